What follows belongs to an exercise in optimizing a design on an open flow for small area; a production flow would make more cautious choices. Where RTL was checked, it was by simulation tests only, not by an equivalence proof against the original. The runs stand in the order in which they began. Some may have run side by side, so a run need not build on the results above it, and the first need not be the original design. Not every run is shown, and edits may drop behaviour that the tests do not exercise. Function not checked in runs 1, 2 and 7: the RTL went through the layout flow alone. No driver is modelled on the clock port, so clocking that relies on it looks cheaper here than on a real chip.

==> design.v <==
`timescale 1ns / 1ps
module AHB_MASTER(
                     input             Hclk,
                     input             Hresetn,
                     input [1:0]       Htrans,
                     input [31:0]      Haddr,
                     input [31:0]      Hwdata,
                     input [1:0]       Hburst,
                     input             Hwrite, Hsel, Hready,
                     output reg [31:0]  Haddr_temp,
                     output reg [31:0]  Hwdata_temp,
                     output reg        valid,
                     output reg        Hwrite_temp
                 );
parameter [1:0] IDLE     = 2'b00;
parameter [1:0] BUSY     = 2'b01;
parameter [1:0] ADDRESS  = 2'b10;
parameter [1:0] TRANSFER = 2'b11;
(*MARK_DEBUG = "TRUE"*)(*KEEP = "TRUE"*)reg [1:0] present_state;
(*MARK_DEBUG = "TRUE"*)(*KEEP = "TRUE"*)reg [1:0] next_state;
reg [31:0] addr;
reg [31:0] data;
reg [3:0] count;
reg [3:0] count_next;
always @(posedge Hclk) begin
    if (Hresetn == 1'b0) begin
        addr <= 'b0;
        data <= 'b0;
    end else begin
        if(present_state == ADDRESS || present_state == TRANSFER)
        begin
            addr <= Haddr;
            data <= Hwdata;
        end
    end
end
always @(posedge Hclk) begin
    if (Hresetn == 1'b0) begin
        present_state <= IDLE;
        count <= 4'd0;
    end else begin
        present_state <= next_state;
        count <= count_next;
    end
end
always @* begin
    count_next = count;
    case(present_state)
        IDLE: begin
            if (Hsel && Htrans == 2'b01) begin
                next_state = BUSY;
            end else if (Hsel && (Htrans == 2'b10 || Htrans == 2'b11) && Hready) begin
                next_state = ADDRESS;
            end else begin
                next_state = IDLE;
            end
        end
        BUSY: begin
            if (Hsel && Htrans == 2'b10 && Hready) begin
                next_state = ADDRESS;
            end else if ((Hsel && (Htrans == 2'b01)) || (!Hready)) begin
                next_state = BUSY;
            end else begin
                next_state = IDLE;
            end
        end
        ADDRESS: begin
            if (Hsel && (Htrans == 2'b10 || Htrans == 2'b11) && Hready) begin
                next_state = TRANSFER;
            end else if ((Hsel && (Htrans == 2'b01)) || (!Hready)) begin
                next_state = BUSY;
            end else begin
                next_state = IDLE;   
            end
        end
        TRANSFER: begin
            if (!Hsel || Htrans == 2'b00) begin
                next_state = IDLE;
            end else if ((Htrans == 2'b01) || (!Hready)) begin
                next_state = BUSY;
            end else begin
                case (Hburst)
                    2'b00: next_state = ADDRESS;
                    2'b01: next_state = TRANSFER;
                    2'b10: 
                    begin
                        if(count<=3)
                        begin
                            next_state = TRANSFER;
                            count_next = count+1'b1;
                        end
                        else begin
                            next_state = ADDRESS;
                            count_next = 4'd0;
                        end
                    end
                    2'b11: 
                    begin
                        if(count<=7)
                        begin
                            next_state = TRANSFER;
                            count_next = count+1'b1;
                        end
                        else begin
                            next_state = ADDRESS;
                            count_next = 4'd0;
                        end
                    end
                    default: next_state = IDLE;  
                endcase
            end
        end
        default: begin
            next_state = IDLE;  
        end
    endcase
end
always @(posedge Hclk) begin
    case(present_state)
        IDLE: begin
            valid <= 1'b0;
            Haddr_temp  <= 'b0;
            Hwdata_temp <= 'b0;
            Hwrite_temp <= 1'b0; 
        end
        BUSY: begin
            valid <= valid;
            Haddr_temp  <= Haddr_temp;
            Hwdata_temp <= Hwdata_temp;
            Hwrite_temp <= Hwrite_temp; 
        end
        ADDRESS: begin
            valid <= valid;
            Haddr_temp  <= addr;
            if(Hburst == 2'b00)
            begin
                Hwdata_temp <= data;
                Hwrite_temp <= Hwrite;
            end
            else
            begin
                Hwdata_temp <= Hwdata_temp;
                Hwrite_temp <= Hwrite_temp; 
           end
        end
        TRANSFER: begin
            case (Hburst)
                2'b00: begin
                    valid <= 1'b1;
                    Haddr_temp <= Haddr_temp;
                    Hwdata_temp <= data;
                    Hwrite_temp <= Hwrite; 
                end
                2'b01: begin
                    valid <= 1'b1;
                    Haddr_temp <= Haddr_temp + 1'b1;  
                    Hwdata_temp <= data;  
                    Hwrite_temp <= Hwrite;
                end
                2'b10: begin
                    if (Haddr_temp < (Haddr + 4)) begin
                        valid <= 1'b1;
                        Hwdata_temp <= data;
                        Haddr_temp <=  Haddr_temp + 1'b1;
                        Hwrite_temp <= Hwrite;
                    end else begin
                        valid <= 1'b1;
                        Hwdata_temp <= data;
                        Haddr_temp <=  addr;
                        Hwrite_temp <= Hwrite;
                    end
                end
                2'b11: begin
                    if (Haddr_temp < (Haddr + 8)) begin
                        valid <= 1'b1;
                        Hwdata_temp <= data;
                        Haddr_temp <= Haddr_temp + 1'b1;  
                        Hwrite_temp <= Hwrite;
                    end else begin
                        valid <= 1'b1;
                        Hwdata_temp <= data;
                        Haddr_temp <= addr;                
                        Hwrite_temp <= Hwrite;
                    end
                end
                default: begin
                    valid <= 1'b0;
                    Haddr_temp  <= 'b0;
                    Hwdata_temp <= 'b0;
                    Hwrite_temp <= 'b0; 
                end
            endcase
        end
    endcase
end
endmodule
`timescale 1ns / 1ps
module APB_SLAVE(
input Presetn,
input Pclk,
input [32:0] addr_temp,
input [31:0] data_temp,
input [31:0] Prdata,
input transfer,
input Pready,
output reg    Psel,
output reg [31:0] Paddr,
output reg [31:0] Pdata,
output reg [31:0] rdata_temp,
output reg Pwrite,
output reg Penable
);
reg [2:0] present_state, next_state;
parameter idle  = 2'b01;
parameter setup  = 2'b10;
parameter enable = 2'b11;
always@(posedge Pclk)
begin
  if(!Presetn)
     present_state <= idle;
  else
     present_state <= next_state;
end
always@(*)
begin
next_state = idle;
case(present_state)
idle:
   begin
     if(!transfer)
        next_state = idle;
     else
        next_state = setup;
   end
setup:
    begin      
     if(Psel)
     next_state = enable;
     else
     next_state = idle;
    end
enable:
    begin
     if(Psel)
       if(transfer)
         begin
           if(Pready)
             begin
             next_state = setup;
             end
           else 
             next_state = enable;
         end
     else
       next_state = idle;
   end    
endcase
end
always @(posedge Pclk)
begin
if(!Presetn)
begin
 Psel       <= 1'b0;
 Penable    <= 1'b0;
 Paddr      <= 32'b0;
 Pdata      <= 32'b0;
 rdata_temp <= 32'b0;
 Pwrite     <= 1'b0;
end
else
case(present_state)
idle:
begin
 Psel    <= 1'b1;
 Penable <= 1'b0;
end 
setup:
 Penable <= 1'b0;
enable:
     begin
     if(Psel)
       Penable <= 1'b1;
       if(transfer)
         begin
           if(Pready)
             begin
             Paddr <= addr_temp[31:0];
             Pwrite <= addr_temp[32];
              if(addr_temp[32])
               begin
                 Pdata  <= data_temp;
                 rdata_temp  <= 'b0;
               end
               else
               begin
                 Pdata  <= Pdata;
                 rdata_temp  <= Prdata;
               end  
             end 
             end
end
endcase
end
endmodule
module FIFO_SYNC #(
    parameter WIDTH = 32,
    parameter DEPTH = 16,
    parameter AW    = 4
)(
    input                  clk,
    input                  rst,
    input      [WIDTH-1:0] din,
    input                  wr_en,
    input                  rd_en,
    output reg [WIDTH-1:0] dout,
    output                 full,
    output                 empty
);
reg [WIDTH-1:0] mem [0:DEPTH-1];
reg [AW-1:0]    wptr;
reg [AW-1:0]    rptr;
reg [AW:0]      count;
wire do_wr = wr_en && !full;
wire do_rd = rd_en && !empty;
assign full  = (count == DEPTH);
assign empty = (count == 0);
always @(posedge clk) begin
    if (do_wr)
        mem[wptr] <= din;
end
always @(posedge clk) begin
    if (rst) begin
        wptr  <= {AW{1'b0}};
        rptr  <= {AW{1'b0}};
        count <= {(AW+1){1'b0}};
        dout  <= {WIDTH{1'b0}};
    end else begin
        if (do_wr)
            wptr <= wptr + 1'b1;
        if (do_rd) begin
            rptr <= rptr + 1'b1;
            dout <= mem[rptr];
        end
        case ({do_wr, do_rd})
            2'b10:   count <= count + 1'b1;
            2'b01:   count <= count - 1'b1;
            default: count <= count;
        endcase
    end
end
endmodule
`timescale 1ns / 1ps
module FIFO_CONTROL(
                     input Hclk,
                     input Hresetn,
                     input[31:0]  Haddr_temp,
                     input[31:0]  Hwdata_temp,
                     input       valid,
                     input       Hwrite_temp,
                     input       Pready,
                     output [31:0] data_temp,
                     output [32:0] addr_temp,
                     output transfer,
                     output full
    );
    wire resetn,empty_data, wr_en,rd_en,full_data,full_addr,empty_addr;
    wire [32:0] addr_in;
    FIFO_SYNC #(.WIDTH(32)) F1(
  .rst(resetn),                   
  .clk(Hclk),                
  .din(Hwdata_temp),                   
  .wr_en(wr_en),               
  .rd_en(rd_en),               
  .dout(data_temp),                 
  .full(full_data),                 
  .empty(empty_data)               
);
FIFO_SYNC #(.WIDTH(33)) F2 (
  .rst(resetn),                   
  .clk(Hclk),                
  .din(addr_in),                   
  .wr_en(wr_en),               
  .rd_en(rd_en),               
  .dout(addr_temp),                 
  .full(full_addr),                 
  .empty(empty_addr)               
);
assign full     =  full_data || full_addr;
assign transfer = (!empty_data && !empty_addr);
assign wr_en    =  valid && Hwrite_temp;
assign rd_en    =  transfer && Pready ;
assign addr_in  =  {Hwrite_temp, Haddr_temp};
assign resetn   = !Hresetn;
endmodule
`timescale 1ns / 1ps
module TOP_BRIDGE(
   input Hclk, Hresetn,
                     input [1:0]       Htrans,
                     input [31:0]       Haddr,
                     input [31:0]       Hwdata,
                     input [1:0]       Hburst,
                     input             Hwrite,
                     input             Hsel,
                     input             Pready,
                     input [31:0]      Prdata,
                     output Psel,
                     output [31:0] Paddr,
                     output [31:0] Pdata,
                     output [31:0] rdata_temp,
                     output Pwrite,
                     output Penable
    );
                    wire [31:0]  Haddr_temp;
                    wire [31:0]  Hwdata_temp;
                    wire         valid;
                    wire         Hwrite_temp;
                    wire [31:0]  data_temp;
                    wire [32:0]  addr_temp;
                    wire         transfer;
                    wire         full;
                    wire         Hready;
                    assign Hready = !full;
                    AHB_MASTER AS (
                      .Hclk(Hclk),
                      .Hresetn(Hresetn),
                      .Htrans(Htrans),
                      .Haddr(Haddr),
                      .Hwdata(Hwdata),
                      .Hburst(Hburst),
                      .Hwrite(Hwrite), 
                      .Hsel(Hsel), 
                      .Hready(Hready),
                      .Haddr_temp(Haddr_temp),
                      .Hwdata_temp(Hwdata_temp),
                      .valid(valid),
                      .Hwrite_temp(Hwrite_temp)
                    );  
                    FIFO_CONTROL FC (
                      .Hclk(Hclk), 
                      .Hresetn(Hresetn),
                      .Haddr_temp(Haddr_temp),
                      .Hwdata_temp(Hwdata_temp),
                      .valid(valid),
                      .Hwrite_temp(Hwrite_temp),
                      .Pready(Pready),
                     .data_temp(data_temp),
                     .addr_temp(addr_temp),
                     .transfer(transfer),
                     .full(full)
                    );
                    APB_SLAVE AM (
                    .Presetn(Hresetn),
                    .Pclk(Hclk),
                    .addr_temp(addr_temp),
                    .data_temp(data_temp),
                    .Prdata(Prdata),
                    .transfer(transfer),
                    .Pready(Pready),
                    .Psel(Psel),
                    .Paddr(Paddr),
                    .Pdata(Pdata),
                    .rdata_temp(rdata_temp),
                    .Pwrite(Pwrite),
                    .Penable(Penable)
                    );
endmodule
==> run.sh <==
#!/bin/bash
# synth_recipe.tcl (not shown) runs the flow's synth.tcl, then flattens the netlist and writes it again
# the make line also repeats each setting of config.mk as NAME=value (left out here)
make -C /OpenROAD-flow-scripts/flow DESIGN_CONFIG=/design/flow/config.mk WORK_HOME=/design/flow/orfs CLKGATE_MAP_FILE= SYNTH_SCRIPT=/design/flow/synth_recipe.tcl finish
==> config.mk <==
export PLATFORM = sky130hd
export DESIGN_NAME = TOP_BRIDGE
export DESIGN_NICKNAME = TOP_BRIDGE
export VERILOG_FILES = /design/flow/design.v
export SDC_FILE = /design/flow/constraint.sdc
export NUM_CORES = 4
export LEC_CHECK = 0
export CAP_MARGIN = 20
export CORE_MARGIN = 2
export CORE_UTILIZATION = 40
export PLACE_DENSITY = 0.6
export SLEW_MARGIN = 20
==> constraint.sdc <==
create_clock -name core_clock -period 5.0 [get_ports {Hclk}]
set_input_delay 1.0000 -clock core_clock [delete_from_list [all_inputs] [get_ports {Hclk}]]
set_output_delay 1.0000 -clock core_clock [all_outputs]
set_load 0.01 [all_outputs]
==> metrics.md, run 1 <==
| Metric | Value |
|---|---|
| Post-DP HPWL | `80.1 mm` |
| Worst EP arrival | `4860 ps` |
| Critical Path Slowest Stage Cell | `clkdlybuf4s50_1` |
| Clk buf depth | `3` |
| Final worst-path cycle share | `87.1%` |
| Num CTS Buffers | `144` |
| CTS H-tree lvls | `4` |
| Worst-path clk slew | `60 ps` |
| # DRC | `0` |
| DR top layer | `met4` |
| Crit path time final | `4360 ps` |
| Initial core utilization | `40.4%` |
| Mapped Cells | `3279` |
| Largest Register | `FC.F2.mem` |
| Cell Chain, Critical Path | `clkdlybuf4s50_1 > ha_1 > and3_1 > and2_1 > nor3b_4 > nand2_1 > nor2_1 > nand3_1 > xor2_1 > ha_1 > nand2_1 > or3_4 > nand2b_1 > nand4_1 > a21oi_2 > o31ai_4 > buf_12 > o2bb2ai_1` |
| Die Ht | `376 um` |
| Area leader, netlist | `edfxtp_1` |
| Post-Synthesis Net Count | `3478` |
| Share of cells above drive strength 1 | `20.0%` |
| Yosys top cell area share | `59.9%` |
| Metal3 WL | `5.69 mm` |
| Worst Setup Start Kind | `input port` |
| Global-route congestion overflow total | `0` |
| Critical Path Fanout Max | `31` |
| Die width | `376 um` |
| Cts repair resizes | `0` |
| Max-Cap Viols | `0` |
| Initial antenna violation count | `2` |
| Standard-cell rows | `136` |
| Main synth FF type | `edfxtp_1` |
| Vias | `29400` |
| RePlAce Congestion | `0.816` |
| Clk sink count | `1368` |
| Syn avg cell area | `16.9 um2` |
| Vias per inst | `5.37` |
| Sequential Area | `38500 um2` |
| Port bufs | `203` |
| Skew-Pair Late Insertion Delay | `760 ps` |
| Fillers | `11700` |
| Layout area overhead | `16.8%` |
| Final Max Tran Viols | `0` |
| Biggest regs | `FC.F2.mem: 528 flops, FC.F1.mem: 512 flops, FC.F2.dout: 33 flops` |
| Global-route wire length before repair | `201 mm` |
| Seq/Total Area, Yosys | `69.3%` |
| Met2 WL | `71.1 mm` |
| Die Footprint | `142000 um2` |
| Worst clock skew | `24.0 ps` |
| Max reg flops | `528` |
| Routed WL per cell | `24.7 um` |
| Synth Warn # | `4` |
| Final #Nets | `3756` |
| Metal1 wirelength | `56.0 mm` |
| Critical Path End Type | `flip-flop` |
| Final Setup Violations | `0` |
| Path type of the worst setup path | `input port to flip-flop` |
| Top cells by area, synth | `edfxtp_1 60%, mux4_2 13%, dfxtp_1 9.5%` |
| Largest net degree at the start of global routing | `111` |
| Mapped cell area | `55500 um2` |
| Antenna cells | `0` |
| Drt pass-1 iters | `7` |
| Number of global-route vias before repair | `30300` |
| EDFF count, synth | `1106` |
| Relative slew slack | `32.5%` |
| Final hold vios | `0` |
| Final core occ | `47.1%` |
| Critical path required time | `5500 ps` |
| I/O pin count | `204` |
| Worst-Margin Slew | `1010 ps` |
| Unrepaired setup endpoints after global routing | `false` |
| Cell variety after synth | `67` |
| Clk root buf | `clkbuf_16` |
| Overall routing resource usage | `19.3%` |
| WL final | `135 mm` |
| #FFs+latches synth | `1368` |
| Area of the multi-input gates | `16200 um2` |
| Fmax | `0.230 GHz` |
| Post-CTS Hold Fix Bufs | `0` |
| Initial DRC count | `2631` |
| Post-DRT Antenna Nets | `0` |
| Status | `complete, no violations` |
| Hold Crit Class | `flip-flop to flip-flop` |
| Post-CTS setup buffer count | `0` |
| Max stage delay on crit path | `480 ps` |
| Async SR Flop Fraction | `0%` |
| CTS tree | `built` |
| Core box area | `137000 um2` |
-- kinds of logic after synthesis --
kind of cell,share of synthesized area [%]
and+or+nand+nor,6.45
adders and majority gates,2.15
buffers and inverters,2.00
xor gates and xnor gates,1.66
DFF,69.3
AOI/OAI and AO/OA,5.18
muxes,13.2
-- synthesized netlist by cell type (16+ instances only) --
master        n
buf_6        21
nor3_1       16
xnor2_1      54
clkbuf_1     93
mux4_2      325
xor2_1       51
edfxtp_1   1106
o21ai_0      20
nand3b_1     33
a21boi_0     73
and2_1       58
a21oi_1      35
nor2_1       64
buf_1        20
nand4_1      24
inv_1        39
buf_2        45
a21boi_1    162
ha_1         92
nand2_1     499
nand3_1      35
o2bb2ai_2    30
dfxtp_1     262
-- placed cells by master, fill, tap and decap left out, types with 20 or more instances in the layout --
| master | count |
|---|---|
| edfxtp_1 | 1106 |
| nand2_1 | 497 |
| mux4_2 | 325 |
| dfxtp_1 | 254 |
| clkdlybuf4s50_1 | 202 |
| a21boi_1 | 162 |
| clkbuf_16 | 147 |
| buf_4 | 100 |
| ha_1 | 92 |
| a21boi_0 | 73 |
| and2_1 | 57 |
| xnor2_1 | 54 |
| xor2_1 | 51 |
| inv_1 | 39 |
| nor2_1 | 39 |
| clkbuf_1 | 38 |
| nand3_1 | 35 |
| a21oi_1 | 34 |
| nand3b_1 | 33 |
| clkinv_1 | 32 |
| o2bb2ai_2 | 30 |
| nor2_4 | 25 |
| nand4_1 | 24 |
| clkinv_2 | 22 |
| o21ai_0 | 20 |
-- per-layer routing --
metal | vias to the layer above | track usage (%)
met4 | 0 | 4.66
met5 | - | 0
met3 | 181 | 2.83
li1 | 13200 | -
met1 | 15300 | 24.9
met2 | 687 | 34.3
-- metrics by stage --
step | hold WS (ps) | area (um2) | std cells | setup WS, ps | TNS, ps
after CTS | 450 | 64800 | 5470 | 676 | 0
after detailed placement | 442 | 60200 | 5204 | -159 | -3760
after global routing | 464 | 64800 | 5471 | 397 | 0
after floorplan | 431 | 55500 | 3279 | 658 | 0
after global placement | 436 | 60200 | 5204 | -86.6 | -1730
final | 447 | 64800 | 5471 | 644 | 0
-- final cells by class --
type,instances,share of cell area (%)
Timing Repair Buffer,321,4.87
Tap cell,1794,3.46
Inverter,40,0.234
Sequential cell,1368,59.4
Multi-Input combinational cell,1682,25.0
Clock inverter,77,1.10
Clock buffer,189,5.98
-- path summary, 6_finish.rpt --
path                                    end  cells after the start                           start  slack [ps]
max             AS.Haddr_temp[31]$_DFFE_PP_                     18                        Haddr[3]         640
min reg2reg  AM.rdata_temp[17]$_SDFFE_PN0P_                      2  AM.rdata_temp[17]$_SDFFE_PN0P_         450
max reg2reg     FC.F2.count[4]$_SDFFE_PN0P_                     12    AS.Hwrite_temp$_SDFFCE_PN0P_        1420
min          AM.rdata_temp[17]$_SDFFE_PN0P_                      2  AM.rdata_temp[17]$_SDFFE_PN0P_         450
-- critical path: cells and delay by family --
kind	cells	cell delay, ps
XOR/XNOR	1	170
buffers and inverters	2	760
adder cells (fa/ha/maj)	2	480
AND/OR/NAND/NOR	10	1980
AO/OA/AOI/OAI	3	450
Power of run 1 is not shown: the default activity estimate is doubtful for this run.
==> run 2: changes to the inputs <==
==> design.v (replaced) <==
module AHB_MASTER(
    input             Hclk,
    input             Hresetn,
    input      [1:0]  Htrans,
    input      [31:0] Haddr,
    input      [31:0] Hwdata,
    input      [1:0]  Hburst,
    input             Hwrite, Hsel, Hready,
    output reg [31:0] Haddr_temp,
    output reg [31:0] Hwdata_temp,
    output reg        valid,
    output reg        Hwrite_temp
);
localparam [1:0] IDLE     = 2'b00;
localparam [1:0] BUSY     = 2'b01;
localparam [1:0] ADDRESS  = 2'b10;
localparam [1:0] TRANSFER = 2'b11;
reg [1:0]  present_state, next_state;
reg [31:0] addr;
reg [31:0] data;
reg [3:0]  count, count_next;
always @(posedge Hclk) begin
    if (!Hresetn)
        addr <= 32'b0;
    else if (present_state[1])
        addr <= Haddr;
    if (present_state[1])
        data <= Hwdata;
end
always @(posedge Hclk) begin
    if (!Hresetn) begin
        present_state <= IDLE;
        count         <= 4'd0;
    end else begin
        present_state <= next_state;
        count         <= count_next;
    end
end
wire active = Hsel && Htrans[1];
wire busy   = Hsel && (Htrans == 2'b01);
always @* begin
    count_next = count;
    case (present_state)
        IDLE:
            if (busy)                 next_state = BUSY;
            else if (active && Hready) next_state = ADDRESS;
            else                      next_state = IDLE;
        BUSY:
            if (Hsel && Htrans == 2'b10 && Hready) next_state = ADDRESS;
            else if (busy || !Hready)              next_state = BUSY;
            else                                   next_state = IDLE;
        ADDRESS:
            if (active && Hready)     next_state = TRANSFER;
            else if (busy || !Hready) next_state = BUSY;
            else                      next_state = IDLE;
        default:  
            if (!Hsel || Htrans == 2'b00)        next_state = IDLE;
            else if (Htrans == 2'b01 || !Hready) next_state = BUSY;
            else if (Hburst == 2'b00)            next_state = ADDRESS;
            else if (Hburst == 2'b01)            next_state = TRANSFER;
            else if (count <= {1'b0, Hburst[0], 2'b11}) begin
                next_state = TRANSFER;
                count_next = count + 1'b1;
            end else begin
                next_state = ADDRESS;
                count_next = 4'd0;
            end
    endcase
end
wire [31:0] limit = Haddr + {28'b0, Hburst[0], ~Hburst[0], 2'b00};
wire        below = Haddr_temp < limit;
always @(posedge Hclk) begin
    case (present_state)
        IDLE:
            valid <= 1'b0;
        BUSY: ;
        ADDRESS: begin
            Haddr_temp <= addr;
            if (Hburst == 2'b00) begin
                Hwdata_temp <= data;
                Hwrite_temp <= Hwrite;
            end
        end
        default: begin  
            valid       <= 1'b1;
            Hwdata_temp <= data;
            Hwrite_temp <= Hwrite;
            if (Hburst != 2'b00)
                Haddr_temp <= (Hburst == 2'b01 || below) ? Haddr_temp + 1'b1 : addr;
        end
    endcase
end
endmodule
module APB_SLAVE(
    input             Presetn,
    input             Pclk,
    input      [31:0] addr_temp,
    input      [31:0] data_temp,
    input             popped,
    input      [31:0] Prdata,
    input             transfer,
    input             Pready,
    output reg        Psel,
    output     [31:0] Paddr,
    output     [31:0] Pdata,
    output     [31:0] rdata_temp,
    output reg        Pwrite,
    output reg        Penable
);
localparam [1:0] idle   = 2'b00;
localparam [1:0] setup  = 2'b01;
localparam [1:0] enable = 2'b10;
reg [1:0]  present_state;
reg        rmode;
reg [31:0] a_reg, d_reg;
wire load = (present_state == enable) && transfer && Pready;
always @(posedge Pclk) begin
    if (!Presetn)
        present_state <= idle;
    else case (present_state)
        idle:    present_state <= transfer ? setup : idle;
        setup:   present_state <= enable;
        default: present_state <= !transfer ? idle : Pready ? setup : enable;
    endcase
end
always @(posedge Pclk) begin
    Psel    <= Presetn;
    Penable <= Presetn && (present_state == enable);
    if (!Presetn) begin
        Pwrite <= 1'b0;
        rmode  <= 1'b0;
    end else if (load) begin
        Pwrite <= popped;
        rmode  <= !popped;
    end
    if (load) begin
        a_reg <= addr_temp;
        d_reg <= popped ? data_temp : Prdata;
    end
end
assign Paddr      = a_reg & {32{Pwrite}};
assign Pdata      = d_reg & {32{Pwrite}};
assign rdata_temp = d_reg & {32{rmode}};
endmodule
module FIFO_SYNC #(
    parameter WIDTH = 64,
    parameter DEPTH = 16,
    parameter AW    = 4
)(
    input                  clk,
    input                  rst,
    input      [WIDTH-1:0] din,
    input                  wr_en,
    input                  rd_en,
    output reg [WIDTH-1:0] dout,
    output                 full,
    output                 empty
);
reg [AW:0]   wptr;
reg [AW:0]   rptr;
reg [AW-1:0] wptr_n;
assign empty = (wptr == rptr);
assign full  = (wptr == {~rptr[AW], rptr[AW-1:0]});
wire do_wr = wr_en && !full;
wire do_rd = rd_en && !empty;
reg  [WIDTH-1:0] mem [0:DEPTH-1];
reg  [WIDTH-1:0] rd_data;
integer k;
genvar i;
generate
for (i = 0; i < DEPTH; i = i + 1) begin : row
    wire we   = do_wr && (wptr[AW-1:0] == i);
    wire hold = !do_wr || (wptr_n != ~i[AW-1:0]);
    always @(posedge clk)
        mem[i] <= ({WIDTH{we}} & din) | ({WIDTH{hold}} & mem[i]);
end
endgenerate
always @* begin
    rd_data = {WIDTH{1'b0}};
    for (k = 0; k < DEPTH; k = k + 1)
        rd_data = rd_data | ({WIDTH{rptr[AW-1:0] == k}} & mem[k]);
end
always @(posedge clk)
    if (do_rd)
        dout <= rd_data;
always @(posedge clk) begin
    if (rst) begin
        wptr   <= {(AW+1){1'b0}};
        wptr_n <= {AW{1'b1}};
        rptr   <= {(AW+1){1'b0}};
    end else begin
        if (do_wr) begin
            wptr   <= wptr + 1'b1;
            wptr_n <= wptr_n - 1'b1;
        end
        if (do_rd)
            rptr <= rptr + 1'b1;
    end
end
endmodule
module FIFO_CONTROL(
    input         Hclk,
    input         Hresetn,
    input  [31:0] Haddr_temp,
    input  [31:0] Hwdata_temp,
    input         valid,
    input         Hwrite_temp,
    input         Pready,
    output [31:0] data_temp,
    output [31:0] addr_temp,
    output reg    popped,
    output        transfer,
    output        full
);
wire empty;
wire rd = transfer && Pready;
FIFO_SYNC #(.WIDTH(64)) F (
    .clk(Hclk),
    .rst(!Hresetn),
    .din({Haddr_temp, Hwdata_temp}),
    .wr_en(valid && Hwrite_temp),
    .rd_en(rd),
    .dout({addr_temp, data_temp}),
    .full(full),
    .empty(empty)
);
assign transfer = !empty;
always @(posedge Hclk)
    popped <= Hresetn && (popped || rd);
endmodule
module TOP_BRIDGE(
    input         Hclk, Hresetn,
    input  [1:0]  Htrans,
    input  [31:0] Haddr,
    input  [31:0] Hwdata,
    input  [1:0]  Hburst,
    input         Hwrite,
    input         Hsel,
    input         Pready,
    input  [31:0] Prdata,
    output        Psel,
    output [31:0] Paddr,
    output [31:0] Pdata,
    output [31:0] rdata_temp,
    output        Pwrite,
    output        Penable
);
wire [31:0] Haddr_temp, Hwdata_temp, data_temp, addr_temp;
wire        valid, Hwrite_temp, popped, transfer, full;
AHB_MASTER AS (
    .Hclk(Hclk), .Hresetn(Hresetn), .Htrans(Htrans), .Haddr(Haddr),
    .Hwdata(Hwdata), .Hburst(Hburst), .Hwrite(Hwrite), .Hsel(Hsel),
    .Hready(!full),
    .Haddr_temp(Haddr_temp), .Hwdata_temp(Hwdata_temp), .valid(valid),
    .Hwrite_temp(Hwrite_temp)
);
FIFO_CONTROL FC (
    .Hclk(Hclk), .Hresetn(Hresetn), .Haddr_temp(Haddr_temp),
    .Hwdata_temp(Hwdata_temp), .valid(valid), .Hwrite_temp(Hwrite_temp),
    .Pready(Pready),
    .data_temp(data_temp), .addr_temp(addr_temp), .popped(popped),
    .transfer(transfer), .full(full)
);
APB_SLAVE AM (
    .Presetn(Hresetn), .Pclk(Hclk), .addr_temp(addr_temp),
    .data_temp(data_temp), .popped(popped), .Prdata(Prdata),
    .transfer(transfer), .Pready(Pready),
    .Psel(Psel), .Paddr(Paddr), .Pdata(Pdata), .rdata_temp(rdata_temp),
    .Pwrite(Pwrite), .Penable(Penable)
);
endmodule
--- a/config.mk
+++ b/config.mk
@@ -5,8 +5,10 @@
 export SDC_FILE = /design/flow/constraint.sdc
 export NUM_CORES = 4
 export LEC_CHECK = 0
-export CAP_MARGIN = 20
+export CAP_MARGIN = 0
 export CORE_MARGIN = 2
 export CORE_UTILIZATION = 40
+export CTS_BUF_LIST = sky130_fd_sc_hd__clkbuf_8
+export CTS_CLUSTER_SIZE = 40
 export PLACE_DENSITY = 0.6
-export SLEW_MARGIN = 20
+export SLEW_MARGIN = 0
==> run 2 against run 1 <==
  * Worst hold slack lost 55 ps
  * Critical path depth shrank 2
  * Fmax grew 1.0%
  * Clock skew grew 30 ps
  * Synthesized cell count grew 31%
  * Sequential cell count shrank 59
  * Cell area shrank 9.7%
  * Count of clock-buffer cells in the layout grew 78
  * Wire length grew 40%
  * Global-route usage grew 9.4 points
  * Critical endpoint is now AS.Haddr_temp[8]$_DFFE_PP_
==> metrics.md, run 2 <==
| Metric | Value |
|---|---|
| CTS H-tree lvls | `4` |
| Worst-Margin Slew | `1250 ps` |
| # DRC | `0` |
| Worst Reg2Reg Path Length in Cells | `7` |
| Worst clock skew | `53.8 ps` |
| Critical Path End Type | `flip-flop` |
| Sequential Area | `28500 um2` |
| Yosys top cell area share | `43.1%` |
| Crit path buf inv count | `2` |
| Post-DP HPWL | `105 mm` |
| Die Footprint | `129000 um2` |
| Post-Synthesis Net Count | `4442` |
| Worst Setup Start Kind | `input port` |
| Mux contribution to synthesized area | `3.54%` |
| Cell variety after synth | `66` |
| Top cells by area, synth | `dfxtp_1 43%, a22o_1 19%, edfxtp_1 13%` |
| Port bufs | `203` |
| Overall routing resource usage | `28.7%` |
| Mapped Cells | `4282` |
| Main synth FF type | `dfxtp_1` |
| Drt pass-1 iters | `8` |
| Die width | `359 um` |
| Critical path required time | `5640 ps` |
| Crit path time final | `4310 ps` |
| EDFF count, synth | `226` |
| Commonest non-fill, non-tap cell in the layout | `a22o_1` |
| Most instantiated library cell after synthesis | `a22o_1` |
| Core box area | `125000 um2` |
| Initial DRC count | `5178` |
| Worst-path clk slew | `60 ps` |
| Worst EP arrival | `4950 ps` |
| Final Setup Violations | `0` |
| Relative slew slack | `16.9%` |
| Clk buf depth | `3` |
| Largest net degree at the start of global routing | `65` |
| Seq/Total Area, Yosys | `56.6%` |
| Critical Path Fanout Max | `32` |
| Standard-cell rows | `130` |
| Synth Warn # | `5` |
| Mapped cell area | `50300 um2` |
| Synth Area in Simple Gates | `6.07%` |
| CTS tree | `built` |
| Async SR Flop Fraction | `0%` |
| Worst hold slack | `392 ps` |
| Number of global-route vias before repair | `38700` |
| Max stage delay on crit path | `490 ps` |
| Num CTS Buffers | `213` |
| Vias | `39700` |
| Synth Area in Compound Gates | `26.7%` |
| Largest family of logic cells by synthesized area | `compound AO/OA/AOI/OAI gates` |
| #FFs+latches synth | `1309` |
| Crit path max-delay family | `compound AO/OA/AOI/OAI gates` |
| Unrepaired setup endpoints after global routing | `false` |
| Fillers | `11400` |
| Final hold vios | `0` |
| Share of cells above drive strength 1 | `13.2%` |
| Clk root buf | `clkbuf_8` |
| Area leader, netlist | `dfxtp_1` |
| WL final | `189 mm` |
| Syn avg cell area | `11.7 um2` |
| Area of the multi-input gates | `19900 um2` |
| Layout area overhead | `16.3%` |
| Path type of the worst setup path | `input port to flip-flop` |
| Die Ht | `359 um` |
| Cts repair resizes | `0` |
| Hold depth | `0` |
| Hold Crit Class | `flip-flop to flip-flop` |
| Post-CTS setup buffer count | `0` |
| RePlAce Congestion | `0.820` |
| Vias per inst | `6.42` |
| WP depth | `16` |
| Biggest regs | `FC.F.mem: 1024 flops, FC.F.dout: 64 flops` |
| Final #Nets | `4500` |
| Synth Area in XOR/XNOR | `1.29%` |
| Max reg flops | `1024` |
| Cell Chain, Critical Path | `clkdlybuf4s50_1 > ha_1 > fa_1 > nand3_1 > nor2_1 > nand4_1 > nor2_1 > xnor2_1 > ha_1 > a21oi_1 > nand2_1 > a2111oi_0 > a21oi_1 > a41oi_4 > buf_12 > mux2_1` |
| Final worst-path cycle share | `86.3%` |
| Fmax | `0.232 GHz` |
| Routed WL per cell | `30.7 um` |
| Post-Synth Adder-Cell Area | `1.38%` |
| List of most frequent post-synthesis cells | `1109 x a22o_1, 1083 x dfxtp_1, 282 x clkbuf_1` |
| Largest Register | `FC.F.mem` |
| Commonest non-fill, non-tap cells in the layout | `1109 x a22o_1, 1078 x dfxtp_1, 267 x clkbuf_8, 226 x edfxtp_1, 202 x clkdlybuf4s50_1` |
| Max-Cap Viols | `0` |
| Clk sink count | `1309` |
| Global-route congestion overflow total | `0` |
| Post-CTS Hold Fix Bufs | `0` |
| Critical Path Slowest Stage Cell | `clkdlybuf4s50_1` |
| Initial core utilization | `40.2%` |
| Initial antenna violation count | `6` |
| Global-route wire length before repair | `272 mm` |
| I/O pin count | `204` |
| Status | `complete, no violations` |
| Final Max Tran Viols | `0` |
| Post-DRT Antenna Nets | `0` |
| Skew-Pair Late Insertion Delay | `920 ps` |
-- run 2: cell types whose count changed after synthesis, sizes merged, moves of 229 or more --
cell    before   now
nand2      499   115
a22o         0  1109
mux4       325     0
edfxtp    1106   226
dfxtp      262  1083
a21boi     235     6
-- run 2: final cells by class --
class	instances	area share, %
multi-input combinational	2443	34.0
sequential	1309	48.7
clock inverter	135	1.36
tap	1650	3.53
inverter	23	0.150
antenna	1	0.00428
timing repair buffer	350	5.99
clock buffer	267	6.28
-- run 2: routing by layer --
layer	routed length, um	global-route usage, %	up-vias
met3	19700	5.79	491
met2	83400	44.4	2455
met5	26	0	-
met4	7580	11.3	4
met1	78600	39.3	20000
li1	-	-	16800
-- run 2: worst reg2reg max path, delay by kind of cell (launching register included) --
kind	cells	cell delay, ps
compound gates	2	890
xor+xnor	1	320
buf+inv	2	1050
flops	1	760
simple gates	2	940
-- run 2: logic make-up (layout without fill, tap and decap cells) --
family	after synthesis	count (layout)
compound gates	1594	1594
xor+xnor	74	74
fa+ha+maj	55	55
buf+inv	530	775
flops	1309	1309
mux	166	166
other cells	0	1
simple gates	554	554
-- run 2: final timing paths --
kind / start / end / slack (ps)
min: AS.data[29]$_DFFE_PP_ / AS.Hwdata_temp[29]$_DFFE_PP_ / 390
max: Haddr[2] / AS.Haddr_temp[8]$_DFFE_PP_ / 690
max reg2reg: FC.F.rptr[3]$_SDFFE_PN0P_ / FC.F.mem[9][41]$_DFF_P_ / 910
min reg2reg: AS.data[29]$_DFFE_PP_ / AS.Hwdata_temp[29]$_DFFE_PP_ / 390
-- run 2: through the flow --
stage,worst slack [ps],utilization [%],area (um2),std cells,setup TNS (ps)
final,687,46.7,58500,6178,0
after global routing,408,46.7,58500,6178,0
after CTS,703,46.7,58500,6177,0
after detailed placement,-243,43.1,54000,5775,-6920
after global placement,-247,43.1,54000,5775,-7320
after floorplan,26.6,-,50300,4282,0
Power of run 2 is not shown: the default activity estimate is doubtful for this run.
==> run 3: changes to the inputs <==
--- a/design.v
+++ b/design.v
@@ -6,9 +6,11 @@
     input      [31:0] Hwdata,
     input      [1:0]  Hburst,
     input             Hwrite, Hsel, Hready,
+    input             ph,
     output reg [31:0] Haddr_temp,
     output reg [31:0] Hwdata_temp,
     output reg        valid,
+    output reg        valid_n,
     output reg        Hwrite_temp
 );
 localparam [1:0] IDLE     = 2'b00;
@@ -16,6 +18,7 @@
 localparam [1:0] ADDRESS  = 2'b10;
 localparam [1:0] TRANSFER = 2'b11;
 reg [1:0]  present_state, next_state;
+reg [1:0]  state_n;
 reg [31:0] addr;
 reg [31:0] data;
 reg [3:0]  count, count_next;
@@ -24,17 +27,25 @@
         addr <= 32'b0;
     else if (present_state[1])
         addr <= Haddr;
-    if (present_state[1])
-        data <= Hwdata;
 end
 always @(posedge Hclk) begin
     if (!Hresetn) begin
         present_state <= IDLE;
+        state_n       <= ~IDLE;
         count         <= 4'd0;
     end else begin
         present_state <= next_state;
+        state_n       <= ~next_state;
         count         <= count_next;
     end
+end
+wire data_ld   = present_state[1];
+wire data_hold = state_n[1];
+wire wd_ld     = present_state[1] && (present_state[0] || Hburst == 2'b00);
+wire wd_hold   = state_n[1] || (state_n[0] && Hburst != 2'b00);
+always @(posedge Hclk) begin
+    data        <= ~(({32{data_hold}} | (Hwdata ^ {32{ph}})) & ({32{data_ld}} | data));
+    Hwdata_temp <= ~(({32{wd_hold}} | data) & ({32{wd_ld}} | Hwdata_temp));
 end
 wire active = Hsel && Htrans[1];
 wire busy   = Hsel && (Htrans == 2'b01);
@@ -71,19 +82,19 @@
 wire        below = Haddr_temp < limit;
 always @(posedge Hclk) begin
     case (present_state)
-        IDLE:
-            valid <= 1'b0;
+        IDLE: begin
+            valid   <= 1'b0;
+            valid_n <= 1'b1;
+        end
         BUSY: ;
         ADDRESS: begin
             Haddr_temp <= addr;
-            if (Hburst == 2'b00) begin
-                Hwdata_temp <= data;
+            if (Hburst == 2'b00)
                 Hwrite_temp <= Hwrite;
-            end
         end
         default: begin  
             valid       <= 1'b1;
-            Hwdata_temp <= data;
+            valid_n     <= 1'b0;
             Hwrite_temp <= Hwrite;
             if (Hburst != 2'b00)
                 Haddr_temp <= (Hburst == 2'b01 || below) ? Haddr_temp + 1'b1 : addr;
@@ -133,12 +144,14 @@
         Pwrite <= popped;
         rmode  <= !popped;
     end
-    if (load) begin
-        a_reg <= addr_temp;
+    if (!Presetn)
+        a_reg <= 32'b0;
+    else if (load)
+        a_reg <= addr_temp & {32{popped}};
+    if (load)
         d_reg <= popped ? data_temp : Prdata;
-    end
-end
-assign Paddr      = a_reg & {32{Pwrite}};
+end
+assign Paddr      = a_reg;
 assign Pdata      = d_reg & {32{Pwrite}};
 assign rdata_temp = d_reg & {32{rmode}};
 endmodule
@@ -151,51 +164,43 @@
     input                  rst,
     input      [WIDTH-1:0] din,
     input                  wr_en,
+    input                  wr_hold,
     input                  rd_en,
     output reg [WIDTH-1:0] dout,
     output                 full,
     output                 empty
 );
-reg [AW:0]   wptr;
-reg [AW:0]   rptr;
-reg [AW-1:0] wptr_n;
-assign empty = (wptr == rptr);
-assign full  = (wptr == {~rptr[AW], rptr[AW-1:0]});
-wire do_wr = wr_en && !full;
-wire do_rd = rd_en && !empty;
+reg [AW:0] count;
+assign empty = (count == 0);
+assign full  = count[AW];
+wire do_wr   = wr_en && !full;
+wire wr_keep = wr_hold || full;
+wire do_rd   = rd_en && !empty;
 reg  [WIDTH-1:0] mem [0:DEPTH-1];
 reg  [WIDTH-1:0] rd_data;
 integer k;
+always @(posedge clk)
+    mem[0] <= ~(({WIDTH{wr_keep}} | din) & ({WIDTH{do_wr}} | mem[0]));
 genvar i;
 generate
-for (i = 0; i < DEPTH; i = i + 1) begin : row
-    wire we   = do_wr && (wptr[AW-1:0] == i);
-    wire hold = !do_wr || (wptr_n != ~i[AW-1:0]);
+for (i = 1; i < DEPTH; i = i + 1) begin : row
     always @(posedge clk)
-        mem[i] <= ({WIDTH{we}} & din) | ({WIDTH{hold}} & mem[i]);
+        mem[i] <= ~(({WIDTH{wr_keep}} | mem[i-1]) & ({WIDTH{do_wr}} | mem[i]));
 end
 endgenerate
+wire keep = !do_rd;
 always @* begin
-    rd_data = {WIDTH{1'b0}};
+    rd_data = {WIDTH{keep}} & dout;
     for (k = 0; k < DEPTH; k = k + 1)
-        rd_data = rd_data | ({WIDTH{rptr[AW-1:0] == k}} & mem[k]);
+        rd_data = rd_data | ({WIDTH{do_rd && count == k + 1}} & mem[k]);
 end
 always @(posedge clk)
-    if (do_rd)
-        dout <= rd_data;
+    dout <= ~rd_data;
 always @(posedge clk) begin
-    if (rst) begin
-        wptr   <= {(AW+1){1'b0}};
-        wptr_n <= {AW{1'b1}};
-        rptr   <= {(AW+1){1'b0}};
-    end else begin
-        if (do_wr) begin
-            wptr   <= wptr + 1'b1;
-            wptr_n <= wptr_n - 1'b1;
-        end
-        if (do_rd)
-            rptr <= rptr + 1'b1;
-    end
+    if (rst)
+        count <= {(AW+1){1'b0}};
+    else if (do_wr != do_rd)
+        count <= do_wr ? count + 1'b1 : count - 1'b1;
 end
 endmodule
 module FIFO_CONTROL(
@@ -204,26 +209,31 @@
     input  [31:0] Haddr_temp,
     input  [31:0] Hwdata_temp,
     input         valid,
+    input         valid_n,
     input         Hwrite_temp,
     input         Pready,
+    input         ph,
     output [31:0] data_temp,
     output [31:0] addr_temp,
     output reg    popped,
     output        transfer,
     output        full
 );
-wire empty;
-wire rd = transfer && Pready;
+wire        empty;
+wire        rd = transfer && Pready;
+wire [63:0] dout;
 FIFO_SYNC #(.WIDTH(64)) F (
     .clk(Hclk),
     .rst(!Hresetn),
-    .din({Haddr_temp, Hwdata_temp}),
+    .din({Haddr_temp ^ {32{ph}}, Hwdata_temp}),
     .wr_en(valid && Hwrite_temp),
+    .wr_hold(valid_n || !Hwrite_temp),
     .rd_en(rd),
-    .dout({addr_temp, data_temp}),
+    .dout(dout),
     .full(full),
     .empty(empty)
 );
+assign {addr_temp, data_temp} = dout ^ {64{ph}};
 assign transfer = !empty;
 always @(posedge Hclk)
     popped <= Hresetn && (popped || rd);
@@ -246,18 +256,21 @@
     output        Penable
 );
 wire [31:0] Haddr_temp, Hwdata_temp, data_temp, addr_temp;
-wire        valid, Hwrite_temp, popped, transfer, full;
+wire        valid, valid_n, Hwrite_temp, popped, transfer, full;
+reg ph;
+always @(posedge Hclk)
+    ph <= Hresetn && !ph;
 AHB_MASTER AS (
     .Hclk(Hclk), .Hresetn(Hresetn), .Htrans(Htrans), .Haddr(Haddr),
     .Hwdata(Hwdata), .Hburst(Hburst), .Hwrite(Hwrite), .Hsel(Hsel),
-    .Hready(!full),
-    .Haddr_temp(Haddr_temp), .Hwdata_temp(Hwdata_temp), .valid(valid),
+    .Hready(!full), .ph(ph),
+    .Haddr_temp(Haddr_temp), .Hwdata_temp(Hwdata_temp), .valid(valid), .valid_n(valid_n),
     .Hwrite_temp(Hwrite_temp)
 );
 FIFO_CONTROL FC (
     .Hclk(Hclk), .Hresetn(Hresetn), .Haddr_temp(Haddr_temp),
-    .Hwdata_temp(Hwdata_temp), .valid(valid), .Hwrite_temp(Hwrite_temp),
-    .Pready(Pready),
+    .Hwdata_temp(Hwdata_temp), .valid(valid), .valid_n(valid_n), .Hwrite_temp(Hwrite_temp),
+    .Pready(Pready), .ph(ph),
     .data_temp(data_temp), .addr_temp(addr_temp), .popped(popped),
     .transfer(transfer), .full(full)
 );
==> flow/run.sh (new file) <==
#!/bin/bash
# Standard layout with two changes: the port buffers are the smallest
# buffer, and the clock tree uses larger sink clusters and no dummy loads.
set -euo pipefail
export BUFFER_PORTS_ARGS="-buffer_cell sky130_fd_sc_hd__buf_1"
export CTS_ARGS="-sink_clustering_enable -repair_clock_nets -dont_use_dummy_load -buf_list sky130_fd_sc_hd__clkbuf_16 -sink_clustering_size 30 -sink_clustering_max_diameter 80"
bash standard.sh > standard.log 2>&1
==> standard.sh (new file) <==
#!/bin/bash
# synth_recipe.tcl (not shown) runs the flow's synth.tcl, then flattens the netlist and writes it again
# the make line also repeats each setting of config.mk as NAME=value (left out here)
make -C /OpenROAD-flow-scripts/flow DESIGN_CONFIG=/design/flow/config.mk WORK_HOME=/design/flow/orfs CLKGATE_MAP_FILE= SYNTH_SCRIPT=/design/flow/synth_recipe.tcl "${@:-finish}"
==> config.mk (replaced) <==
export PLATFORM = sky130hd
export DESIGN_NAME = TOP_BRIDGE
export DESIGN_NICKNAME = TOP_BRIDGE
export VERILOG_FILES = /design/flow/design.v
export SDC_FILE = /design/flow/constraint.sdc
export NUM_CORES = 4
export LEC_CHECK = 0
export CAP_MARGIN = 0
export CORE_AREA = 2.3 2.72 373.98 372.64
export DIE_AREA = 0 0 376.425 376.425
export PLACE_DENSITY = 0.6
export SLEW_MARGIN = 0
removed: run.sh
==> run 3 against run 2 <==
  * Still clean on timing, DRC and antenna
  * Final cell count hardly changed
  * Global-route usage is 11 points lower
  * Utilization is 10 points lower
  * Synthesized area is 7.3% lower
  * Die area is 10% higher
  * First-iteration DRC count is 36% lower
  * Sequential share of layout area is 4.5 points higher
  * Critical path depth is 2 higher
  * Cell area is 14% lower
  * Sequential cell count is 5 lower
  * Highest routed layer unchanged
==> metrics.md, run 3 <==
| Metric | Value |
|---|---|
| Status | `complete, no violations` |
| Final Max Tran Viols | `0` |
| Commonest non-fill, non-tap cells in the layout | `1234 x dfxtp_1, 1089 x o22ai_1, 452 x a22oi_1, 225 x nand2_1, 202 x buf_1` |
| Final worst-path cycle share | `86.3%` |
| Clk buf depth | `3` |
| Number of global-route vias before repair | `33900` |
| Mapped Cells | `4460` |
| Largest Register | `FC.F.mem` |
| Hold Crit Class | `flip-flop to flip-flop` |
| Cts repair resizes | `0` |
| Num CTS Buffers | `53` |
| #FFs+latches synth | `1304` |
| Async SR Flop Fraction | `0%` |
| Biggest regs | `FC.F.mem: 1024 flops, FC.F.dout: 64 flops` |
| Critical Path End Type | `flip-flop` |
| CTS tree | `built` |
| Crit path time final | `4320 ps` |
| Worst Setup Start Kind | `input port` |
| Die Footprint | `142000 um2` |
| Largest net degree at the start of global routing | `224` |
| Commonest non-fill, non-tap cell in the layout | `dfxtp_1` |
| Yosys top cell area share | `53.1%` |
| Relative slew slack | `13.7%` |
| Die Ht | `376 um` |
| Post-DRT Antenna Nets | `0` |
| Vias per inst | `5.80` |
| Global-route congestion overflow total | `0` |
| Path type of the worst setup path | `input port to flip-flop` |
| Routed WL per cell | `21.0 um` |
| Reg-to-reg critical path endpoint | `FC.F.mem[8][61]$_DFF_P_` |
| Area leader, netlist | `dfxtp_1` |
| List of most frequent post-synthesis cells | `1237 x dfxtp_1, 1089 x o22ai_1, 452 x a22oi_1` |
| Final hold vios | `0` |
| Worst EP arrival | `4720 ps` |
| I/O pin count | `204` |
| Reg2Reg Launch Point | `FC.F.count[4]$_SDFFE_PN0P_` |
| Post-CTS Hold Fix Bufs | `0` |
| Post-Synthesis Net Count | `4612` |
| Main synth FF type | `dfxtp_1` |
| Hold endpoint | `FC.F.mem[11][62]$_DFF_P_` |
| Layout area overhead | `8.02%` |
| Max-Cap Viols | `0` |
| Port bufs | `203` |
| Synth Warn # | `6` |
| Final #Nets | `4536` |
| Overall routing resource usage | `17.5%` |
| Final core occ | `36.6%` |
| Worst-Margin Slew | `1290 ps` |
| Core box area | `137000 um2` |
| Mapped cell area | `46600 um2` |
| Seq/Total Area, Yosys | `57.4%` |
| Drt pass-1 iters | `5` |
| Standard-cell rows | `136` |
| Worst Reg2Reg Path Length in Cells | `5` |
| Clk root buf | `clkbuf_16` |
| Fmax | `0.232 GHz` |
| Die width | `376 um` |
| Critical Path Fanout Max | `32` |
| Clk sink count | `1304` |
| Worst-path clk slew | `110 ps` |
| Worst clock skew | `73.0 ps` |
| Unrepaired setup endpoints after global routing | `false` |
| RePlAce Congestion | `0.809` |
| CTS H-tree lvls | `2` |
| EDFF count, synth | `67` |
| Critical path required time | `5400 ps` |
| Max reg flops | `1024` |
| # DRC | `0` |
| Skew-Pair Late Insertion Delay | `710 ps` |
| Final Setup Violations | `0` |
| Hold depth | `1` |
| FF-to-FF setup slack | `1850 ps` |
| Share of cells above drive strength 1 | `4.52%` |
| Cell variety after synth | `57` |
| WL final | `130 mm` |
| Global-route wire length before repair | `201 mm` |
| Initial antenna violation count | `2` |
| Top cells by area, synth | `dfxtp_1 53%, o22ai_1 15%, a22oi_1 7.3%` |
| Vias | `35800` |
| Initial DRC count | `3328` |
| Post-DP HPWL | `77.3 mm` |
| Post-CTS setup buffer count | `0` |
| Hold Crit Start | `FC.F.mem[10][62]$_DFF_P_` |
| Syn avg cell area | `10.5 um2` |
| Initial core utilization | `33.9%` |
| Fillers | `13700` |
| Most instantiated library cell after synthesis | `dfxtp_1` |
run 3: metrics by stage:
stage	cells	worst slack [ps]	hold WS [ps]	setup TNS [ps]	instance area, um2
finish	6177	685	412	0	50400
global route	6176	406	435	0	50400
CTS	6176	712	405	0	50400
detailed placement	6123	-6.42	426	-6.42	49000
global placement	6123	47.0	418	0	49000
floorplan	4460	330	412	0	46600
run 3: kinds of logic (layout without fill, tap and decap cells):
| group | count (synthesis) | after routing | share of synthesized area [%] |
|---|---|---|---|
| other cells | 0 | 1 | 0 |
| mux | 64 | 64 | 1.66 |
| fa+ha+maj | 47 | 47 | 1.28 |
| compound gates | 1747 | 1747 | 25.2 |
| simple gates | 665 | 665 | 7.13 |
| xor+xnor | 191 | 191 | 3.59 |
| flops | 1304 | 1304 | 57.4 |
| buf+inv | 442 | 364 | 3.70 |
run 3: worst max-delay path, cell delays in order:
cell	delay, ps
buf_1	90
inv_1	80
ha_1	160
inv_1	50
fa_1	390
nor3_1	320
nand2_1	120
nor2_1	120
buf_4	150
nand2_1	60
xor2_1	150
ha_1	290
and3_1	180
a221oi_1	290
o21ai_0	250
a2111oi_4	310
buf_12	300
mux2_2	370
run 3: how the worst max path moves through the flow:
stage               cells after the start                           to  startpoint  slack (ps)
finish                                 18  AS.Haddr_temp[31]$_DFFE_PP_   Hburst[0]         680
global route                           18  AS.Haddr_temp[31]$_DFFE_PP_   Hburst[0]         410
CTS                                    18  AS.Haddr_temp[31]$_DFFE_PP_   Hburst[0]         710
detailed placement                     18  AS.Haddr_temp[31]$_DFFE_PP_   Hburst[0]          -6
global placement                       18  AS.Haddr_temp[31]$_DFFE_PP_   Hburst[0]          50
floorplan                              16  AS.Haddr_temp[10]$_DFFE_PP_   Hburst[0]         330
run 3: layout make-up:
cell class	instances	area, um2	area share [%]
inverter	25	93.8	0.186
antenna	1	2.50	0.00497
timing repair buffer	286	1710	3.40
multi-input combinational	2714	18200	36.1
sequential	1304	26800	53.2
tap	1794	2240	4.46
clock buffer	53	1330	2.63
run 3: layer usage:
metal / wire (um) / global-route usage (%) / vias to the layer above
li1: - / - / 17000
met1: 61400 / 25.4 / 17700
met2: 59100 / 28.0 / 954
met3: 7410 / 2.14 / 131
met4: 2020 / 3.25 / 4
met5: 26 / 0 / -
Power of run 3 is not shown: the default activity estimate is doubtful for this run.
==> run 4: changes to the inputs <==
--- a/config.mk
+++ b/config.mk
@@ -6,7 +6,7 @@
 export NUM_CORES = 4
 export LEC_CHECK = 0
 export CAP_MARGIN = 0
-export CORE_AREA = 2.3 2.72 373.98 372.64
-export DIE_AREA = 0 0 376.425 376.425
-export PLACE_DENSITY = 0.6
+export CORE_MARGIN = 2
+export CORE_UTILIZATION = 35
+export PLACE_DENSITY = 0.55
 export SLEW_MARGIN = 0
==> run 4 against run 3 <==
  * Utilization rose by 1.7 points
  * Wire length increased by 4.9%
  * Sequential share of layout area shrank 0.11 points
  * Sequential cell count unchanged
  * Global-route usage increased by 1.7 points
  * Cell area is 0.20% higher
  * Critical endpoint is now AS.Haddr_temp[1]$_DFFE_PP_
  * Critical path depth shrank 1
==> metrics.md, run 4 <==
| Metric | Value |
|---|---|
| Status | `complete, no violations` |
| Critical path required time | `5400 ps` |
| Post-CTS Hold Fix Bufs | `0` |
| I/O pin count | `204` |
| CTS H-tree lvls | `2` |
| Synth Warn # | `6` |
| Global-route congestion overflow total | `0` |
| Largest Register | `FC.F.mem` |
| Reg-to-reg critical path endpoint | `FC.F.dout[6]$_DFF_P_` |
| Setup TNS Final | `0 ps` |
| Final worst-path cycle share | `85.6%` |
| Skew-Pair Late Insertion Delay | `710 ps` |
| Area leader, netlist | `dfxtp_1` |
| Die width | `369 um` |
| Core box area | `132000 um2` |
| Path type of the worst setup path | `input port to flip-flop` |
| Num CTS Buffers | `53` |
| Global-route wire length before repair | `208 mm` |
| Clk root buf | `clkbuf_16` |
| Cell variety after synth | `57` |
| Critical Path End Type | `flip-flop` |
| Hold Crit Start | `FC.F.mem[12][46]$_DFF_P_` |
| Vias per inst | `5.84` |
| Hold depth | `1` |
| Drt pass-1 iters | `6` |
| Worst-Margin Slew | `1160 ps` |
| Unrepaired setup endpoints after global routing | `false` |
| FF-to-FF setup slack | `1890 ps` |
| Max-Cap Viols | `0` |
| Die Footprint | `136000 um2` |
| Post-DRT Antenna Nets | `0` |
| # DRC | `0` |
| Clk buf depth | `3` |
| Mapped Cells | `4460` |
| Yosys top cell area share | `53.1%` |
| Worst Reg2Reg Path Length in Cells | `9` |
| Share of cells above drive strength 1 | `4.69%` |
| Overall routing resource usage | `19.2%` |
| Most instantiated library cell after synthesis | `dfxtp_1` |
| Worst-path clk slew | `110 ps` |
| Initial antenna violation count | `2` |
| EDFF count, synth | `67` |
| Die Ht | `369 um` |
| Number of global-route vias before repair | `34100` |
| Worst clock skew | `145 ps` |
| Initial DRC count | `3259` |
| Largest net degree at the start of global routing | `134` |
| List of most frequent post-synthesis cells | `1237 x dfxtp_1, 1089 x o22ai_1, 452 x a22oi_1` |
| Crit. Startpoint | `Hburst[0]` |
| Layout area overhead | `8.24%` |
| Commonest non-fill, non-tap cells in the layout | `1234 x dfxtp_1, 1089 x o22ai_1, 452 x a22oi_1, 225 x nand2_1, 202 x buf_1` |
| Cts repair resizes | `0` |
| Fmax | `0.234 GHz` |
| Commonest non-fill, non-tap cell in the layout | `dfxtp_1` |
| #FFs+latches synth | `1304` |
| RePlAce Congestion | `0.801` |
| Relative slew slack | `22.5%` |
| CTS tree | `built` |
| Post-Synthesis Net Count | `4612` |
| Crit path time final | `4280 ps` |
| Biggest regs | `FC.F.mem: 1024 flops, FC.F.dout: 64 flops` |
| Initial core utilization | `35.4%` |
| Port bufs | `203` |
| Standard-cell rows | `133` |
| Post-CTS setup buffer count | `0` |
| Fillers | `13200` |
| Max reg flops | `1024` |
| Reg2Reg Launch Point | `FC.F.count[0]$_SDFFE_PN0P_` |
| Final hold vios | `0` |
| Worst EP arrival | `4680 ps` |
| Final #Nets | `4544` |
| Vias | `35900` |
| WL final | `136 mm` |
| Routed WL per cell | `22.2 um` |
| Seq/Total Area, Yosys | `57.4%` |
| Clk sink count | `1304` |
| Main synth FF type | `dfxtp_1` |
| Hold endpoint | `FC.F.mem[13][46]$_DFF_P_` |
| Hold Crit Class | `flip-flop to flip-flop` |
| Critical Path Fanout Max | `32` |
| Mapped cell area | `46600 um2` |
| Post-DP HPWL | `81.0 mm` |
| Syn avg cell area | `10.5 um2` |
| Async SR Flop Fraction | `0%` |
| Final Max Tran Viols | `0` |
| Top cells by area, synth | `dfxtp_1 53%, o22ai_1 15%, a22oi_1 7.3%` |
| Final Setup Violations | `0` |
| Worst Setup Start Kind | `input port` |
==> run 4: worst max path at each step <==
stage	slack, ps	cells after the start	endpoint
after global routing	420	18	AS.Haddr_temp[21]$_DFFE_PP_
after floorplan	330	16	AS.Haddr_temp[10]$_DFFE_PP_
after detailed placement	80	18	AS.Haddr_temp[31]$_DFFE_PP_
after CTS	800	18	AS.Haddr_temp[1]$_DFFE_PP_
final	720	17	AS.Haddr_temp[1]$_DFFE_PP_
after global placement	90	18	AS.Haddr_temp[1]$_DFFE_PP_
==> run 4: logic make-up after synthesis <==
family          after synthesis  share of synthesized area, %
compound gates             1747                          25.2
simple gates                665                          7.13
flops                      1304                          57.4
fa+ha+maj                    47                          1.28
buf+inv                     442                          3.70
xor+xnor                    191                          3.59
mux                          64                          1.66
==> run 4: critical path, cell delays in order <==
cell and delay (ps):
buf_1 90, buf_4 140, ha_1 270, a21oi_1 120, nor3_1 350, nand2_1 210
nor2_1 140, buf_4 170, nand3_1 100, xor2_1 170, ha_1 300, and3_1 170
a221oi_1 280, o21ai_0 210, a2111oi_4 290, buf_12 300, mux2_2 360
==> run 4: per-layer routing <==
| layer | GRT usage, % | vias to the layer above | wire (um) |
|---|---|---|---|
| met5 | 0 | - | 0 |
| met1 | 27.4 | 17900 | 63900 |
| li1 | - | 17000 | - |
| met3 | 1.96 | 134 | 6840 |
| met2 | 31.4 | 868 | 63400 |
| met4 | 3.88 | 0 | 2250 |
==> run 4: cell type report <==
class / count / area (um2) / share of cell area (%)
Clock buffer: 53 / 1330 / 2.63
Timing Repair Buffer: 294 / 1860 / 3.68
Inverter: 25 / 93.8 / 0.186
Sequential cell: 1304 / 26800 / 53.1
Multi-Input combinational cell: 2714 / 18200 / 36.1
Tap cell: 1755 / 2200 / 4.35
Antenna cell: 3 / 7.51 / 0.0149
==> run 4: stage by stage <==
step	setup slack [ps]	area [um2]	cells	hold slack, ps	util [%]
after global routing	417	50500	6147	368	38.3
after floorplan	330	46600	4460	412	-
final	718	50500	6148	334	38.3
after global placement	91.0	49100	6092	416	37.3
after CTS	795	50500	6145	305	38.3
after detailed placement	83.8	49100	6092	423	37.3
Power of run 4 is not shown: the default activity estimate is doubtful for this run.
==> run 5: changes to the inputs <==
==> flow/run.sh (replaced) <==
#!/bin/bash
# Standard layout with two changes: the port buffers are the smallest
# buffer, and the clock tree uses larger sink clusters (up to 25 flip-flops
# per leaf buffer) and no dummy loads.
set -euo pipefail
export BUFFER_PORTS_ARGS="-buffer_cell sky130_fd_sc_hd__buf_1"
export CTS_ARGS="-sink_clustering_enable -repair_clock_nets -dont_use_dummy_load -buf_list sky130_fd_sc_hd__clkbuf_16 -sink_clustering_size 25 -sink_clustering_max_diameter 100"
bash standard.sh > standard.log 2>&1
--- a/config.mk
+++ b/config.mk
@@ -6,7 +6,7 @@
 export NUM_CORES = 4
 export LEC_CHECK = 0
 export CAP_MARGIN = 0
-export CORE_MARGIN = 2
-export CORE_UTILIZATION = 35
-export PLACE_DENSITY = 0.55
+export CORE_AREA = 2.3 2.72 373.98 372.64
+export DIE_AREA = 0 0 376.425 376.425
+export PLACE_DENSITY = 0.6
 export SLEW_MARGIN = 0
==> run 5 against run 4 <==
  * Critical path type unchanged
  * Critical path depth up 1
  * Die area up 4.1%
  * Still clean on timing, DRC and antenna
  * Sequential cell count unchanged
  * Wire length down 4.7%
  * Synthesized cell count unchanged
==> metrics.md, run 5 <==
| Metric | Value |
|---|---|
| Final #Nets | `4541` |
| Worst-path clk slew | `100 ps` |
| Port bufs | `203` |
| Global-route wire length before repair | `201 mm` |
| DP Area | `49000 um2` |
| Max-Cap Viols | `0` |
| Crit path time final | `4270 ps` |
| Synth Area in Simple Gates | `7.13%` |
| Critical Path Fanout Max | `32` |
| Post-Synth Adder-Cell Area | `1.28%` |
| Final Setup Violations | `0` |
| Post-CTS setup buffer count | `0` |
| Post-Synthesis Net Count | `4612` |
| Mux contribution to synthesized area | `1.66%` |
| RePlAce Congestion | `0.809` |
| EDFF count, synth | `67` |
| Largest Register | `FC.F.mem` |
| Worst EP arrival | `4710 ps` |
| Clk root buf | `clkbuf_16` |
| Vias | `35800` |
| Worst hold slack | `401 ps` |
| Number of global-route vias before repair | `34100` |
| Post-CTS Hold Fix Bufs | `0` |
| Cts repair resizes | `0` |
| Path type of the worst setup path | `input port to flip-flop` |
| Main synth FF type | `dfxtp_1` |
| Share of cells above drive strength 1 | `4.63%` |
| Worst Setup Start Kind | `input port` |
| Vias per inst | `5.80` |
| Relative slew slack | `14.9%` |
| Async SR Flop Fraction | `0%` |
| Crit path max-delay family | `adder cells` |
| Clk buf depth | `3` |
| Num CTS Buffers | `58` |
| Initial antenna violation count | `1` |
| Mapped cell area | `46600 um2` |
| Final Max Tran Viols | `0` |
| Skew-Pair Late Insertion Delay | `740 ps` |
| Largest family of logic cells by synthesized area | `compound AO/OA/AOI/OAI gates` |
| Critical Path End Type | `flip-flop` |
| Status | `complete, no violations` |
| Cell variety after synth | `57` |
| Top cells by area, synth | `dfxtp_1 53%, o22ai_1 15%, a22oi_1 7.3%` |
| Worst clock skew | `102 ps` |
| Die width | `376 um` |
| Routed WL per cell | `21.0 um` |
| Area leader, netlist | `dfxtp_1` |
| CTS tree | `built` |
| Crit path buf inv count | `5` |
| Drt pass-1 iters | `6` |
| WL final | `130 mm` |
| Clk sink count | `1304` |
| Critical Path Slowest Stage Cell | `fa_1` |
| Final worst-path cycle share | `85.4%` |
| # DRC | `0` |
| Overall routing resource usage | `17.6%` |
| Synth Warn # | `6` |
| Yosys top cell area share | `53.1%` |
| Syn avg cell area | `10.5 um2` |
| Non-filler instance count after layout | `6182` |
| CTS H-tree lvls | `2` |
| Final hold vios | `0` |
| Synth Area in XOR/XNOR | `3.59%` |
| Die Ht | `376 um` |
| I/O pin count | `204` |
| Max stage delay on crit path | `390 ps` |
| Final instance area | `50500 um2` |
| Max reg flops | `1024` |
| Commonest non-fill, non-tap cell in the layout | `dfxtp_1` |
| Fmax | `0.234 GHz` |
| Worst-Margin Slew | `1280 ps` |
| Standard-cell rows | `136` |
| Post-DRT Antenna Nets | `0` |
| Hold Crit Class | `flip-flop to flip-flop` |
| Most instantiated library cell after synthesis | `dfxtp_1` |
| Initial core utilization | `33.9%` |
| Unrepaired setup endpoints after global routing | `false` |
| List of most frequent post-synthesis cells | `1237 x dfxtp_1, 1089 x o22ai_1, 452 x a22oi_1` |
| Layout area overhead | `8.29%` |
| Initial DRC count | `3147` |
| Cell Chain, Critical Path | `buf_1 > inv_1 > ha_1 > inv_1 > fa_1 > nor3_1 > nand2_1 > nor2_1 > buf_4 > nand2_1 > xor2_1 > ha_1 > and3_1 > a221oi_1 > o21ai_0 > a2111oi_4 > buf_12 > mux2_2` |
| Die Footprint | `142000 um2` |
| Seq/Total Area, Yosys | `57.4%` |
| Biggest regs | `FC.F.mem: 1024 flops, FC.F.dout: 64 flops` |
| Post-DP HPWL | `77.3 mm` |
| Global-route congestion overflow total | `0` |
| Critical path required time | `5430 ps` |
| Inst Count DP | `6123` |
| Core box area | `137000 um2` |
| Largest net degree at the start of global routing | `224` |
| Mapped Cells | `4460` |
| #FFs+latches synth | `1304` |
| Commonest non-fill, non-tap cells in the layout | `1234 x dfxtp_1, 1089 x o22ai_1, 452 x a22oi_1, 225 x nand2_1, 202 x buf_1` |
| Synth Area in Compound Gates | `25.2%` |
-- run 5: cell counts after synthesis --
Identical to the previous run, type by type.
-- run 5: layout make-up --
type                       count  area, um2
fill                       13700      87000
sequential                  1304      26800
multi-input combinational   2714      18200
tap                         1794       2240
timing repair buffer         286       1710
clock buffer                  58       1450
inverter                      25       93.8
antenna                        1       2.50
-- run 5: logic make-up after synthesis --
logic type                 count (synthesis)
xor gates and xnor gates                 191
muxes                                     64
and+or+nand+nor                          665
buffers and inverters                    442
DFF                                     1304
adders and majority gates                 47
AOI/OAI and AO/OA                       1747
-- run 5: through the flow --
step           setup TNS, ps  setup WS, ps  utilization (%)
4_1_cts                    0           754             36.7
3_5_place_dp           -6.42         -6.42             35.7
2_1_floorplan              0           330                -
5_1_grt                    0           447             36.7
3_3_place_gp               0          47.0             35.7
6_report                   0           728             36.7
-- run 5: final timing paths --
check / start / to / slack [ps] / cells past startpoint
setup / recovery: Hburst[0] / AS.Haddr_temp[31]$_DFFE_PP_ / 730 / 18
hold / removal: FC.F.mem[14][34]$_DFF_P_ / FC.F.mem[15][34]$_DFF_P_ / 400 / 1
setup reg to reg: FC.F.count[4]$_SDFFE_PN0P_ / FC.F.mem[2][3]$_DFF_P_ / 1910 / 5
hold reg to reg: FC.F.mem[14][34]$_DFF_P_ / FC.F.mem[15][34]$_DFF_P_ / 400 / 1
-- run 5: metal layers --
layer / global-route usage [%] / part of all wire, % / vias to the layer above
met5: 0 / 0.0092 / -
met4: 3.85 / 1.8 / 2
met3: 2.10 / 5.5 / 151
met2: 28.0 / 46 / 960
met1: 25.4 / 47 / 17700
li1: - / - / 17000
Power of run 5 is not shown: the default activity estimate is doubtful for this run.
==> run 6: changes to the inputs <==
==> flow/run.sh (replaced) <==
#!/bin/bash
# The standard layout (standard.sh) with three changes:
# - synthesis is the standard flow's own script, except that Yosys's abc maps the
#   combinational logic with flow/area.abc, an area-oriented ABC script
#   (delay-relaxed &nf mapping); flip-flop mapping is unchanged, so the
#   registers are the standard synthesis's;
# - the port buffers are the smallest buffer;
# - the clock tree uses larger sink clusters (up to 25 flip-flops per leaf
#   buffer) and no dummy loads.
# Each tool's output goes to its log under orfs/logs; make's output goes to
# standard.log.
set -euo pipefail
W=$PWD
{
  echo "proc abc {args} {"
  echo "  set i [lsearch -exact \$args -script]"
  echo "  if {\$i >= 0} { lset args [expr {\$i + 1}] $W/flow/area.abc }"
  echo "  yosys abc {*}\$args"
  echo "}"
  cat synth_recipe.tcl
} > flow_synth.tcl
sed "s#SYNTH_SCRIPT=[^ ]*#SYNTH_SCRIPT=$W/flow_synth.tcl#" standard.sh > flow_standard.sh
grep -q "SYNTH_SCRIPT=$W/flow_synth.tcl" flow_standard.sh
export BUFFER_PORTS_ARGS="-buffer_cell sky130_fd_sc_hd__buf_1"
export CTS_ARGS="-sink_clustering_enable -repair_clock_nets -dont_use_dummy_load -buf_list sky130_fd_sc_hd__clkbuf_16 -sink_clustering_size 25 -sink_clustering_max_diameter 100"
bash flow_standard.sh > standard.log 2>&1
==> flow/area.abc (new file) <==
&get -n
&st
&dch
&nf -R 1000 -p
&st
&dch
&nf -R 1000 -p
&put
topo
stime -c
==> run 6 against run 5 <==
  * The layout now fails its checks (negative setup slack)
  * Global-route usage rose by 0.59 points
  * Synthesized cell count fell by 13%
  * Clock skew fell by 6.8 ps
  * Die area did not move
  * Utilization fell by 0.21 points
  * Critical path type unchanged
==> metrics.md, run 6 <==
| Metric | Value |
|---|---|
| Routed WL per cell | `22.3 um` |
| Final instance area | `50200 um2` |
| Syn avg cell area | `11.3 um2` |
| Async SR Flop Fraction | `0%` |
| Port bufs | `203` |
| Seq/Total Area, Yosys | `61.1%` |
| CTS H-tree lvls | `2` |
| GRT busiest layer | `met2` |
| Hold depth | `1` |
| Hold Crit Start | `AS.Hwdata_temp[29]$_DFF_P_` |
| Drt pass-1 iters | `9` |
| Clk buf depth | `3` |
| Critical Path Fanout Max | `15` |
| Overall routing resource usage | `18.2%` |
| Critical Path Slowest Stage Cell | `or3_4` |
| Crit path buf inv count | `10` |
| Initial antenna violation count | `3` |
| Post-Synthesis Net Count | `4040` |
| Vias per inst | `5.89` |
| Mapped cell area | `43800 um2` |
| Biggest regs | `FC.F.mem: 1024 flops, FC.F.dout: 64 flops` |
| Commonest non-fill, non-tap cell in the layout | `dfxtp_1` |
| I/O pin count | `204` |
| Worst Reg2Reg Path Length in Cells | `12` |
| Mapped Cells | `3888` |
| Area leader, netlist | `dfxtp_1` |
| List of most frequent post-synthesis cells | `1237 x dfxtp_1, 1089 x o22ai_1, 207 x a222oi_1` |
| Largest Register | `FC.F.mem` |
| Max stage delay on crit path | `360 ps` |
| Clk root buf | `clkbuf_16` |
| FF-to-FF setup slack | `1270 ps` |
| Core box area | `137000 um2` |
| Clk sink count | `1304` |
| # DRC | `0` |
| Crit path max-delay family | `simple AND/OR/NAND/NOR gates` |
| Inst Count DP | `6002` |
| Global routing usage on met2 | `29.3%` |
| Worst-path clk slew | `90 ps` |
| Initial DRC count | `4181` |
| Fmax | `0.195 GHz` |
| Status | `complete, but fails checks` |
| Hold Crit Class | `flip-flop to flip-flop` |
| WL final | `135 mm` |
| Global-route congestion overflow total | `0` |
| Unrepaired setup endpoints after global routing | `true` |
| Reg-to-reg critical path endpoint | `AS.Haddr_temp[30]$_DFFE_PP_` |
| RePlAce Congestion | `0.803` |
| Number of global-route vias before repair | `33100` |
| Hold endpoint | `FC.F.mem[0][29]$_DFF_P_` |
| Post-DP HPWL | `78.4 mm` |
| Initial core utilization | `31.9%` |
| Final worst-path cycle share | `102%` |
| Grt met3 use | `2.35%` |
| Worst Setup Start Kind | `input port` |
| Relative slew slack | `24.9%` |
| Final core occ | `36.5%` |
| Setup TNS Final | `-2170 ps` |
| Critical path required time | `5430 ps` |
| Global-route wire length before repair | `204 mm` |
| Die width | `376 um` |
| Vias | `35800` |
| Share of cells above drive strength 1 | `6.44%` |
| Post-CTS Hold Fix Bufs | `0` |
| Final Max Tran Viols | `0` |
| Top cells by area, synth | `dfxtp_1 57%, o22ai_1 16%, a222oi_1 4.7%` |
| Main synth FF type | `dfxtp_1` |
| Yosys top cell area share | `56.5%` |
| Most frequent CP cell | `buf_4` |
| Path type of the worst setup path | `input port to flip-flop` |
| Final hold vios | `0` |
| Final Setup Violations | `28` |
| Synth Warn # | `6` |
| Fail Reasons | `negative setup slack` |
| Non-filler instance count after layout | `6080` |
| Die Footprint | `142000 um2` |
| Die Ht | `376 um` |
| Setup WS post-layout | `-123 ps` |
| Worst EP arrival | `5550 ps` |
| Skew-Pair Late Insertion Delay | `740 ps` |
| Max-Cap Viols | `0` |
| Largest net degree at the start of global routing | `199` |
| Crit path time final | `5120 ps` |
| Reg2Reg Launch Point | `AS.Haddr_temp[0]$_DFFE_PP_` |
| Max reg flops | `1024` |
| #FFs+latches synth | `1304` |
| Met1 Use GR | `25.9%` |
| EDFF count, synth | `67` |
| Cell variety after synth | `42` |
| Critical Path End Type | `flip-flop` |
| DP Area | `48300 um2` |
| Worst clock skew | `94.8 ps` |
| Post-DRT Antenna Nets | `0` |
| Num CTS Buffers | `61` |
| WP depth | `30` |
| Layout area overhead | `14.6%` |
| Worst-Margin Slew | `1120 ps` |
| Standard-cell rows | `136` |
| Commonest non-fill, non-tap cells in the layout | `1230 x dfxtp_1, 1089 x o22ai_1, 207 x a222oi_1, 200 x buf_1, 145 x nand2_1` |
| Most instantiated library cell after synthesis | `dfxtp_1` |
| CTS tree | `built` |
| Final #Nets | `4439` |
-- run 6: changes by cell type after synthesis, moves of 46 or more --
| cell | before | now |
|---|---|---|
| a22oi_1 | 452 | 103 |
| a21oi_1 | 51 | 117 |
| buf_1 | 80 | 0 |
| a211oi_1 | 11 | 64 |
| and2_0 | 0 | 70 |
| clkbuf_1 | 298 | 0 |
| a222oi_1 | 0 | 207 |
| and2_1 | 85 | 0 |
| clkinv_1 | 1 | 48 |
| nand2_1 | 225 | 150 |
| o21ai_0 | 10 | 56 |
-- run 6: logic make-up after synthesis --
| group | share of synthesized area, % |
|---|---|
| simple gates | 6.38 |
| flops | 61.1 |
| buf+inv | 0.411 |
| compound gates | 27.2 |
| xor+xnor | 3.52 |
| mux | 0.0257 |
| fa+ha+maj | 1.36 |
-- run 6: layout make-up --
cell class                      count  area (um2)
Timing Repair Buffer              335        2200
Clock buffer                       61        1530
Sequential cell                  1304       26800
Multi-Input combinational cell   2537       17200
Inverter                           48         195
Antenna cell                        1        2.50
Tap cell                         1794        2240
Fill cell                       13800       87300
-- run 6: worst max-delay path by stage --
stage,from,slack (ps),to
after floorplan,AS.valid_n$_DFFE_PN_,-15900,FC.F.mem[0][0]$_DFF_P_
after global placement,Haddr[2],-1170,AS.Haddr_temp[4]$_DFFE_PP_
after detailed placement,Hburst[0],-1290,AS.Haddr_temp[4]$_DFFE_PP_
after CTS,Hburst[0],-110,AS.Haddr_temp[20]$_DFFE_PP_
after global routing,Hburst[0],-330,AS.Haddr_temp[23]$_DFFE_PP_
final,Hburst[0],-120,AS.Haddr_temp[30]$_DFFE_PP_
-- run 6: stage by stage --
| step | setup WS (ps) | hold WS [ps] |
|---|---|---|
| 2_1_floorplan | -15900 | 404 |
| 3_3_place_gp | -1170 | 418 |
| 3_5_place_dp | -1290 | 423 |
| 4_1_cts | -110 | 372 |
| 5_1_grt | -328 | 399 |
| 6_report | -123 | 365 |
-- run 6: per-layer routing --
metal  routed length [um]  vias to the layer above  part of all wire [%]
li1                     -                    16800                     -
met1                61700                    17700                    46
met2                62200                     1165                    46
met3                 9110                      128                   6.7
met4                 2420                        0                   1.8
met5                    0                        -                     0
-- run 6: what timing repair did --
item | CTS | global route
buffers inserted | 13 | 0
pin swaps | 15 | 5
gates cloned | 3 | 0
resized for setup | 68 | 14
setup endpoints to repair | 32 | 32
Power of run 6 is not shown: the default activity estimate is doubtful for this run.
==> run 7: changes to the inputs <==
--- a/design.v
+++ b/design.v
@@ -78,8 +78,62 @@
             end
     endcase
 end
-wire [31:0] limit = Haddr + {28'b0, Hburst[0], ~Hburst[0], 2'b00};
-wire        below = Haddr_temp < limit;
+wire [31:0] x = Haddr_temp ^ Haddr;
+wire [31:4] run;
+genvar b;
+generate
+for (b = 4; b < 32; b = b + 1) begin : runbit
+    assign run[b] = ~(x[b] ^ (x[b-1] & Haddr[b-1]));
+end
+endgenerate
+wire run_hi = &run;
+wire next8  = x[3] && run_hi;
+wire next4  = x[2] && !(x[3] ^ (x[2] & Haddr[2])) && run_hi;
+wire [31:0] g0, e0;
+generate
+for (b = 0; b < 32; b = b + 1) begin : leaf
+    if (b < 3) begin : pad
+        assign g0[b] = 1'b0;
+        assign e0[b] = 1'b1;
+    end else begin : cmp
+        assign g0[b] = Haddr_temp[b] & ~Haddr[b];
+        assign e0[b] = ~x[b];
+    end
+end
+endgenerate
+wire [15:0] g1, e1;
+wire [7:0]  g2, e2;
+wire [3:0]  g3, e3;
+wire [1:0]  g4, e4;
+generate
+for (b = 0; b < 16; b = b + 1) begin : l1
+    assign g1[b] = g0[2*b+1] | (e0[2*b+1] & g0[2*b]);
+    assign e1[b] = e0[2*b+1] & e0[2*b];
+end
+for (b = 0; b < 8; b = b + 1) begin : l2
+    assign g2[b] = g1[2*b+1] | (e1[2*b+1] & g1[2*b]);
+    assign e2[b] = e1[2*b+1] & e1[2*b];
+end
+for (b = 0; b < 4; b = b + 1) begin : l3
+    assign g3[b] = g2[2*b+1] | (e2[2*b+1] & g2[2*b]);
+    assign e3[b] = e2[2*b+1] & e2[2*b];
+end
+for (b = 0; b < 2; b = b + 1) begin : l4
+    assign g4[b] = g3[2*b+1] | (e3[2*b+1] & g3[2*b]);
+    assign e4[b] = e3[2*b+1] & e3[2*b];
+end
+endgenerate
+wire gt_hi = g4[1] | (e4[1] & g4[0]);
+wire eq_hi = e4[1] & e4[0];
+wire all1_8 = &Haddr[31:3];
+wire all1_4 = all1_8 && Haddr[2];
+wire le_8   = !gt_hi;
+wire le_4   = !gt_hi && (!eq_hi || !Haddr_temp[2] || Haddr[2]);
+wire lo_8   = Haddr_temp[2:0] < Haddr[2:0];
+wire lo_4   = Haddr_temp[1:0] < Haddr[1:0];
+wire below8 = (le_8 && !all1_8) || (next8 && lo_8);
+wire below4 = (le_4 && !all1_4) || (next4 && lo_4);
+wire below  = Hburst[0] ? below8 : below4;
 always @(posedge Hclk) begin
     case (present_state)
         IDLE: begin
==> flow/area.abc (replaced) <==
strash
dch
amap
&get -n
&st
&dch
&nf -R 1000 -p
&put
topo
stime -c
==> run 7 against run 6 <==
  * Now clean on timing, DRC and antenna
  * Via count is 1.0% lower
  * Synthesized cell count grew 2.2%
  * First-iteration DRC count down 7.0%
  * Largest cell class unchanged
  * Highest routed layer unchanged
==> metrics.md, run 7 <==
| Metric | Value |
|---|---|
| Post-Synthesis Net Count | `4152` |
| Overall routing resource usage | `17.5%` |
| Critical Path Fanout Max | `20` |
| Drt pass-1 iters | `7` |
| Initial core utilization | `32.1%` |
| Hold endpoint | `FC.F.mem[10][63]$_DFF_P_` |
| Largest net degree at the start of global routing | `245` |
| Mapped cell area | `44100 um2` |
| Fillers | `13800` |
| Cts repair resizes | `0` |
| Crit path max-delay family | `compound AO/OA/AOI/OAI gates` |
| Setup WS post-layout | `989 ps` |
| Clk root buf | `clkbuf_16` |
| Top cells by area, synth | `dfxtp_1 56%, o22ai_1 15%, edfxtp_1 4.6%` |
| Yosys top cell area share | `56.2%` |
| Global-route congestion overflow total | `0` |
| Share of cells above drive strength 1 | `3.87%` |
| Unrepaired setup endpoints after global routing | `false` |
| Worst Setup Start Kind | `input port` |
| Synth Warn # | `6` |
| Post-DP HPWL | `76.4 mm` |
| Worst-path clk slew | `90 ps` |
| Die Footprint | `142000 um2` |
| CTS tree | `built` |
| Initial DRC count | `3890` |
| Place WS | `294 ps` |
| Vias per inst | `5.80` |
| Die Ht | `376 um` |
| Biggest regs | `FC.F.mem: 1024 flops, FC.F.dout: 64 flops` |
| Post-DRT Antenna Nets | `0` |
| Standard-cell rows | `136` |
| Max reg flops | `1024` |
| Worst clock skew | `126 ps` |
| Worst EP arrival | `4490 ps` |
| Most frequent CP cell | `buf_4` |
| Final worst-path cycle share | `80.2%` |
| Port bufs | `203` |
| Synth Area in XOR/XNOR | `2.90%` |
| Commonest non-fill, non-tap cells in the layout | `1231 x dfxtp_1, 1088 x o22ai_1, 234 x nand2_1, 202 x buf_1, 190 x a222oi_1` |
| Path type of the worst setup path | `input port to flip-flop` |
| Crit path buf inv count | `4` |
| Number of global-route vias before repair | `33000` |
| Fmax | `0.249 GHz` |
| Largest family of logic cells by synthesized area | `compound AO/OA/AOI/OAI gates` |
| Async SR Flop Fraction | `0%` |
| Critical path required time | `5480 ps` |
| Global-route wire length before repair | `197 mm` |
| Worst Reg2Reg Path Length in Cells | `12` |
| Cell Chain, Critical Path | `buf_1 > clkinv_1 > ha_1 > xor2_1 > o21ai_0 > a2111oi_0 > buf_4 > nand4_1 > nor4_1 > nand2_1 > a41oi_1 > o21ai_4 > buf_4 > o31ai_1` |
| CTS H-tree lvls | `2` |
| Final hold vios | `0` |
| Post-CTS Hold Fix Bufs | `0` |
| Area of the multi-input gates | `17200 um2` |
| Mapped Cells | `3974` |
| Max-Cap Viols | `0` |
| Crit path time final | `4010 ps` |
| List of most frequent post-synthesis cells | `1237 x dfxtp_1, 1088 x o22ai_1, 235 x nand2_1` |
| Hold Crit Class | `flip-flop to flip-flop` |
| Skew-Pair Late Insertion Delay | `760 ps` |
| Synth Area in Simple Gates | `6.67%` |
| FF-to-FF setup slack | `1090 ps` |
| Num CTS Buffers | `60` |
| Largest Register | `FC.F.mem` |
| Setup TNS Final | `0 ps` |
| Initial antenna violation count | `2` |
| Final #Nets | `4494` |
| RePlAce Congestion | `0.835` |
| Core box area | `137000 um2` |
| I/O pin count | `204` |
| Clk sink count | `1304` |
| Critical Path End Type | `flip-flop` |
| Max stage delay on crit path | `590 ps` |
| Critical Path Slowest Stage Cell | `a2111oi_0` |
| #FFs+latches synth | `1304` |
| Hold depth | `1` |
| Hold Crit Start | `FC.F.mem[9][63]$_DFF_P_` |
| Reg2Reg Launch Point | `AS.Haddr_temp[20]$_DFFE_PP_` |
| Most instantiated library cell after synthesis | `dfxtp_1` |
| Cell variety after synth | `48` |
| Final Max Tran Viols | `0` |
| Post-Synth Adder-Cell Area | `2.07%` |
| Status | `complete, no violations` |
| Area leader, netlist | `dfxtp_1` |
| Sequential Area | `26800 um2` |
| Layout area overhead | `12.7%` |
| # DRC | `0` |
| Relative slew slack | `21.6%` |
| Clk buf depth | `3` |
| Synth Area in Compound Gates | `26.9%` |
| Die width | `376 um` |
| Syn avg cell area | `11.1 um2` |
| EDFF count, synth | `67` |
| Mux contribution to synthesized area | `0.0738%` |
| Worst-Margin Slew | `1170 ps` |
| Post-CTS setup buffer count | `0` |
| WL final | `129 mm` |
| Routed WL per cell | `21.2 um` |
| Seq/Total Area, Yosys | `60.7%` |
| Reg-to-reg critical path endpoint | `AS.Haddr_temp[24]$_DFFE_PP_` |
| Vias | `35500` |
| Final Setup Violations | `0` |
| Commonest non-fill, non-tap cell in the layout | `dfxtp_1` |
| Main synth FF type | `dfxtp_1` |
[run 7: area by class of cell]
class                      instances  share of cell area [%]
timing repair buffer             280                    3.43
sequential                      1304                    53.9
clock buffer                      60                    3.02
tap                             1794                    4.52
inverter                          74                   0.559
antenna                            2                  0.0101
multi-input combinational       2596                    34.6
[run 7: per-stage QoR]
stage               cells  utilization, %  instance area, um2  hold WS (ps)
floorplan            3974               -               44100           412
global placement     6048            35.1               48200           417
detailed placement   6048            35.1               48200           422
CTS                  6108            36.2               49700           365
global route         6109            36.2               49700           386
finish               6110            36.2               49700           369
[run 7: cells by family after synthesis]
group	after synthesis
compound gates	1767
flops	1304
simple gates	607
xor+xnor	146
buf+inv	74
fa+ha+maj	73
mux	3
[run 7: worst register-to-register path: stages (launching register included)]
cell,delay (ps)
edfxtp_1,550
clkinv_1,180
ha_1,220
xnor2_1,120
a2111oi_0,670
buf_4,220
nand4_1,80
nor4_1,490
nand2_1,110
a41oi_1,320
o21ai_4,250
buf_4,250
o31ai_1,260
[run 7: per-layer routing]
| metal | up-vias | routed length, um | GRT usage (%) |
|---|---|---|---|
| li1 | 17000 | - | - |
| met1 | 17400 | 59300 | 24.6 |
| met2 | 956 | 59400 | 28.2 |
| met3 | 147 | 7380 | 2.11 |
| met4 | 0 | 3090 | 4.68 |
| met5 | - | 0 | 0 |
[run 7: worst max-delay path by stage]
stage,start,endpoint,slack [ps],cells after the start
finish,Haddr[25],AS.Haddr_temp[24]$_DFFE_PP_,990,14
global placement,Haddr[25],AS.Haddr_temp[28]$_DFFE_PP_,330,15
CTS,Haddr[25],AS.Haddr_temp[24]$_DFFE_PP_,970,14
detailed placement,Haddr[25],AS.Haddr_temp[24]$_DFFE_PP_,290,14
global route,Haddr[25],AS.Haddr_temp[29]$_DFFE_PP_,760,15
floorplan,FC.F.count[4]$_SDFFE_PN0P_,FC.F.mem[0][0]$_DFF_P_,-15940,3
Power of run 7 is not shown: the default activity estimate is doubtful for this run.
==> run 8: changes to the inputs <==
--- a/design.v
+++ b/design.v
@@ -6,7 +6,6 @@
     input      [31:0] Hwdata,
     input      [1:0]  Hburst,
     input             Hwrite, Hsel, Hready,
-    input             ph,
     output reg [31:0] Haddr_temp,
     output reg [31:0] Hwdata_temp,
     output reg        valid,
@@ -18,7 +17,6 @@
 localparam [1:0] ADDRESS  = 2'b10;
 localparam [1:0] TRANSFER = 2'b11;
 reg [1:0]  present_state, next_state;
-reg [1:0]  state_n;
 reg [31:0] addr;
 reg [31:0] data;
 reg [3:0]  count, count_next;
@@ -31,22 +29,15 @@
 always @(posedge Hclk) begin
     if (!Hresetn) begin
         present_state <= IDLE;
-        state_n       <= ~IDLE;
         count         <= 4'd0;
     end else begin
         present_state <= next_state;
-        state_n       <= ~next_state;
         count         <= count_next;
     end
 end
-wire data_ld   = present_state[1];
-wire data_hold = state_n[1];
-wire wd_ld     = present_state[1] && (present_state[0] || Hburst == 2'b00);
-wire wd_hold   = state_n[1] || (state_n[0] && Hburst != 2'b00);
-always @(posedge Hclk) begin
-    data        <= ~(({32{data_hold}} | (Hwdata ^ {32{ph}})) & ({32{data_ld}} | data));
-    Hwdata_temp <= ~(({32{wd_hold}} | data) & ({32{wd_ld}} | Hwdata_temp));
-end
+always @(posedge Hclk)
+    if (present_state[1])
+        data <= Hwdata;
 wire active = Hsel && Htrans[1];
 wire busy   = Hsel && (Htrans == 2'b01);
 always @* begin
@@ -143,12 +134,15 @@
         BUSY: ;
         ADDRESS: begin
             Haddr_temp <= addr;
-            if (Hburst == 2'b00)
+            if (Hburst == 2'b00) begin
+                Hwdata_temp <= data;
                 Hwrite_temp <= Hwrite;
+            end
         end
         default: begin  
             valid       <= 1'b1;
             valid_n     <= 1'b0;
+            Hwdata_temp <= data;
             Hwrite_temp <= Hwrite;
             if (Hburst != 2'b00)
                 Haddr_temp <= (Hburst == 2'b01 || below) ? Haddr_temp + 1'b1 : addr;
@@ -279,7 +273,7 @@
 FIFO_SYNC #(.WIDTH(64)) F (
     .clk(Hclk),
     .rst(!Hresetn),
-    .din({Haddr_temp ^ {32{ph}}, Hwdata_temp}),
+    .din({Haddr_temp, Hwdata_temp} ^ {64{ph}}),
     .wr_en(valid && Hwrite_temp),
     .wr_hold(valid_n || !Hwrite_temp),
     .rd_en(rd),
@@ -317,7 +311,7 @@
 AHB_MASTER AS (
     .Hclk(Hclk), .Hresetn(Hresetn), .Htrans(Htrans), .Haddr(Haddr),
     .Hwdata(Hwdata), .Hburst(Hburst), .Hwrite(Hwrite), .Hsel(Hsel),
-    .Hready(!full), .ph(ph),
+    .Hready(!full),
     .Haddr_temp(Haddr_temp), .Hwdata_temp(Hwdata_temp), .valid(valid), .valid_n(valid_n),
     .Hwrite_temp(Hwrite_temp)
 );
==> run 8 against run 7 <==
  * Fmax shrank 3.5%
  * Synthesized area grew 0.38%
  * Count of clock-buffer cells in the layout increased by 1
  * Via count is 0.25% lower
  * Sequential share of layout area up 0.76 points
  * Cell area increased by 0.82%
  * Still clean
  * Register-to-register slack worse by 240 ps
  * First-iteration DRC count grew 7.7%
  * Utilization increased by 0.30 points
  * Die area is the same
  * Worst hold slack worse by 8.7 ps
  * Non-clock buffer count is 18 higher
==> metrics.md, run 8 <==
| Metric | Value |
|---|---|
| Die width | `376 um` |
| Place WS | `224 ps` |
| Most instantiated library cell after synthesis | `dfxtp_1` |
| Worst clock skew | `124 ps` |
| Die Ht | `376 um` |
| Setup WS post-layout | `845 ps` |
| Final worst-path cycle share | `83.1%` |
| Hold Crit Class | `flip-flop to flip-flop` |
| Clk buf depth | `3` |
| FF-to-FF setup slack | `850 ps` |
| Final Max Tran Viols | `0` |
| Post-CTS setup buffer count | `0` |
| Post-DP HPWL | `77.9 mm` |
| Biggest regs | `FC.F.mem: 1024 flops, FC.F.dout: 64 flops` |
| Final #Nets | `4429` |
| CTS tree | `built` |
| Post-CTS Hold Fix Bufs | `0` |
| Area of the multi-input gates | `16800 um2` |
| Antenna cells | `0` |
| Crit path time final | `4160 ps` |
| I/O pin count | `204` |
| Unrepaired setup endpoints after global routing | `false` |
| Cts repair resizes | `0` |
| Max reg flops | `1024` |
| Clk sink count | `1302` |
| Yosys top cell area share | `53.0%` |
| Drt pass-1 iters | `7` |
| Synth Warn # | `6` |
| Die Footprint | `142000 um2` |
| Async SR Flop Fraction | `0%` |
| Vias per inst | `5.85` |
| CTS H-tree lvls | `2` |
| Clk root buf | `clkbuf_16` |
| Area leader, netlist | `dfxtp_1` |
| WL final | `131 mm` |
| Main synth FF type | `dfxtp_1` |
| Cell variety after synth | `44` |
| Commonest non-fill, non-tap cell in the layout | `dfxtp_1` |
| List of most frequent post-synthesis cells | `1171 x dfxtp_1, 1024 x o22ai_1, 253 x a222oi_1` |
| Final hold vios | `0` |
| #FFs+latches synth | `1302` |
| Largest net degree at the start of global routing | `214` |
| Port bufs | `203` |
| Worst EP arrival | `4560 ps` |
| Critical path required time | `5400 ps` |
| Skew-Pair Late Insertion Delay | `720 ps` |
| Core box area | `137000 um2` |
| # DRC | `0` |
| Hold depth | `0` |
| Critical Path Fanout Max | `45` |
| Mapped cell area | `44300 um2` |
| Global-route wire length before repair | `198 mm` |
| Vias | `35400` |
| Reg-to-reg critical path endpoint | `AS.Haddr_temp[1]$_DFFE_PP_` |
| Largest Register | `FC.F.mem` |
| Layout area overhead | `13.2%` |
| Max-Cap Viols | `0` |
| Fmax | `0.241 GHz` |
| Hold endpoint | `AS.Hwdata_temp[11]$_DFFE_PP_` |
| Seq/Total Area, Yosys | `61.8%` |
| Sequential Area | `27400 um2` |
| Global-route congestion overflow total | `0` |
| Post-DRT Antenna Nets | `0` |
| Number of global-route vias before repair | `32600` |
| Setup TNS Final | `0 ps` |
| RePlAce Congestion | `0.849` |
| Top cells by area, synth | `dfxtp_1 53%, o22ai_1 14%, edfxtp_1 8.9%` |
| Routed WL per cell | `21.6 um` |
| Initial core utilization | `32.2%` |
| Mapped Cells | `3890` |
| Commonest non-fill, non-tap cells in the layout | `1165 x dfxtp_1, 1024 x o22ai_1, 253 x a222oi_1, 202 x buf_1, 201 x nand2_1` |
| Critical Path End Type | `flip-flop` |
| EDFF count, synth | `131` |
| Fillers | `13700` |
| Initial DRC count | `4189` |
| Worst-Margin Slew | `1150 ps` |
| Syn avg cell area | `11.4 um2` |
| Num CTS Buffers | `61` |
| Worst Setup Start Kind | `input port` |
| Share of cells above drive strength 1 | `4.40%` |
| Relative slew slack | `22.9%` |
| Worst-path clk slew | `100 ps` |
| Overall routing resource usage | `17.6%` |
| Hold Crit Start | `AS.data[11]$_DFFE_PP_` |
| Status | `complete, no violations` |
| Path type of the worst setup path | `input port to flip-flop` |
| Initial antenna violation count | `12` |
| Final Setup Violations | `0` |
| Crit. Startpoint | `Haddr[11]` |
| Reg2Reg Launch Point | `AS.Haddr_temp[10]$_DFFE_PP_` |
| Standard-cell rows | `136` |
| Worst Reg2Reg Path Length in Cells | `14` |
| Post-Synthesis Net Count | `4068` |
## run 8: metrics by stage
| stage | hold slack, ps | cell area [um2] | std cells | util, % |
|---|---|---|---|---|
| detailed placement | 405 | 48600 | 5982 | 35.3 |
| CTS | 366 | 50100 | 6043 | 36.5 |
| finish | 360 | 50100 | 6043 | 36.5 |
| global placement | 406 | 48600 | 5982 | 35.3 |
| floorplan | 400 | 44300 | 3890 | - |
| global route | 387 | 50100 | 6043 | 36.5 |
## run 8: kinds of logic (layout without fill, tap and decap cells)
logic type	count (synthesis)	after routing	synth area share, %
adders and majority gates	73	73	2.06
and+or+nand+nor	619	619	6.76
muxes	7	7	0.175
xor gates and xnor gates	139	139	2.75
buffers and inverters	71	430	0.602
AOI/OAI and AO/OA	1679	1679	25.8
DFF	1302	1302	61.8
## run 8: metal layers
metal  part of all wire [%]  wire length (um)  track usage, %  up-vias
met3                    7.1              9250            2.61      151
met5                  0.018                23               0        -
met4                    1.9              2430            3.46        4
li1                       -                 -               -    16700
met2                     44             57900            27.3     1193
met1                     47             61000            25.7    17300
## run 8: critical path, cell delays in order
cell and delay, ps:
buf_1 180, clkinv_1 120, ha_1 350, a221oi_1 290, o221ai_1 170, a2111oi_0 310
nand4_1 160, nor4_1 310, nand4_1 170, or4_1 420, nand3_1 100, a21oi_1 40
or3_1 420, buf_12 210, mux2_1 310
## run 8: cell type report
cell class                      count  area share [%]
Sequential cell                  1302            54.6
Multi-Input combinational cell   2517            33.4
Clock buffer                       61            3.05
Inverter                           71           0.542
Tap cell                         1794            4.48
Timing Repair Buffer              298            3.84
## run 8: worst max path at each step
stage | slack (ps) | end
detailed placement | 220 | AS.Haddr_temp[5]$_DFFE_PP_
CTS | 920 | AS.Haddr_temp[1]$_DFFE_PP_
floorplan | -15900 | FC.F.mem[0][0]$_DFF_P_
global route | 620 | AS.Haddr_temp[1]$_DFFE_PP_
finish | 840 | AS.Haddr_temp[1]$_DFFE_PP_
global placement | 310 | AS.Haddr_temp[3]$_DFFE_PP_
Power of run 8 is not shown: the default activity estimate is doubtful for this run.
==> run 9: changes to the inputs <==
--- a/config.mk
+++ b/config.mk
@@ -8,5 +8,5 @@
 export CAP_MARGIN = 0
 export CORE_AREA = 2.3 2.72 373.98 372.64
 export DIE_AREA = 0 0 376.425 376.425
-export PLACE_DENSITY = 0.6
+export PLACE_DENSITY = 0.75
 export SLEW_MARGIN = 0
==> run 9 against run 8 <==
  * Still clean
  * First-iteration DRC count rose by 20%
  * Worst hold slack improved by 21 ps
  * Sequential cell count did not move
  * Register-to-register slack improved by 90 ps
  * Via count rose by 0.32%
  * Die area did not move
  * Utilization fell by 0.25 points
  * Critical path depth did not move
  * Critical path type unchanged
==> metrics.md, run 9 <==
| Metric | Value |
|---|---|
| Status | `complete, no violations` |
| Final #Nets | `4407` |
| Final worst-path cycle share | `82.7%` |
| Post-CTS Hold Fix Bufs | `0` |
| Vias per inst | `5.89` |
| Die Footprint | `142000 um2` |
| Max-Cap Viols | `0` |
| Commonest non-fill, non-tap cells in the layout | `1166 x dfxtp_1, 1024 x o22ai_1, 253 x a222oi_1, 202 x buf_1, 201 x nand2_1` |
| # DRC | `0` |
| Initial antenna violation count | `14` |
| Met1 Use GR | `24.2%` |
| Worst clock skew | `85.4 ps` |
| Post-DP HPWL | `76.4 mm` |
| Biggest regs | `FC.F.mem: 1024 flops, FC.F.dout: 64 flops` |
| Largest net degree at the start of global routing | `221` |
| Seq/Total Area, Yosys | `61.8%` |
| Syn avg cell area | `11.4 um2` |
| RePlAce Congestion | `0.891` |
| Die width | `376 um` |
| Mapped cell area | `44300 um2` |
| Relative slew slack | `17.4%` |
| Worst Setup Start Kind | `input port` |
| Critical path required time | `5380 ps` |
| Share of cells above drive strength 1 | `3.88%` |
| Worst EP arrival | `4510 ps` |
| Initial core utilization | `32.2%` |
| Critical Path Fanout Max | `59` |
| Top cells by area, synth | `dfxtp_1 53%, o22ai_1 14%, edfxtp_1 8.9%` |
| Skew-Pair Late Insertion Delay | `720 ps` |
| Main synth FF type | `dfxtp_1` |
| Unrepaired setup endpoints after global routing | `false` |
| Cts repair resizes | `0` |
| Yosys top cell area share | `53.0%` |
| Largest Register | `FC.F.mem` |
| Crit path time final | `4130 ps` |
| Final hold vios | `0` |
| CTS H-tree lvls | `2` |
| Initial DRC count | `5033` |
| Commonest non-fill, non-tap cell in the layout | `dfxtp_1` |
| Clk root buf | `clkbuf_16` |
| Num CTS Buffers | `60` |
| Fillers | `13500` |
| Post-CTS setup buffer count | `0` |
| Async SR Flop Fraction | `0%` |
| Global-route congestion overflow total | `0` |
| List of most frequent post-synthesis cells | `1171 x dfxtp_1, 1024 x o22ai_1, 253 x a222oi_1` |
| GRT busiest layer | `met2` |
| Layout area overhead | `12.4%` |
| Setup TNS Final | `0 ps` |
| CTS tree | `built` |
| Max reg flops | `1024` |
| Clk buf depth | `3` |
| Port bufs | `203` |
| EDFF count, synth | `131` |
| Die Ht | `376 um` |
| WL final | `127 mm` |
| Synth Warn # | `6` |
| Clk sink count | `1302` |
| Area leader, netlist | `dfxtp_1` |
| Overall routing resource usage | `17.0%` |
| Standard-cell rows | `136` |
| Final Max Tran Viols | `0` |
| Post-DRT Antenna Nets | `0` |
| Vias | `35500` |
| Path type of the worst setup path | `input port to flip-flop` |
| Critical Path End Type | `flip-flop` |
| Most instantiated library cell after synthesis | `dfxtp_1` |
| Number of global-route vias before repair | `32700` |
| Hold Crit Class | `flip-flop to flip-flop` |
| #FFs+latches synth | `1302` |
| Worst-Margin Slew | `1240 ps` |
| Global routing usage on met2 | `26.5%` |
| Core box area | `137000 um2` |
| Post-Synthesis Net Count | `4068` |
| I/O pin count | `204` |
| Grt met3 use | `3.29%` |
| Mapped Cells | `3890` |
| Drt pass-1 iters | `14` |
| Fmax | `0.242 GHz` |
| Non-filler instance count after layout | `6022` |
| Routed WL per cell | `21.2 um` |
| Worst-path clk slew | `90 ps` |
| Final Setup Violations | `0` |
| Cell variety after synth | `44` |
| Inst Count DP | `5961` |
| Global-route wire length before repair | `193 mm` |
## run 9: cell counts after synthesis
No cell type changed its count.
## run 9: path summary, 6_finish.rpt
check                         startpoint                           to  slack [ps]  cells past startpoint
max reg2reg  AS.Haddr_temp[10]$_DFFE_PP_  AS.Haddr_temp[26]$_DFFE_PP_         940                     14
max                            Haddr[12]  AS.Haddr_temp[26]$_DFFE_PP_         870                     15
min             FC.F.mem[10][37]$_DFF_P_     FC.F.mem[11][37]$_DFF_P_         380                      1
min reg2reg     FC.F.mem[10][37]$_DFF_P_     FC.F.mem[11][37]$_DFF_P_         380                      1
## run 9: kinds of logic (layout without fill, tap and decap cells)
| family | Yosys count | count (layout) | synth area share, % |
|---|---|---|---|
| AND/OR/NAND/NOR | 619 | 619 | 6.76 |
| AO/OA/AOI/OAI | 1679 | 1679 | 25.8 |
| multiplexers | 7 | 7 | 0.175 |
| other | 0 | 1 | 0 |
| flip-flops | 1302 | 1302 | 61.8 |
| adder cells (fa/ha/maj) | 73 | 73 | 2.06 |
| XOR/XNOR | 139 | 139 | 2.75 |
| buffers and inverters | 71 | 408 | 0.602 |
## run 9: per-stage QoR
step	hold slack (ps)	area, um2	utilization [%]	setup slack, ps
after floorplan	400	44300	-	-15900
after detailed placement	405	48300	35.1	212
after CTS	366	49800	36.2	909
after global placement	406	48300	35.1	228
after global routing	382	49800	36.2	548
final	381	49800	36.2	867
## run 9: layout make-up
cell class	count	area (um2)	area share, %
well taps	1794	2240	4.51
inverters	71	272	0.545
diodes	1	2.50	0.00503
flip-flops and latches	1302	27400	55.0
repair buffers	277	1610	3.23
clock buffers	60	1500	3.02
multi-input cells	2517	16800	33.7
## run 9: critical path, stage by stage
cell	delay (ps)
buf_1	150
clkinv_1	120
ha_1	360
a221oi_1	290
o221ai_1	170
a2111oi_0	280
nand4_1	200
nor4_1	260
nand4_1	190
or4_1	430
nand3_1	90
a21oi_1	40
or3_1	390
buf_12	220
mux2_1	320
## run 9: per-layer routing
metal / vias to the layer above / share of wire (%)
li1: 16700 / -
met1: 17100 / 44
met2: 1490 / 45
met3: 203 / 9.1
met5: - / 0.048
met4: 10 / 2.1
Power of run 9 is not shown: the default activity estimate is doubtful for this run.
==> run 10: changes to the inputs <==
--- a/config.mk
+++ b/config.mk
@@ -8,5 +8,5 @@
 export CAP_MARGIN = 0
 export CORE_AREA = 2.3 2.72 373.98 372.64
 export DIE_AREA = 0 0 376.425 376.425
-export PLACE_DENSITY = 0.75
+export PLACE_DENSITY = 0.88
 export SLEW_MARGIN = 0
==> run 10 against run 9 <==
  * Count of clock-buffer cells in the layout shrank 1
  * Die area unchanged
  * Cell area shrank 0.11%
  * Critical endpoint is now AS.Haddr_temp[11]$_DFFE_PP_
  * Critical path type unchanged
  * Clock skew increased by 20 ps
  * Non-clock buffer count is 2 lower
  * Worst hold slack lost 4.7 ps
==> metrics.md, run 10 <==
| Metric | Value |
|---|---|
| CTS tree | `built` |
| Routed WL per cell | `21.2 um` |
| Final worst-path cycle share | `82.9%` |
| Worst-Margin Slew | `1170 ps` |
| Num CTS Buffers | `59` |
| Post-CTS Hold Fix Bufs | `0` |
| Max reg flops | `1024` |
| Area leader, netlist | `dfxtp_1` |
| Worst clock skew | `105 ps` |
| Status | `complete, no violations` |
| Cts repair resizes | `0` |
| Max-Cap Viols | `0` |
| Worst-path clk slew | `100 ps` |
| Post-CTS setup buffer count | `0` |
| I/O pin count | `204` |
| DP Area | `48200 um2` |
| Vias per inst | `6.00` |
| Seq/Total Area, Yosys | `61.8%` |
| Critical Path End Type | `flip-flop` |
| Die Footprint | `142000 um2` |
| Setup TNS Final | `0 ps` |
| Global-route congestion overflow total | `0` |
| Largest Register | `FC.F.mem` |
| # DRC | `0` |
| Clk root buf | `clkbuf_16` |
| Path type of the worst setup path | `input port to flip-flop` |
| Crit. Startpoint | `Haddr[11]` |
| Relative slew slack | `21.8%` |
| Core box area | `137000 um2` |
| Synth Warn # | `6` |
| Main synth FF type | `dfxtp_1` |
| RePlAce Congestion | `0.892` |
| Global-route wire length before repair | `194 mm` |
| Clk sink count | `1302` |
| Drt pass-1 iters | `8` |
| Port bufs | `203` |
| Mapped Cells | `3890` |
| Layout area overhead | `12.3%` |
| Post-DRT Antenna Nets | `0` |
| Final hold vios | `0` |
| Worst EP arrival | `4540 ps` |
| Hold Crit Class | `flip-flop to flip-flop` |
| Commonest non-fill, non-tap cells in the layout | `1166 x dfxtp_1, 1024 x o22ai_1, 253 x a222oi_1, 202 x buf_1, 201 x nand2_1` |
| Clk buf depth | `3` |
| #FFs+latches synth | `1302` |
| Share of cells above drive strength 1 | `3.81%` |
| Initial antenna violation count | `9` |
| Standard-cell rows | `136` |
| Skew-Pair Late Insertion Delay | `700 ps` |
| List of most frequent post-synthesis cells | `1171 x dfxtp_1, 1024 x o22ai_1, 253 x a222oi_1` |
| Number of global-route vias before repair | `33900` |
| Area of the multi-input gates | `16800 um2` |
| Unrepaired setup endpoints after global routing | `false` |
| Async SR Flop Fraction | `0%` |
| Fmax | `0.241 GHz` |
| Critical Path Fanout Max | `17` |
| Initial core utilization | `32.2%` |
| Hold Crit Start | `AS.data[0]$_DFFE_PP_` |
| CTS H-tree lvls | `2` |
| Cell variety after synth | `44` |
| Biggest regs | `FC.F.mem: 1024 flops, FC.F.dout: 64 flops` |
| Die width | `376 um` |
| Mapped cell area | `44300 um2` |
| Initial DRC count | `5323` |
| Crit path time final | `4140 ps` |
| Post-Synthesis Net Count | `4068` |
| Reg2Reg Launch Point | `AS.Haddr_temp[10]$_DFFE_PP_` |
| Final instance area | `49700 um2` |
| Most instantiated library cell after synthesis | `dfxtp_1` |
| WL final | `128 mm` |
| Die Ht | `376 um` |
| Critical path required time | `5400 ps` |
| Overall routing resource usage | `17.0%` |
| Post-DP HPWL | `78.2 mm` |
| EDFF count, synth | `131` |
| Yosys top cell area share | `53.0%` |
| Commonest non-fill, non-tap cell in the layout | `dfxtp_1` |
| Final #Nets | `4404` |
| Sequential Area | `27400 um2` |
| Fillers | `13300` |
| Largest net degree at the start of global routing | `231` |
| Worst Setup Start Kind | `input port` |
| Vias | `36100` |
| Syn avg cell area | `11.4 um2` |
| Final Max Tran Viols | `0` |
| Final Setup Violations | `0` |
| Top cells by area, synth | `dfxtp_1 53%, o22ai_1 14%, edfxtp_1 8.9%` |
[run 10: cell types whose count changed in the layout (fill, tap and decap cells not counted), sizes merged]
cell  before  now
buf      277  274
[run 10: final timing paths]
check                           endpoint  slack [ps]  depth (start not counted)
max          AS.Haddr_temp[11]$_DFFE_PP_         860                         15
max reg2reg  AS.Haddr_temp[11]$_DFFE_PP_         920                         14
min          AS.Hwdata_temp[0]$_DFFE_PP_         380                          0
min reg2reg  AS.Hwdata_temp[0]$_DFFE_PP_         380                          0
[run 10: critical path, stage by stage]
cell	delay, ps
buf_1	170
clkinv_1	120
ha_1	350
a221oi_1	290
o221ai_1	180
a2111oi_0	330
nand4_1	170
nor4_1	240
nand4_1	150
or4_1	420
nand3_1	90
a21oi_1	50
or3_1	410
buf_4	230
mux2_1	330
[run 10: cells by family after synthesis]
family / share of synthesized area, %
compound gates: 25.8
flops: 61.8
simple gates: 6.76
xor+xnor: 2.75
fa+ha+maj: 2.06
buf+inv: 0.602
mux: 0.175
[run 10: cell type report]
cell class | instances | share of cell area (%)
flip-flops and latches | 1302 | 55.1
multi-input cells | 2517 | 33.7
well taps | 1794 | 4.51
repair buffers | 275 | 3.18
clock buffers | 59 | 2.97
inverters | 71 | 0.546
diodes | 1 | 0.00503
[run 10: per-stage QoR]
step / worst slack [ps] / utilization (%) / hold WS (ps) / std cells
2_1_floorplan: -15900 / - / 400 / 3890
3_3_place_gp: 252 / 35.1 / 404 / 5959
3_5_place_dp: 287 / 35.1 / 405 / 5959
4_1_cts: 937 / 36.2 / 368 / 6018
5_1_grt: 635 / 36.2 / 395 / 6018
6_report: 857 / 36.2 / 377 / 6019
[run 10: layer usage]
layer / wire (um) / share of wire, % / track usage [%]
met5: 11 / 0.0086 / 0
met4: 4290 / 3.4 / 6.09
met3: 12900 / 10 / 3.24
met2: 57500 / 45 / 26.8
met1: 53000 / 41 / 23.2
Power of run 10 is not shown: the default activity estimate is doubtful for this run.
==> run 11: changes to the inputs <==
--- a/flow/run.sh
+++ b/flow/run.sh
@@ -5,6 +5,8 @@
 #   (delay-relaxed &nf mapping); flip-flop mapping is unchanged, so the
 #   registers are the standard synthesis's;
 # - the port buffers are the smallest buffer;
+# - after global routing, cells on paths with timing slack are downsized
+#   (RECOVER_POWER=100);
 # - the clock tree uses larger sink clusters (up to 25 flip-flops per leaf
 #   buffer) and no dummy loads.
 # Each tool's output goes to its log under orfs/logs; make's output goes to
@@ -22,5 +24,6 @@
 sed "s#SYNTH_SCRIPT=[^ ]*#SYNTH_SCRIPT=$W/flow_synth.tcl#" standard.sh > flow_standard.sh
 grep -q "SYNTH_SCRIPT=$W/flow_synth.tcl" flow_standard.sh
 export BUFFER_PORTS_ARGS="-buffer_cell sky130_fd_sc_hd__buf_1"
+export RECOVER_POWER=100
 export CTS_ARGS="-sink_clustering_enable -repair_clock_nets -dont_use_dummy_load -buf_list sky130_fd_sc_hd__clkbuf_16 -sink_clustering_size 25 -sink_clustering_max_diameter 100"
 bash flow_standard.sh > standard.log 2>&1
--- a/config.mk
+++ b/config.mk
@@ -8,5 +8,5 @@
 export CAP_MARGIN = 0
 export CORE_AREA = 2.3 2.72 373.98 372.64
 export DIE_AREA = 0 0 376.425 376.425
-export PLACE_DENSITY = 0.88
+export PLACE_DENSITY = 0.75
 export SLEW_MARGIN = 0
==> run 11 against run 10 <==
  * Now fails the layout checks on max-capacitance violations, max-slew violations
  * Fmax down 7.8%
  * Sequential share of layout area up 0.11 points
  * Sequential cell count unchanged
  * Wire length is 0.22% lower
  * Critical endpoint is now FC.F.dout[6]$_DFF_P_
==> metrics.md, run 11 <==
| Metric | Value |
|---|---|
| Die Ht | `376 um` |
| Clk root buf | `clkbuf_16` |
| Final hold vios | `0` |
| Clk buf depth | `3` |
| Die Footprint | `142000 um2` |
| Overall routing resource usage | `17.0%` |
| Cell variety after synth | `44` |
| Area of the multi-input gates | `16700 um2` |
| Worst EP arrival | `5040 ps` |
| Commonest non-fill, non-tap cell in the layout | `dfxtp_1` |
| Initial DRC count | `4832` |
| Yosys top cell area share | `53.0%` |
| Fmax | `0.223 GHz` |
| Num CTS Buffers | `60` |
| Crit path time final | `4490 ps` |
| Worst-Margin Slew | `3570 ps` |
| Cts repair resizes | `0` |
| Critical Path Fanout Max | `13` |
| Critical path required time | `5540 ps` |
| CTS tree | `built` |
| Seq/Total Area, Yosys | `61.8%` |
| Post-DP HPWL | `76.4 mm` |
| Unrepaired setup endpoints after global routing | `false` |
| FF-to-FF setup slack | `510 ps` |
| Share of cells above drive strength 1 | `3.34%` |
| Die width | `376 um` |
| Max-Cap Viols | `13` |
| Area leader, netlist | `dfxtp_1` |
| Path type of the worst setup path | `flip-flop to flip-flop` |
| Worst-path clk slew | `100 ps` |
| # DRC | `0` |
| Worst Setup Start Kind | `flip-flop` |
| Max reg flops | `1024` |
| Async SR Flop Fraction | `0%` |
| Vias | `35400` |
| Initial antenna violation count | `14` |
| CTS H-tree lvls | `2` |
| Final worst-path cycle share | `89.9%` |
| Final #Nets | `4407` |
| Fillers | `13500` |
| Port bufs | `203` |
| Worst Reg2Reg Path Length in Cells | `10` |
| Mapped Cells | `3890` |
| WL final | `127 mm` |
| Main synth FF type | `dfxtp_1` |
| Syn avg cell area | `11.4 um2` |
| Critical Path End Type | `flip-flop` |
| Final Max Tran Viols | `1065` |
| Post-CTS setup buffer count | `0` |
| Worst clock skew | `91.2 ps` |
| Hold depth | `1` |
| Largest Register | `FC.F.mem` |
| Post-CTS Hold Fix Bufs | `0` |
| Initial core utilization | `32.2%` |
| Vias per inst | `5.87` |
| Setup TNS Final | `0 ps` |
| Status | `complete, but fails checks` |
| Biggest regs | `FC.F.mem: 1024 flops, FC.F.dout: 64 flops` |
| Top cells by area, synth | `dfxtp_1 53%, o22ai_1 14%, edfxtp_1 8.9%` |
| Core box area | `137000 um2` |
| Fail Reasons | `max-capacitance violations, max-slew violations` |
| Skew-Pair Late Insertion Delay | `730 ps` |
| Commonest non-fill, non-tap cells in the layout | `1170 x dfxtp_1, 1024 x o22ai_1, 253 x a222oi_1, 202 x nand2_1, 192 x buf_1` |
| Global-route wire length before repair | `193 mm` |
| Final Setup Violations | `0` |
| Hold Crit Class | `flip-flop to flip-flop` |
| Number of global-route vias before repair | `32700` |
| Clk sink count | `1302` |
| Sequential Area | `27400 um2` |
| Drt pass-1 iters | `10` |
| Mapped cell area | `44300 um2` |
| Global-route congestion overflow total | `0` |
| Standard-cell rows | `136` |
| RePlAce Congestion | `0.891` |
| #FFs+latches synth | `1302` |
| Largest net degree at the start of global routing | `221` |
| Routed WL per cell | `21.2 um` |
| Most instantiated library cell after synthesis | `dfxtp_1` |
| List of most frequent post-synthesis cells | `1171 x dfxtp_1, 1024 x o22ai_1, 253 x a222oi_1` |
| Synth Warn # | `6` |
| Layout area overhead | `12.0%` |
| I/O pin count | `204` |
| Post-DRT Antenna Nets | `0` |
| Relative slew slack | `-138%` |
| Post-Synthesis Net Count | `4068` |
| EDFF count, synth | `131` |
==> run 11: path summary, 6_finish.rpt <==
path,startpoint,endpoint
hold / removal,FC.F.mem[10][37]$_DFF_P_,FC.F.mem[11][37]$_DFF_P_
hold reg to reg,FC.F.mem[10][37]$_DFF_P_,FC.F.mem[11][37]$_DFF_P_
setup / recovery,FC.F.count[4]$_SDFFE_PN0P_,FC.F.dout[6]$_DFF_P_
setup reg to reg,FC.F.count[4]$_SDFFE_PN0P_,FC.F.dout[6]$_DFF_P_
==> run 11: final cells by class <==
type	count	area share (%)
tap	1794	4.53
antenna	1	0.00505
timing repair buffer	277	2.96
inverter	71	0.540
clock buffer	60	3.03
sequential	1302	55.2
multi-input combinational	2517	33.7
==> run 11: critical path, stage by stage (launching register included) <==
cell        delay [ps]
dfxtp_1            580
clkinvlp_2         430
nand2_1            310
nand3_1            360
nor2_1            1200
clkbuf_1           920
a222oi_1           210
nand4_1            160
a221oi_1            60
nand4_1            110
a221oi_1            50
==> run 11: cell families after synthesis <==
group | Yosys count | share of synthesized area [%]
AO/OA/AOI/OAI | 1679 | 25.8
XOR/XNOR | 139 | 2.75
adder cells (fa/ha/maj) | 73 | 2.06
buffers and inverters | 71 | 0.602
flip-flops | 1302 | 61.8
multiplexers | 7 | 0.175
AND/OR/NAND/NOR | 619 | 6.76
==> run 11: per-layer routing <==
metal  vias to the layer above  GRT usage [%]  routed length (um)
met5                         -              0                  61
met2                      1471           26.5               57100
li1                      16700              -                   -
met3                       215           3.29               12000
met4                        10           4.17                2900
met1                     17000           24.2               55300
==> run 11: stage by stage <==
step                area, um2  util (%)  std cells  hold slack [ps]  setup WS [ps]
CTS                     49800      36.2       6021              366            909
finish                  49600      36.1       6022              377            506
global placement        48300      35.1       5961              406            228
detailed placement      48300      35.1       5961              405            212
floorplan               44300         -       3890              400         -15900
global route            49600      36.1       6021              382            289
Power of run 11 is not shown: the default activity estimate is doubtful for this run.
==> run 12: changes to the inputs <==
--- a/flow/run.sh
+++ b/flow/run.sh
@@ -5,9 +5,7 @@
 #   (delay-relaxed &nf mapping); flip-flop mapping is unchanged, so the
 #   registers are the standard synthesis's;
 # - the port buffers are the smallest buffer;
-# - after global routing, cells on paths with timing slack are downsized
-#   (RECOVER_POWER=100);
-# - the clock tree uses larger sink clusters (up to 25 flip-flops per leaf
+# - the clock tree uses larger sink clusters (up to 30 flip-flops per leaf
 #   buffer) and no dummy loads.
 # Each tool's output goes to its log under orfs/logs; make's output goes to
 # standard.log.
@@ -24,6 +22,5 @@
 sed "s#SYNTH_SCRIPT=[^ ]*#SYNTH_SCRIPT=$W/flow_synth.tcl#" standard.sh > flow_standard.sh
 grep -q "SYNTH_SCRIPT=$W/flow_synth.tcl" flow_standard.sh
 export BUFFER_PORTS_ARGS="-buffer_cell sky130_fd_sc_hd__buf_1"
-export RECOVER_POWER=100
-export CTS_ARGS="-sink_clustering_enable -repair_clock_nets -dont_use_dummy_load -buf_list sky130_fd_sc_hd__clkbuf_16 -sink_clustering_size 25 -sink_clustering_max_diameter 100"
+export CTS_ARGS="-sink_clustering_enable -repair_clock_nets -dont_use_dummy_load -buf_list sky130_fd_sc_hd__clkbuf_16 -sink_clustering_size 30 -sink_clustering_max_diameter 100"
 bash flow_standard.sh > standard.log 2>&1
--- a/config.mk
+++ b/config.mk
@@ -8,5 +8,5 @@
 export CAP_MARGIN = 0
 export CORE_AREA = 2.3 2.72 373.98 372.64
 export DIE_AREA = 0 0 376.425 376.425
-export PLACE_DENSITY = 0.75
+export PLACE_DENSITY = 0.88
 export SLEW_MARGIN = 0
==> run 12 against run 11 <==
  * The run now finishes clean
  * First-iteration DRC count increased by 17%
  * Fmax is 7.4% higher
  * Highest routed layer unchanged
  * Worst hold slack improved by 38 ps
  * Setup slack improved by 310 ps
  * Non-clock buffer count shrank 2
  * Utilization is 0.057 points lower
  * Synthesized cell count unchanged
  * Clock skew grew 13 ps
  * Sequential share of layout area increased by 0.11 points
  * Synthesized area unchanged
  * Critical endpoint is now AS.Haddr_temp[11]$_DFFE_PP_
==> metrics.md, run 12 <==
| Metric | Value |
|---|---|
| Area leader, netlist | `dfxtp_1` |
| Commonest non-fill, non-tap cell in the layout | `dfxtp_1` |
| List of most frequent post-synthesis cells | `1171 x dfxtp_1, 1024 x o22ai_1, 253 x a222oi_1` |
| Critical Path Slowest Stage Cell | `or4_1` |
| Async SR Flop Fraction | `0%` |
| CTS tree | `built` |
| Die width | `376 um` |
| Worst EP arrival | `4550 ps` |
| Relative slew slack | `19.5%` |
| Post-CTS Hold Fix Bufs | `0` |
| Status | `complete, no violations` |
| # DRC | `0` |
| Fmax | `0.239 GHz` |
| Core box area | `137000 um2` |
| Vias per inst | `6.01` |
| Final worst-path cycle share | `83.7%` |
| Commonest non-fill, non-tap cells in the layout | `1166 x dfxtp_1, 1024 x o22ai_1, 253 x a222oi_1, 202 x buf_1, 201 x nand2_1` |
| Layout area overhead | `11.9%` |
| Main synth FF type | `dfxtp_1` |
| Post-DRT Antenna Nets | `0` |
| Global-route congestion overflow total | `0` |
| Cell variety after synth | `44` |
| Initial antenna violation count | `10` |
| Initial core utilization | `32.2%` |
| Clk root buf | `clkbuf_16` |
| Yosys top cell area share | `53.0%` |
| Global-route wire length before repair | `193 mm` |
| Largest Register | `FC.F.mem` |
| Top cells by area, synth | `dfxtp_1 53%, o22ai_1 14%, edfxtp_1 8.9%` |
| Most instantiated library cell after synthesis | `dfxtp_1` |
| I/O pin count | `204` |
| Mapped cell area | `44300 um2` |
| WL final | `127 mm` |
| Num CTS Buffers | `51` |
| Port bufs | `203` |
| Largest net degree at the start of global routing | `231` |
| Setup TNS Final | `0 ps` |
| Vias | `36100` |
| Final Setup Violations | `0` |
| Hold Crit Class | `flip-flop to flip-flop` |
| Post-CTS setup buffer count | `0` |
| Post-Synthesis Net Count | `4068` |
| Mapped Cells | `3890` |
| Path type of the worst setup path | `input port to flip-flop` |
| Max-Cap Viols | `0` |
| Number of global-route vias before repair | `33700` |
| Biggest regs | `FC.F.mem: 1024 flops, FC.F.dout: 64 flops` |
| Unrepaired setup endpoints after global routing | `false` |
| CTS H-tree lvls | `2` |
| #FFs+latches synth | `1302` |
| EDFF count, synth | `131` |
| Cts repair resizes | `0` |
| Worst-Margin Slew | `1210 ps` |
| Crit path time final | `4180 ps` |
| Drt pass-1 iters | `9` |
| Clk sink count | `1302` |
| Critical path required time | `5370 ps` |
| Standard-cell rows | `136` |
| Worst Setup Start Kind | `input port` |
| Max stage delay on crit path | `430 ps` |
| Post-DP HPWL | `78.2 mm` |
| Max reg flops | `1024` |
| Routed WL per cell | `21.1 um` |
| Cell Chain, Critical Path | `buf_1 > clkinv_1 > ha_1 > a221oi_1 > o221ai_1 > a2111oi_0 > nand4_1 > nor4_1 > nand4_1 > or4_1 > nand3_1 > a21oi_1 > or3_1 > buf_4 > mux2_1` |
| Overall routing resource usage | `16.9%` |
| Final #Nets | `4396` |
| RePlAce Congestion | `0.892` |
| Syn avg cell area | `11.4 um2` |
| Worst clock skew | `104 ps` |
| Share of cells above drive strength 1 | `3.63%` |
| Synth Warn # | `6` |
| Worst-path clk slew | `110 ps` |
| Initial DRC count | `5645` |
| Final Max Tran Viols | `0` |
| Skew-Pair Late Insertion Delay | `670 ps` |
| Seq/Total Area, Yosys | `61.8%` |
| Die Ht | `376 um` |
| Die Footprint | `142000 um2` |
| Critical Path End Type | `flip-flop` |
| Most frequent CP cell | `nand4_1` |
| Critical Path Fanout Max | `17` |
| Clk buf depth | `3` |
| Final hold vios | `0` |
## run 12: per-stage QoR
| step | hold WS [ps] | area, um2 | setup WS, ps | cells | util (%) |
|---|---|---|---|---|---|
| floorplan | 400 | 44300 | -15900 | 3890 | - |
| CTS | 407 | 49500 | 912 | 6010 | 36.0 |
| detailed placement | 405 | 48200 | 287 | 5959 | 35.1 |
| finish | 415 | 49500 | 815 | 6011 | 36.0 |
| global route | 418 | 49500 | 600 | 6010 | 36.0 |
| global placement | 404 | 48200 | 252 | 5959 | 35.1 |
## run 12: area by class of cell
| cell class | instances | area [um2] |
|---|---|---|
| Clock buffer | 51 | 1280 |
| Sequential cell | 1302 | 27400 |
| Fill cell | 13300 | 88000 |
| Antenna cell | 1 | 2.50 |
| Multi-Input combinational cell | 2517 | 16800 |
| Tap cell | 1794 | 2240 |
| Inverter | 71 | 272 |
| Timing Repair Buffer | 275 | 1580 |
## run 12: final timing paths
kind	startpoint	endpoint	slack, ps	cells past startpoint
worst max-delay path	Haddr[11]	AS.Haddr_temp[11]$_DFFE_PP_	820	15
worst min-delay path	AS.data[0]$_DFFE_PP_	AS.Hwdata_temp[0]$_DFFE_PP_	420	0
worst max register to register	AS.Haddr_temp[10]$_DFFE_PP_	AS.Haddr_temp[11]$_DFFE_PP_	920	14
worst min register to register	AS.data[0]$_DFFE_PP_	AS.Hwdata_temp[0]$_DFFE_PP_	420	0
## run 12: logic make-up after synthesis
family	synth area share (%)
AOI/OAI and AO/OA	25.8
DFF	61.8
and+or+nand+nor	6.76
xor gates and xnor gates	2.75
adders and majority gates	2.06
buffers and inverters	0.602
muxes	0.175
## run 12: critical path: cells and delay by family
kind	cells	cell delay, ps
AO/OA/AOI/OAI	4	860
buffers and inverters	3	510
AND/OR/NAND/NOR	6	1500
adder cells (fa/ha/maj)	1	350
multiplexers	1	330
## run 12: routing by layer
metal	track usage, %	up-vias	wire length (um)
li1	-	16700	-
met5	0	-	31
met3	3.18	288	12900
met1	23.2	17300	52500
met4	5.26	4	3790
met2	26.7	1860	57500
Power of run 12 is not shown: the default activity estimate is doubtful for this run.

-- what the ideal ports hide --
Ports are ideal in the flow. The routed layouts listed here were re-timed in OpenROAD.
Step 1, drivers: a clkbuf_16 drives Hclk and a buf_2 each remaining input, both assumed.
Step 2 adds t to the input delays and takes it off the output delays; t is the mean of the earliest and latest rising clock arrival at the registers after step 1. Input paths then give back, and output paths get back, about the clock's delay inside the block.
Slacks: ideal / step 1 / step 2; pairs: ideal / step 1.
| run | shift t [ns] | slack for setup (ns) | worst setup path after step 2 | cell pins on the clock port's net |
|---|---|---|---|---|
| run 1 | 0.818 | 0.644 / 0.690 / -0.128 | input to register | 1 |
| run 2 | 0.970 | 0.687 / 0.739 / -0.230 | input to register | 1 |
| run 3 | 0.721 | 0.685 / 0.733 / 0.013 | input to register | 1 |
| run 4 | 0.717 | 0.718 / 0.718 / 0.002 | input to register | 1 |
| run 5 | 0.758 | 0.728 / 0.778 / 0.020 | input to register | 1 |
| run 6 | 0.750 | -0.123 / -0.164 / -0.914 | input to register | 1 |
| run 7 | 0.763 | 0.989 / 0.878 / 0.114 | input to register | 1 |
| run 8 | 0.732 | 0.845 / 0.777 / 0.045 | input to register | 1 |
| run 9 | 0.745 | 0.867 / 0.787 / 0.042 | input to register | 1 |
| run 10 | 0.731 | 0.857 / 0.785 / 0.054 | input to register | 1 |
| run 11 | 0.749 | 0.506 / 0.506 / -0.186 | input to register | 1 |
| run 12 | 0.699 | 0.815 / 0.742 / 0.044 | input to register | 1 |
The setup slack of run 2, which loses most, moves by +0.052 ns with the drivers and by -0.917 ns with both steps.
